Source: an optimization exercise on an open RTL-to-GDS flow (aim: small area). Production flows keep margins and buffers that such runs may drop. Only simulation tests tie the RTL to the original design; equivalence was not proved. Runs are listed by start time; runs that overlapped did not see each other's results, and the first one shown may already differ from the original design. The series may have gaps, and a smaller design here may also do less where the tests do not look. Power and IR drop assume default switching activity.

File: flow/design.v
`timescale 1 ns / 1 ps
module iq_analyse #
(
  parameter integer DATA_WIDTH = 16
)
(
  input  wire clk,
  input wire  ce,
  input wire strobe_in,
  input wire rst,
  input  wire signed [DATA_WIDTH-1:0]  I_4sum,
  input  wire signed [DATA_WIDTH-1:0]  Q_4sum,
  input  wire [DATA_WIDTH-1:0]  Amp_4sum,
  output reg [6:0] bits_count,
  output wire signed [DATA_WIDTH+8-1:8]  DI_out,
  output wire signed [DATA_WIDTH+8-1:8]  DQ_out,
  output reg max_val_sync,
  output reg strobe_out
);
  integer i;
  reg [22:0] strobe_sr;
  reg strobe1;
  reg strobe2;
  always @(posedge clk) begin
    if (rst) begin
      strobe_sr <= 23'b0;
      strobe1 <= 1'b0;
      strobe2 <= 1'b0;
      strobe_out <= 1'b0;
    end else begin
      strobe_sr <= {strobe_sr[21:0], strobe_in};
      strobe1 <= strobe_sr[22];
      strobe2 <= strobe1;
      strobe_out <= strobe2;
    end
  end
  reg [2:0] sync_count;
  reg [2:0] max_sync;
  reg [15:0] Max_Amp;
  reg [23:0] A [0:4];
  wire samp = ce & strobe_in;
  wire adv = samp & (sync_count == 3'd0);
  wire ave_upd = ce & strobe2 & (sync_count == max_sync);
  wire [15:0] Ave_Amp_Out = A[0][23:8];
  wire [23:0] A_next = A[0] + {8'h00, Amp_4sum} - {8'h00, A[0][23:8]};
  wire max_hi0 = (Max_Amp[15:8] == 8'h00);
  wire [7:0] max_dec = max_hi0 ? {7'b0, |Max_Amp[7:0]} : Max_Amp[15:8];
  wire [15:0] Max_dec = Max_Amp - {8'h00, max_dec};
  always @(posedge clk) begin
    if (rst) begin
      sync_count <= 3'd0;
      max_sync <= 3'd0;
      bits_count <= 7'd0;
      Max_Amp <= 16'h0110;
      for (i = 0; i < 5; i = i + 1)
        A[i] <= 24'h000100;
      max_val_sync <= 1'b0;
    end else begin
      max_val_sync <= (sync_count == max_sync) & strobe_out;
      if (samp) begin
        if (Ave_Amp_Out > Max_Amp) begin
          Max_Amp <= Ave_Amp_Out;
          max_sync <= sync_count;
        end else begin
          Max_Amp <= Max_dec;
        end
        for (i = 0; i < 4; i = i + 1)
          A[i] <= A[i+1];
        A[4] <= A_next;
        sync_count <= (sync_count == 3'd4) ? 3'd0 : sync_count + 3'd1;
        if (sync_count == 3'd0)
          bits_count <= (bits_count == 7'd79) ? 7'd0 : bits_count + 7'd1;
      end
    end
  end
  reg signed [23:0] WI, WQ;           
  reg [47:0] T;                 
  reg [47:0] H [0:3];           
  reg [47:0] R [0:74];          
  reg [4:0] oh;                 
  reg pending;                  
  reg xfer, xfer_n;             
  reg v40, v79;                 
  wire [23:0] I_upd = WI - {{8{WI[23]}}, WI[23:8]} + {{8{I_4sum[15]}}, I_4sum};
  wire [23:0] Q_upd = WQ - {{8{WQ[23]}}, WQ[23:8]} + {{8{Q_4sum[15]}}, Q_4sum};
  wire [23:0] I_live = ave_upd ? I_upd : WI;
  wire [23:0] Q_live = ave_upd ? Q_upd : WQ;
  wire [47:0] head = xfer ? H[1] : H[0];
  wire [4:0] psel = {5{v40}} & (pending ? {oh[3:0], oh[4]} : oh);
  reg [47:0] partner;
  always @(*) begin
    partner = 48'd0;
    for (i = 0; i < 5; i = i + 1)
      partner = partner | (R[35+i] & {48{psel[i]}});
  end
  wire pending_nx = (pending & ~xfer) | adv;
  wire at0_nx = xfer ? oh[0] : oh[1];
  always @(posedge clk) begin
    if (rst) begin
      oh <= 5'b00001;
      pending <= 1'b0;
      xfer <= 1'b0;
      xfer_n <= 1'b1;
      v40 <= 1'b0;
      v79 <= 1'b0;
      WI <= 24'd0;
      WQ <= 24'd0;
    end else begin
      if (!xfer)
        oh <= {oh[0], oh[4:1]};
      pending <= pending_nx;
      xfer <= pending_nx & at0_nx;
      xfer_n <= ~(pending_nx & at0_nx);
      if (adv & (bits_count == 7'd39))
        v40 <= 1'b1;
      if (adv & (bits_count == 7'd78))
        v79 <= 1'b1;
      if (adv) begin
        WI <= head[47:24] & {24{v79}};
        WQ <= head[23:0] & {24{v79}};
      end else begin
        WI <= I_live;
        WQ <= Q_live;
      end
    end
  end
  always @(posedge clk) begin
    if (adv)
      T <= {I_live, Q_live};
  end
  always @(posedge clk) begin
    for (i = 0; i < 3; i = i + 1)
      H[i] <= (H[i+1] & {48{xfer}}) | (H[i] & {48{xfer_n}});
    H[3] <= (R[0] & {48{xfer}}) | (H[3] & {48{xfer_n}});
    for (i = 0; i < 75; i = i + 1) begin
      if (i % 5 == 4) begin
        if (i == 74)
          R[i] <= (T & {48{xfer}}) | (R[i-4] & {48{xfer_n}});
        else
          R[i] <= (R[i+1] & {48{xfer}}) | (R[i-4] & {48{xfer_n}});
      end else begin
        R[i] <= R[i+1];
      end
    end
  end
  reg [23:8] DI, DQ;
  wire lt40 = (bits_count < 7'd40);
  wire [23:0] dI = WI + ~partner[47:24] + {23'd0, lt40};
  wire [23:0] dQ = WQ + ~partner[23:0] + {23'd0, lt40};
  always @(posedge clk) begin
    if (rst) begin
      DI <= 16'd0;
      DQ <= 16'd0;
    end else if (ave_upd) begin
      DI <= dI[23:8] ^ {16{~lt40}};
      DQ <= dQ[23:8] ^ {16{~lt40}};
    end
  end
  assign DI_out = DI;
  assign DQ_out = DQ;
endmodule
File: flow/run.sh
#!/bin/bash
# synth_recipe.tcl (not shown) runs the flow's synth.tcl, then flattens the netlist and writes it again
# the make line also repeats each setting of config.mk as NAME=value (left out here)
make -C /OpenROAD-flow-scripts/flow DESIGN_CONFIG=/design/flow/config.mk WORK_HOME=/design/flow/orfs CLKGATE_MAP_FILE= SYNTH_SCRIPT=/design/flow/synth_recipe.tcl finish
File: flow/config.mk
export PLATFORM = sky130hd
export DESIGN_NAME = iq_analyse
export DESIGN_NICKNAME = iq_analyse
export VERILOG_FILES = /design/flow/design.v
export SDC_FILE = /design/flow/constraint.sdc
export NUM_CORES = 4
export LEC_CHECK = 0
export CAP_MARGIN = 20
export CORE_MARGIN = 2
export CORE_UTILIZATION = 40
export PLACE_DENSITY = 0.6
export SLEW_MARGIN = 20
File: flow/constraint.sdc
create_clock -name core_clock -period 10.0 [get_ports {clk}]
set_input_delay 2.0000 -clock core_clock [delete_from_list [all_inputs] [get_ports {clk}]]
set_output_delay 2.0000 -clock core_clock [all_outputs]
set_load 0.01 [all_outputs]
==> impl_metrics.py, run 1 <==
metrics = {
    "critical_path": {
        "cp-end-kind": "flop",
        "cp.arrival_ps": 6560,
        "cp_max_fo": 79,
        "critPathKind": "in -> reg",
        "crit_required_ps": 10770,
        "crit_start": "ce",
        "rr_startpoint": "pending$_SDFF_PP0_",
        "r2r_slack_ps": 4900,
        "startpoint_type": "input port",
    },
    "sta": {
        "max_freq_mhz": 173,
        "maxSlewHeadroom": 0.208,
        "timing.hold.ws_ps": 233,
        "slew_violations": 0,
        "tns_ps": 0,
        "fin_crit_sh": 0.579,
        "setup_viol": 0,
        "rsz0062_at_grt": "false",
        "timing.final.ws_setup_ps": 4210,
        "tightest_slew_ps": 1190,
        "finClkSkew_ps": 104,
        "min_period_ps": 5790,
        "finalHoldViolCount": 0,
    },
    "global_routing": {
        "grt_pass1_vias": 53891,
        "grt_overflow_total": 0,
        "grt_max_degree": 193,
        "gr-usage-met2": 0.218,
        "use_met1": 0.210,
        "met3_usage": 0.0212,
        "grt_pass1_wl_um": 312000,
        "antenna_found_initial": 5,
        "grt_usage": 0.144,
        "top_usage_layer": "met2",
    },
    "yosys": {
        "syn_area_um2": 106000,
        "yosysTopAreaCellShare": 0.767,
        "netlist_top_cells_count": "dfxtp_1 (4058), a22o_1 (913), nand2_1 (387)",
        "synth.net_count": 7764,
        "synth_seq_cells": 4106,
        "synth_compound_area_frac": 0.119,
        "synth_xor_area_frac": 0.0102,
        "synth_edf_count": 48,
        "synthSimpleGateAreaFrac": 0.0305,
        "ys_seq_area_frac": 0.781,
        "yosys_most_used_dff": "dfxtp_1",
        "synthMuxAreaShare": 0.00630,
        "yosysUniqueCellTypes": 88,
        "syn_inst": 7501,
        "ys_warn_count": 4,
        "synth_top_family_by_area": "compound AO/OA/AOI/OAI gates",
        "avgSynthCellArea_um2": 14.1,
        "yosys.cell_count.top_type": "dfxtp_1",
        "synthAdderAreaFrac": 0.0294,
        "yosysTopAreaCell": "dfxtp_1",
        "async_flop_share": 0,
        "synth_area_leaders": "dfxtp_1 (77%), a22o_1 (7.5%), ha_1 (1.7%)",
    },
    "detailed_routing": {
        "final_antenna_net_count": 0,
        "finalWirelength_um": 197000,
        "drt_first_pass_iters": 8,
        "vias": 53398,
        "routedWlPerCell_um": 17.2,
        "via_per_inst": 4.65,
        "drcViolationCount": 0,
        "drt_iter0_markers": 3329,
    },
    "floorplanning": {
        "fp.dieW_um": 519,
        "core-area_um2": 263000,
        "die_area_um2": 269000,
        "die_h_um": 519,
        "start_util": 0.403,
        "pin_count": 93,
        "row_count": 188,
    },
    "placed_design": {
        "dpl-instance-area_um2": 110000,
        "place_ws_ps": 3390,
        "io_buffer_count": 92,
        "dp_hpwl_um": 116000,
        "gp_congestion": 0.819,
    },
    "cells_and_area": {
        "fin_nets": 7938,
        "area_delta_synth_final_pct": 16.2,
        "regArea_um2": 82700,
        "drive_gt1_frac": 0.0867,
        "multiInputGateArea_um2": 20800,
        "final_area_um2": 123000,
        "fillers": 22925,
    },
    "clock_tree": {
        "cts_max_path_buffers": 4,
        "cts_max_level": 5,
        "cts_setup_buffers": 0,
        "clk_latency_ps": 890,
        "clock-sinks": 4106,
        "clockRootBuffer": "clkbuf_16",
        "cts_made_buffers": 375,
        "clk_pin_slew_worst_paths_ps": 60,
        "hold_buffers": 0,
        "cts_tree": "done",
        "cts_resized": 0,
    },
    "power_and_ir_drop": {
        "vdd_drop_max_mv": 0.282,
        "p_per_area_nw_per_um2": 254,
        "leakage_nw": 48.8,
        "power.total_mw": 31.3,
    },
    "worst_hold_path": {
        "hold_path_class": "reg -> reg",
        "hold_start": "R[12][35]$_DFF_P_",
    },
    "job": {
        "drv_cap": 0,
    },
    "run_status": {
        "status": "no timing/DRC/antenna violations",
    },
}
[path summary, 6_finish.rpt]
| path | depth (start not counted) | to |
|---|---|---|
| worst max-delay path | 10 | WI[22]$_SDFF_PP0_ |
| worst min-delay path | 0 | R[11][35]$_DFF_P_ |
| worst max register to register | 15 | DI[20]$_SDFFE_PP0P_ |
| worst min register to register | 0 | R[11][35]$_DFF_P_ |
[power breakdown]
part	leakage [nW]	switching [mW]	internal, mW
sequential	33.2	0.0390	16.5
combinational	9.41	0.297	0.185
clock	6.23	5.85	8.43
[logic make-up (layout without fill, tap and decap cells)]
group                    count (synthesis)  after routing
other                                    0              4
adder cells (fa/ha/maj)                211            211
XOR/XNOR                               123            123
buffers and inverters                  673           1141
multiplexers                            64             64
flip-flops                            4106           4106
AND/OR/NAND/NOR                        727            727
AO/OA/AOI/OAI                         1597           1597
[layer usage]
metal | part of all wire | vias to the layer above
met5 | 0.000066 | -
li1 | - | 26090
met4 | 0.029 | 2
met1 | 0.50 | 26027
met2 | 0.43 | 938
met3 | 0.037 | 341
[placed cells by master (no fill, tap or decap), types with 8 or more instances in the layout]
| master | instances |
|---|---|
| dfxtp_1 | 4056 |
| a22o_1 | 913 |
| nand2_1 | 386 |
| clkbuf_16 | 384 |
| inv_1 | 333 |
| a21oi_1 | 238 |
| ha_1 | 148 |
| nor2_1 | 125 |
| clkbuf_8 | 104 |
| o21ai_0 | 97 |
| clkdlybuf4s50_1 | 91 |
| xnor2_1 | 87 |
| clkbuf_1 | 84 |
| fa_1 | 63 |
| a222oi_1 | 53 |
| a221oi_1 | 51 |
| nand3_1 | 51 |
| edfxtp_1 | 48 |
| a21o_1 | 47 |
| clkinv_2 | 44 |
| mux2i_1 | 43 |
| nor2b_1 | 42 |
| xor2_1 | 36 |
| buf_4 | 36 |
| nor3_1 | 24 |
| a211oi_1 | 23 |
| bufinv_16 | 23 |
| o21a_1 | 22 |
| o21ai_1 | 22 |
| a31oi_1 | 21 |
| mux2_2 | 21 |
| o211ai_1 | 16 |
| nand2b_1 | 14 |
| nand4_1 | 14 |
| or3_1 | 13 |
| o31ai_1 | 12 |
| inv_6 | 9 |
| clkinv_4 | 8 |
[sequential cells by signal (all words and copies together), names as in the netlist, 23 cells and up]
signal,flops
H,192
A,120
T,48
WI,24
strobe_sr,23
R,3600
WQ,24
[worst max-delay path, stage by stage]
cell	delay, ps
clkdlybuf4s50_1	600
and2_4	710
nand3b_1	380
buf_4	430
inv_4	470
buf_4	610
nand2_1	680
nor2_1	270
a21oi_1	70
o221ai_1	200
[cell type report]
| cell class | count | share of cell area |
|---|---|---|
| timing repair buffer | 135 | 0.0108 |
| tap | 3515 | 0.0357 |
| inverter | 335 | 0.0102 |
| antenna | 4 | 0.0000813 |
| clock inverter | 100 | 0.0105 |
| multi-input combinational | 2722 | 0.169 |
| sequential | 4106 | 0.672 |
| clock buffer | 571 | 0.0921 |
[per-stage QoR]
stage	std cells	utilization
2_1_floorplan	7501	-
3_3_place_gp	10813	0.420
3_5_place_dp	10813	0.420
4_1_cts	11484	0.468
5_1_grt	11487	0.468
6_report	11488	0.468
==> run 2: changes to the inputs <==
--- a/flow/config.mk
+++ b/flow/config.mk
@@ -7,6 +7,7 @@
 export LEC_CHECK = 0
 export CAP_MARGIN = 20
 export CORE_MARGIN = 2
-export CORE_UTILIZATION = 40
-export PLACE_DENSITY = 0.6
+export CORE_UTILIZATION = 65
+export CTS_BUF_LIST = sky130_fd_sc_hd__clkbuf_8
+export PLACE_DENSITY = 0.75
 export SLEW_MARGIN = 20
==> impl_metrics.py, run 2 <==
metrics = {
    "run_status": {
        "status": "no timing/DRC/antenna violations",
    },
    "floorplanning": {
        "die_area_um2": 166000,
        "start_util": 0.653,
        "pin_count": 93,
        "fp.dieW_um": 408,
        "row_count": 148,
        "die_h_um": 408,
        "core-area_um2": 162000,
    },
    "cells_and_area": {
        "drive_gt1_frac": 0.113,
        "final_common_cell": "dfxtp_1",
        "area_delta_synth_final_pct": 13.7,
        "instances_no_fill": 10484,
        "largest_reg_flops": 3600,
        "top_regs": "R x3600, H x192, A x120",
        "fin_nets": 8156,
        "final_cell_mix": "dfxtp_1 (4056), a22o_1 (913), clkbuf_8 (742)",
        "largest-register": "R",
    },
    "clock_tree": {
        "clk_latency_ps": 1060,
        "cts_max_level": 6,
        "cts_setup_buffers": 0,
        "cts_tree": "done",
        "clockRootBuffer": "clkbuf_8",
        "hold_buffers": 0,
        "clk_pin_slew_worst_paths_ps": 60,
        "cts_max_path_buffers": 4,
        "cts_resized": 0,
        "clock-sinks": 4106,
        "cts_made_buffers": 590,
    },
    "sta": {
        "setup_viol": 0,
        "rsz0062_at_grt": "false",
        "timing.final.ws_setup_ps": 4910,
        "finalHoldViolCount": 0,
        "timing.hold.ws_ps": 261,
        "finClkSkew_ps": 80.6,
        "maxSlewHeadroom": 0.134,
        "tightest_slew_ps": 1300,
        "slew_violations": 0,
        "min_period_ps": 5090,
        "tns_ps": 0,
        "max_freq_mhz": 197,
        "fin_crit_sh": 0.509,
    },
    "placed_design": {
        "place_inst": 9475,
        "gp_congestion": 0.889,
        "io_buffer_count": 92,
        "dp_hpwl_um": 115000,
        "place_ws_ps": 4230,
    },
    "worst_hold_path": {
        "hold_path_class": "reg -> reg",
    },
    "yosys": {
        "ys_seq_area_frac": 0.781,
        "synth.net_count": 7764,
        "yosys.cell_count.top_type": "dfxtp_1",
        "yosysUniqueCellTypes": 88,
        "yosysTopAreaCellShare": 0.767,
        "netlist_top_cells_count": "dfxtp_1 (4058), a22o_1 (913), nand2_1 (387)",
        "synth_edf_count": 48,
        "synth_seq_cells": 4106,
        "avgSynthCellArea_um2": 14.1,
        "syn_inst": 7501,
        "yosysTopAreaCell": "dfxtp_1",
        "synth_area_leaders": "dfxtp_1 (77%), a22o_1 (7.5%), ha_1 (1.7%)",
        "async_flop_share": 0,
        "ys_warn_count": 4,
        "syn_area_um2": 106000,
        "yosys_most_used_dff": "dfxtp_1",
    },
    "global_routing": {
        "gr-usage-met2": 0.357,
        "antenna_found_initial": 6,
        "top_usage_layer": "met2",
        "use_met1": 0.337,
        "grt_pass1_vias": 57045,
        "grt_overflow_total": 0,
        "grt_pass1_wl_um": 315000,
        "grt_usage": 0.238,
        "met3_usage": 0.0531,
        "grt_max_degree": 229,
    },
    "critical_path": {
        "crit_required_ps": 10910,
        "critPathKind": "reg -> reg",
        "slowest_delay_ps": 770,
        "cp.arrival_ps": 6000,
        "startpoint_type": "flop",
        "cp_max_fo": 12,
        "cp-end-kind": "flop",
        "r2r_slack_ps": 4910,
        "path_cells": "mux2i_1 -> nor2b_4 -> buf_4 -> a222oi_1 -> inv_1 -> a221oi_1 -> ha_1 -> a21o_1 -> a211oi_1 -> nor2_1 -> a2111oi_4 -> a21oi_4 -> a41oi_4 -> nand2b_2 -> xnor2_1 -> o31ai_1",
        "crit_slowest_cell": "a221oi_1",
    },
    "power_and_ir_drop": {
        "power.total_mw": 29.9,
        "p_per_area_nw_per_um2": 248,
        "leakage_nw": 49.3,
        "vdd_drop_max_mv": 0.207,
    },
    "detailed_routing": {
        "via_per_inst": 5.27,
        "vias": 55230,
        "final_antenna_net_count": 0,
        "finalWirelength_um": 198000,
        "routedWlPerCell_um": 18.9,
        "drt_first_pass_iters": 6,
        "drt_iter0_markers": 3796,
        "drcViolationCount": 0,
    },
    "job": {
        "drv_cap": 0,
    },
}
-- run 2: worst max-delay path, delay by kind of cell, from the launching register on --
| family | cells | cell delay (ps) |
|---|---|---|
| buf+inv | 2 | 300 |
| simple gates | 3 | 300 |
| fa+ha+maj | 1 | 440 |
| xor+xnor | 1 | 500 |
| flops | 1 | 500 |
| mux | 1 | 330 |
| compound gates | 8 | 2540 |
-- run 2: kinds of logic (layout without fill, tap and decap cells) --
| group | count (synthesis) | count (layout) | share of synthesized area |
|---|---|---|---|
| muxes | 64 | 64 | 0.00630 |
| xor gates and xnor gates | 123 | 123 | 0.0102 |
| DFF | 4106 | 4106 | 0.781 |
| and+or+nand+nor | 727 | 727 | 0.0305 |
| buffers and inverters | 673 | 1476 | 0.0240 |
| AOI/OAI and AO/OA | 1597 | 1597 | 0.119 |
| adders and majority gates | 211 | 211 | 0.0294 |
| other | 0 | 5 | 0 |
-- run 2: cell type report --
type,count,area (um2)
inverters,335,1260
fillers,9777,41800
well taps,2175,2720
clock buffers,741,10200
diodes,5,12.5
multi-input cells,2722,20800
flip-flops and latches,4106,82700
repair buffers,138,1320
clock inverters,262,1480
-- run 2: metal layers --
metal	vias up	share of wire
met3	413	0.052
met4	0	0.032
met2	1287	0.44
met5	-	0
met1	26979	0.47
li1	26551	-
-- run 2: metrics by stage --
step	cell area, um2	util
4_1_cts	120000	0.742
2_1_floorplan	106000	-
3_3_place_gp	109000	0.670
6_report	120000	0.742
3_5_place_dp	109000	0.670
5_1_grt	120000	0.742
-- run 2: worst paths after layout --
check / to / start / cells after the start
worst max register to register: DI[20]$_SDFFE_PP0P_ / pending$_SDFF_PP0_ / 16
worst max-delay path: DI[20]$_SDFFE_PP0P_ / pending$_SDFF_PP0_ / 16
worst min register to register: R[73][8]$_DFF_P_ / R[74][8]$_DFF_P_ / 0
worst min-delay path: R[73][8]$_DFF_P_ / R[74][8]$_DFF_P_ / 0
-- run 2: power by group --
part	switching (mW)	internal, mW
clock network	5.91	6.97
logic	0.295	0.183
registers	0.0406	16.5
==> run 3: changes to the inputs <==
--- a/flow/config.mk
+++ b/flow/config.mk
@@ -9,5 +9,7 @@
 export CORE_MARGIN = 2
 export CORE_UTILIZATION = 65
 export CTS_BUF_LIST = sky130_fd_sc_hd__clkbuf_8
+export CTS_CLUSTER_DIAMETER = 50
+export CTS_CLUSTER_SIZE = 15
 export PLACE_DENSITY = 0.75
 export SLEW_MARGIN = 20
==> impl_metrics.py, run 3 <==
metrics = {
    "power_and_ir_drop": {
        "seqPwrFrac": 0.661,
        "leakage_nw": 45.3,
        "p_int_mw": 19.8,
        "power.total_mw": 24.9,
        "vdd_drop_max_mv": 0.188,
        "p_per_area_nw_per_um2": 219,
        "power_frac_comb": 0.019,
        "power.switching_mw": 5.11,
        "clockPowerShare": 0.320,
        "switching_share": 0.205,
    },
    "yosys": {
        "yosysTopAreaCellShare": 0.767,
        "syn_inst": 7501,
        "syn_area_um2": 106000,
        "yosysTopAreaCell": "dfxtp_1",
        "synth_edf_count": 48,
        "netlist_top_cells_count": "dfxtp_1 (4058), a22o_1 (913), nand2_1 (387)",
        "yosysUniqueCellTypes": 88,
        "synth_area_leaders": "dfxtp_1 (77%), a22o_1 (7.5%), ha_1 (1.7%)",
        "synth_seq_cells": 4106,
        "yosys_most_used_dff": "dfxtp_1",
        "async_flop_share": 0,
        "ys_warn_count": 4,
        "avgSynthCellArea_um2": 14.1,
        "ys_seq_area_frac": 0.781,
        "yosys.cell_count.top_type": "dfxtp_1",
        "synth.net_count": 7764,
    },
    "placed_design": {
        "place_inst": 9475,
        "place_ws_ps": 4230,
        "gp_congestion": 0.889,
        "dp_hpwl_um": 115000,
        "io_buffer_count": 92,
        "dpl-instance-area_um2": 109000,
    },
    "detailed_routing": {
        "finalWirelength_um": 186000,
        "vias": 52819,
        "final_antenna_net_count": 0,
        "drt_first_pass_iters": 8,
        "drcViolationCount": 0,
        "via_per_inst": 5.35,
        "drt_iter0_markers": 3740,
        "routedWlPerCell_um": 18.9,
    },
    "sta": {
        "setup_viol": 0,
        "min_period_ps": 5160,
        "tns_ps": 0,
        "max_freq_mhz": 194,
        "rsz0062_at_grt": "false",
        "slew_violations": 0,
        "timing.final.ws_setup_ps": 4840,
        "maxSlewHeadroom": 0.205,
        "timing.hold.ws_ps": 290,
        "finClkSkew_ps": 91.3,
        "tightest_slew_ps": 1190,
        "finalHoldViolCount": 0,
        "fin_crit_sh": 0.516,
    },
    "clock_tree": {
        "clockRootBuffer": "clkbuf_8",
        "clock-sinks": 4106,
        "cts_made_buffers": 332,
        "cts_tree": "done",
        "cts_resized": 0,
        "clk_pin_slew_worst_paths_ps": 100,
        "clk_latency_ps": 1060,
        "cts_max_level": 5,
        "cts_max_path_buffers": 4,
        "hold_buffers": 0,
        "cts_setup_buffers": 0,
    },
    "worst_hold_path": {
        "hold_depth": 0,
        "hold_path_class": "reg -> reg",
        "hold_start": "R[61][7]$_DFF_P_",
    },
    "cells_and_area": {
        "largest_reg_flops": 3600,
        "final_area_um2": 114000,
        "drive_gt1_frac": 0.0616,
        "area_delta_synth_final_pct": 7.45,
        "top_regs": "R x3600, H x192, A x120",
        "instances_no_fill": 9865,
        "final_common_cell": "dfxtp_1",
        "final_cell_mix": "dfxtp_1 (4056), a22o_1 (913), nand2_1 (386)",
        "largest-register": "R",
        "fin_nets": 7897,
        "post-route-util": 0.702,
    },
    "global_routing": {
        "grt_usage": 0.224,
        "grt_pass1_vias": 53257,
        "grt_max_degree": 229,
        "grt_overflow_total": 0,
        "grt_pass1_wl_um": 297000,
        "antenna_found_initial": 8,
    },
    "floorplanning": {
        "row_count": 148,
        "start_util": 0.653,
        "die_area_um2": 166000,
        "pin_count": 93,
        "die_h_um": 408,
        "fp.dieW_um": 408,
        "core-area_um2": 162000,
    },
    "critical_path": {
        "r2r_cells": 15,
        "crit_slowest_cell": "a221oi_1",
        "cpLargestDelayFamily": "compound AO/OA/AOI/OAI gates",
        "crit_start": "pending$_SDFF_PP0_",
        "startpoint_type": "flop",
        "slowest_delay_ps": 920,
        "cp.arrival_ps": 6060,
        "path_depth": 15,
        "rr_startpoint": "pending$_SDFF_PP0_",
        "path_buf_inv": 3,
        "cp-end-kind": "flop",
        "path_cells": "mux2i_1 -> nor2b_4 -> buf_4 -> buf_4 -> a222oi_1 -> inv_1 -> a221oi_1 -> ha_1 -> o211ai_1 -> or3_4 -> a21oi_4 -> a41oi_4 -> nand2b_2 -> xnor2_1 -> o31ai_1",
        "cp_max_fo": 15,
        "critPathKind": "reg -> reg",
        "crit_top_cell": "buf_4",
        "crit_required_ps": 10910,
    },
    "run_status": {
        "status": "no timing/DRC/antenna violations",
    },
    "job": {
        "drv_cap": 0,
    },
}
-- run 3: cell types whose count changed in the layout (fill, tap and decap cells not counted), moves of 4 or more --
| cell | delta |
|---|---|
| inv_6 | -8 |
| bufinv_16 | -9 |
| clkbuf_8 | -399 |
| clkinv_2 | -50 |
| inv_1 | -152 |
| clkinv_8 | +4 |
| clkinvlp_4 | -8 |
-- run 3: worst paths after layout --
check | end | slack [ps]
hold reg to reg | R[60][7]$_DFF_P_ | 290
setup reg to reg | DI[20]$_SDFFE_PP0P_ | 4840
hold / removal | R[60][7]$_DFF_P_ | 290
setup / recovery | DI[20]$_SDFFE_PP0P_ | 4840
-- run 3: per-layer routing --
layer,track usage,vias to the layer above,share of wire
met5,0,-,0
met4,0.0880,0,0.033
met3,0.0391,367,0.047
met2,0.328,1047,0.43
met1,0.333,25749,0.49
li1,-,25656,-
-- run 3: cell type report --
class	instances	area [um2]
Timing Repair Buffer	137	1310
Sequential cell	4106	82700
Tap cell	2175	2720
Clock inverter	42	350
Clock buffer	342	4710
Fill cell	10859	48400
Multi-Input combinational cell	2722	20800
Antenna cell	6	15.0
Inverter	335	1260
-- run 3: kinds of logic (layout without fill, tap and decap cells) --
family | after synthesis | count (layout) | share of synthesized area
DFF | 4106 | 4106 | 0.781
xor gates and xnor gates | 123 | 123 | 0.0102
adders and majority gates | 211 | 211 | 0.0294
muxes | 64 | 64 | 0.00630
and+or+nand+nor | 727 | 727 | 0.0305
AOI/OAI and AO/OA | 1597 | 1597 | 0.119
buffers and inverters | 673 | 856 | 0.0240
other | 0 | 6 | 0
-- run 3: power by group through the flow --
stage                     Sequential (mW)  Combinational (mW)  Clock [mW]
final                                16.5               0.477        7.97
after global routing                 16.5               0.528        8.78
after CTS                            16.5               0.474        8.19
after detailed placement             16.9               0.469           0
after global placement               16.9               0.462           0
after floorplan                      16.8               0.342           0
-- run 3: worst reg2reg max path, stage by stage (launching register included) --
cell and delay [ps]:
dfxtp_1 520, mux2i_1 330, nor2b_4 80, buf_4 230
buf_4 290, a222oi_1 310, inv_1 60, a221oi_1 920
ha_1 480, o211ai_1 300, or3_4 250, a21oi_4 80
a41oi_4 370, nand2b_2 110, xnor2_1 540, o31ai_1 120
==> run 4: changes to the inputs <==
--- a/flow/design.v
+++ b/flow/design.v
@@ -73,19 +73,20 @@
       end
     end
   end
-  reg signed [23:0] WI, WQ;           
-  reg [47:0] T;                 
+  reg [47:0] W;                 
   reg [47:0] H [0:3];           
   reg [47:0] R [0:74];          
   reg [4:0] oh;                 
   reg pending;                  
   reg xfer, xfer_n;             
   reg v40, v79;                 
-  wire [23:0] I_upd = WI - {{8{WI[23]}}, WI[23:8]} + {{8{I_4sum[15]}}, I_4sum};
-  wire [23:0] Q_upd = WQ - {{8{WQ[23]}}, WQ[23:8]} + {{8{Q_4sum[15]}}, Q_4sum};
-  wire [23:0] I_live = ave_upd ? I_upd : WI;
-  wire [23:0] Q_live = ave_upd ? Q_upd : WQ;
-  wire [47:0] head = xfer ? H[1] : H[0];
+  reg hv;                       
+  wire [47:0] live = pending ? (H[0] & {48{hv}}) : W;
+  wire [23:0] LI = live[47:24];
+  wire [23:0] LQ = live[23:0];
+  wire [23:0] I_upd = LI - {{8{LI[23]}}, LI[23:8]} + {{8{I_4sum[15]}}, I_4sum};
+  wire [23:0] Q_upd = LQ - {{8{LQ[23]}}, LQ[23:8]} + {{8{Q_4sum[15]}}, Q_4sum};
+  wire [47:0] live_nx = ave_upd ? {I_upd, Q_upd} : live;
   wire [4:0] psel = {5{v40}} & (pending ? {oh[3:0], oh[4]} : oh);
   reg [47:0] partner;
   always @(*) begin
@@ -103,8 +104,8 @@
       xfer_n <= 1'b1;
       v40 <= 1'b0;
       v79 <= 1'b0;
-      WI <= 24'd0;
-      WQ <= 24'd0;
+      hv <= 1'b0;
+      W <= 48'd0;
     end else begin
       if (!xfer)
         oh <= {oh[0], oh[4:1]};
@@ -115,27 +116,26 @@
         v40 <= 1'b1;
       if (adv & (bits_count == 7'd78))
         v79 <= 1'b1;
-      if (adv) begin
-        WI <= head[47:24] & {24{v79}};
-        WQ <= head[23:0] & {24{v79}};
-      end else begin
-        WI <= I_live;
-        WQ <= Q_live;
-      end
+      if (adv)
+        hv <= v79;
+      else if (ave_upd)
+        hv <= 1'b1;
+      if (xfer | ~pending)
+        W <= live_nx;
     end
   end
   always @(posedge clk) begin
-    if (adv)
-      T <= {I_live, Q_live};
-  end
-  always @(posedge clk) begin
-    for (i = 0; i < 3; i = i + 1)
+    if (xfer)
+      H[0] <= H[1];
+    else if (pending & ave_upd & ~adv)
+      H[0] <= live_nx;
+    for (i = 1; i < 3; i = i + 1)
       H[i] <= (H[i+1] & {48{xfer}}) | (H[i] & {48{xfer_n}});
     H[3] <= (R[0] & {48{xfer}}) | (H[3] & {48{xfer_n}});
     for (i = 0; i < 75; i = i + 1) begin
       if (i % 5 == 4) begin
         if (i == 74)
-          R[i] <= (T & {48{xfer}}) | (R[i-4] & {48{xfer_n}});
+          R[i] <= (W & {48{xfer}}) | (R[i-4] & {48{xfer_n}});
         else
           R[i] <= (R[i+1] & {48{xfer}}) | (R[i-4] & {48{xfer_n}});
       end else begin
@@ -145,8 +145,8 @@
   end
   reg [23:8] DI, DQ;
   wire lt40 = (bits_count < 7'd40);
-  wire [23:0] dI = WI + ~partner[47:24] + {23'd0, lt40};
-  wire [23:0] dQ = WQ + ~partner[23:0] + {23'd0, lt40};
+  wire [23:0] dI = LI + ~partner[47:24] + {23'd0, lt40};
+  wire [23:0] dQ = LQ + ~partner[23:0] + {23'd0, lt40};
   always @(posedge clk) begin
     if (rst) begin
       DI <= 16'd0;
==> flow/flow/run.sh (new file) <==
#!/bin/bash
# The standard layout (standard.sh: the standard flow's synthesis and ORFS flow, unchanged),
# with two settings passed to ORFS through its own variables:
#  - clock tree: clkbuf_8 buffers, small sink clusters, no dummy loads;
#  - port buffers: the smallest buffer (buf_1) on every input and output.
set -euo pipefail
export CTS_ARGS="-sink_clustering_enable -repair_clock_nets -dont_use_dummy_load -buf_list sky130_fd_sc_hd__clkbuf_8 -sink_clustering_size 15 -sink_clustering_max_diameter 50"
export BUFFER_PORTS_ARGS="-buffer_cell sky130_fd_sc_hd__buf_1"
bash standard.sh > standard.log 2>&1
==> flow/standard.sh (new file) <==
#!/bin/bash
# synth_recipe.tcl (not shown) runs the flow's synth.tcl, then flattens the netlist and writes it again
# the make line also repeats each setting of config.mk as NAME=value (left out here)
make -C /OpenROAD-flow-scripts/flow DESIGN_CONFIG=/design/flow/config.mk WORK_HOME=/design/flow/orfs CLKGATE_MAP_FILE= SYNTH_SCRIPT=/design/flow/synth_recipe.tcl "${@:-finish}"
--- a/flow/config.mk
+++ b/flow/config.mk
@@ -8,8 +8,5 @@
 export CAP_MARGIN = 20
 export CORE_MARGIN = 2
 export CORE_UTILIZATION = 65
-export CTS_BUF_LIST = sky130_fd_sc_hd__clkbuf_8
-export CTS_CLUSTER_DIAMETER = 50
-export CTS_CLUSTER_SIZE = 15
 export PLACE_DENSITY = 0.75
 export SLEW_MARGIN = 20
removed: flow/run.sh
==> impl_metrics.py, run 4 <==
metrics = {
    "sta": {
        "tightest_slew_ps": 1190,
        "tns_ps": 0,
        "max_freq_mhz": 171,
        "min_period_ps": 5860,
        "rsz0062_at_grt": "false",
        "timing.hold.ws_ps": 243,
        "slew_violations": 0,
        "finClkSkew_ps": 90.7,
        "setup_viol": 0,
        "fin_crit_sh": 0.586,
        "finalHoldViolCount": 0,
        "maxSlewHeadroom": 0.206,
    },
    "clock_tree": {
        "cts_resized": 0,
        "cts_tree": "done",
        "cts_made_buffers": 336,
        "cts_setup_buffers": 0,
        "clk_pin_slew_worst_paths_ps": 90,
        "clk_latency_ps": 1040,
        "cts_max_path_buffers": 4,
        "hold_buffers": 0,
        "clock-sinks": 4059,
        "clockRootBuffer": "clkbuf_8",
        "cts_max_level": 5,
    },
    "cells_and_area": {
        "final_cell_mix": "dfxtp_1 (4009), a22o_1 (875), nand2_1 (376)",
        "fillers": 10702,
        "top_regs": "R x3600, H x192, A x120",
        "area_delta_synth_final_pct": 6.65,
        "drive_gt1_frac": 0.0625,
        "final_common_cell": "dfxtp_1",
        "fin_nets": 7899,
        "largest_reg_flops": 3600,
        "largest-register": "R",
    },
    "critical_path": {
        "startpoint_type": "flop",
        "r2r_slack_ps": 4140,
        "cp-end-kind": "flop",
        "r2r_cells": 19,
        "cp_max_fo": 24,
        "crit_start": "pending$_SDFF_PP0_",
        "rr_startpoint": "pending$_SDFF_PP0_",
        "crit_required_ps": 10830,
        "crit_end": "H[0][42]$_DFFE_PP_",
        "cp.arrival_ps": 6690,
        "critPathKind": "reg -> reg",
        "r2r_end": "H[0][42]$_DFFE_PP_",
    },
    "yosys": {
        "yosysTopAreaCellShare": 0.764,
        "async_flop_share": 0,
        "synth.net_count": 7751,
        "yosys_most_used_dff": "dfxtp_1",
        "synth_seq_cells": 4059,
        "synth_area_leaders": "dfxtp_1 (76%), a22o_1 (7.3%), ha_1 (1.8%)",
        "avgSynthCellArea_um2": 14.0,
        "ys_seq_area_frac": 0.778,
        "syn_area_um2": 105000,
        "yosys.cell_count.top_type": "dfxtp_1",
        "syn_inst": 7488,
        "synth_edf_count": 48,
        "yosysTopAreaCell": "dfxtp_1",
        "yosysUniqueCellTypes": 77,
        "netlist_top_cells_count": "dfxtp_1 (4011), a22o_1 (875), nand2_1 (377)",
        "ys_warn_count": 4,
    },
    "power_and_ir_drop": {
        "p_per_area_nw_per_um2": 223,
        "leakage_nw": 44.9,
        "power.switching_mw": 5.32,
        "clockPowerShare": 0.306,
        "p_int_mw": 19.7,
        "seqPwrFrac": 0.651,
        "switching_share": 0.213,
        "power_frac_comb": 0.044,
        "vdd_drop_max_mv": 0.186,
    },
    "global_routing": {
        "grt_max_degree": 201,
        "grt_pass1_vias": 52747,
        "grt_pass1_wl_um": 297000,
        "grt_overflow_total": 0,
        "antenna_found_initial": 6,
        "grt_usage": 0.229,
    },
    "run_status": {
        "status": "no timing/DRC/antenna violations",
    },
    "worst_hold_path": {
        "hold_path_class": "reg -> reg",
    },
    "floorplanning": {
        "row_count": 147,
        "fp.dieW_um": 406,
        "pin_count": 93,
        "core-area_um2": 161000,
        "die_h_um": 406,
        "start_util": 0.654,
        "die_area_um2": 165000,
    },
    "detailed_routing": {
        "drcViolationCount": 0,
        "routedWlPerCell_um": 19.2,
        "drt_first_pass_iters": 6,
        "via_per_inst": 5.41,
        "final_antenna_net_count": 0,
        "drt_iter0_markers": 3821,
        "vias": 53024,
        "finalWirelength_um": 188000,
    },
    "placed_design": {
        "io_buffer_count": 92,
        "gp_congestion": 0.927,
        "dp_hpwl_um": 114000,
    },
    "job": {
        "drv_cap": 0,
    },
}
## run 4: cell types whose count changed in the layout (fill, tap and decap cells not counted), sizes merged, moves of 18 or more
| cell | delta |
|---|---|
| a21oi | +23 |
| a22o | -38 |
| inv | -53 |
| dfxtp | -47 |
| buf | +105 |
| clkdlybuf4s50 | -91 |
| nor3 | +18 |
| a22oi | +29 |
| nor2 | +25 |
## run 4: cell type report
| cell class | instances | area, um2 | area share |
|---|---|---|---|
| Sequential cell | 4059 | 81700 | 0.730 |
| Multi-Input combinational cell | 2781 | 21000 | 0.187 |
| Clock buffer | 336 | 4620 | 0.0413 |
| Tap cell | 2160 | 2700 | 0.0241 |
| Inverter | 307 | 1150 | 0.0103 |
| Timing Repair Buffer | 151 | 846 | 0.00755 |
| Antenna cell | 2 | 5.00 | 0.0000447 |
## run 4: cell families after synthesis
family / Yosys count / synth area share
XOR/XNOR: 117 / 0.00975
multiplexers: 63 / 0.00638
adder cells (fa/ha/maj): 211 / 0.0296
buffers and inverters: 648 / 0.0232
AND/OR/NAND/NOR: 780 / 0.0335
flip-flops: 4059 / 0.778
AO/OA/AOI/OAI: 1610 / 0.120
## run 4: critical path, stage by stage (launching register included)
cell and delay, ps:
dfxtp_1 320, buf_4 330, clkinv_1 660, buf_4 530
a22oi_1 390, inv_1 130, ha_1 300, inv_1 60
ha_1 170, inv_1 70, fa_1 440, nand2b_1 200
a21oi_1 320, o31ai_1 140, a211o_1 300, a2111oi_0 400
o21a_1 280, nor3_1 100, o311a_1 350, a21oi_1 130
## run 4: power groups by stage
stage	registers, mW	clock network, mW	logic, mW
after floorplan	16.6	0	0.797
after global placement	16.6	0	1.05
after detailed placement	16.6	0	1.07
after CTS	16.3	7.84	1.07
after global routing	16.3	8.41	1.19
final	16.3	7.64	1.09
## run 4: through the flow
stage / setup slack, ps / std cells / utilization / area [um2] / power (mW)
after floorplan: 5020 / 7488 / - / 105000 / 17.4
after global placement: 4420 / 9458 / 0.669 / 107000 / 17.7
after detailed placement: 4300 / 9458 / 0.669 / 107000 / 17.7
after CTS: 4210 / 9794 / 0.698 / 112000 / 25.2
after global routing: 3850 / 9796 / 0.698 / 112000 / 25.9
final: 4140 / 9796 / 0.698 / 112000 / 25.0
## run 4: worst min-delay path by stage
stage                      start           endpoint  slack, ps  depth (start not counted)
2_1_floorplan    R[1][0]$_DFF_P_    R[0][0]$_DFF_P_        310                          0
3_3_place_gp   R[41][32]$_DFF_P_  R[40][32]$_DFF_P_        310                          0
3_5_place_dp   R[11][14]$_DFF_P_  R[10][14]$_DFF_P_        310                          0
4_1_cts        R[31][20]$_DFF_P_  R[30][20]$_DFF_P_        250                          0
5_1_grt        R[31][20]$_DFF_P_  R[30][20]$_DFF_P_        250                          0
6_report       R[31][20]$_DFF_P_  R[30][20]$_DFF_P_        240                          0
## run 4: layer usage
metal  GRT usage  vias up  share of wire
met5           0        -       0.000069
met2       0.337     1119           0.43
li1            -    25667              -
met1       0.345    25868           0.49
met4      0.0749        2          0.027
met3      0.0367      368          0.048
==> run 5: changes to the inputs <==
==> flow/run.sh (new file) <==
#!/bin/bash
# synth_recipe.tcl (not shown) runs the flow's synth.tcl, then flattens the netlist and writes it again
# the make line also repeats each setting of config.mk as NAME=value (left out here)
make -C /OpenROAD-flow-scripts/flow DESIGN_CONFIG=/design/flow/config.mk WORK_HOME=/design/flow/orfs CLKGATE_MAP_FILE= SYNTH_SCRIPT=/design/flow/synth_recipe.tcl finish
--- a/flow/config.mk
+++ b/flow/config.mk
@@ -7,6 +7,9 @@
 export LEC_CHECK = 0
 export CAP_MARGIN = 20
 export CORE_MARGIN = 2
-export CORE_UTILIZATION = 65
-export PLACE_DENSITY = 0.75
+export CORE_UTILIZATION = 80
+export CTS_BUF_LIST = sky130_fd_sc_hd__clkbuf_8
+export CTS_CLUSTER_DIAMETER = 50
+export CTS_CLUSTER_SIZE = 15
+export PLACE_DENSITY = 0.88
 export SLEW_MARGIN = 20
removed: flow/flow/run.sh
removed: flow/standard.sh
==> impl_metrics.py, run 5 <==
metrics = {
    "power_and_ir_drop": {
        "p_per_area_nw_per_um2": 228,
        "power_frac_comb": 0.046,
        "power.total_mw": 25.7,
        "leakage_nw": 45.4,
        "vdd_drop_max_mv": 0.206,
        "p_int_mw": 19.8,
        "seqPwrFrac": 0.633,
        "switching_share": 0.228,
        "power.switching_mw": 5.85,
        "clockPowerShare": 0.321,
    },
    "sta": {
        "finalHoldViolCount": 0,
        "tightest_slew_ps": 1250,
        "rsz0062_at_grt": "false",
        "slew_violations": 0,
        "tns_ps": 0,
        "maxSlewHeadroom": 0.166,
        "setup_viol": 0,
        "max_freq_mhz": 156,
        "timing.hold.ws_ps": 286,
        "finClkSkew_ps": 77.4,
        "fin_crit_sh": 0.642,
        "min_period_ps": 6420,
    },
    "cells_and_area": {
        "drive_gt1_frac": 0.0644,
        "top_regs": "R x3600, H x192, A x120",
        "instances_no_fill": 9420,
        "final_area_um2": 112000,
        "area_delta_synth_final_pct": 7.04,
        "largest_reg_flops": 3600,
        "largest-register": "R",
        "multiInputGateArea_um2": 21000,
        "fin_nets": 7885,
        "final_common_cell": "dfxtp_1",
        "final_cell_mix": "dfxtp_1 (4009), a22o_1 (875), nand2_1 (376)",
        "fillers": 5129,
        "regArea_um2": 81700,
    },
    "worst_hold_path": {
        "hold_path_class": "reg -> reg",
    },
    "global_routing": {
        "grt_pass1_vias": 59880,
        "antenna_found_initial": 11,
        "grt_overflow_total": 0,
        "grt_max_degree": 250,
        "grt_usage": 0.356,
        "grt_pass1_wl_um": 365000,
    },
    "clock_tree": {
        "clk_pin_slew_worst_paths_ps": 100,
        "hold_buffers": 0,
        "cts_resized": 0,
        "cts_made_buffers": 328,
        "clockRootBuffer": "clkbuf_8",
        "cts_tree": "done",
        "cts_max_path_buffers": 4,
        "cts_setup_buffers": 0,
        "clock-sinks": 4059,
        "cts_max_level": 5,
        "clk_latency_ps": 1060,
    },
    "job": {
        "drv_cap": 0,
    },
    "detailed_routing": {
        "vias": 57387,
        "routedWlPerCell_um": 25.4,
        "drcViolationCount": 0,
        "drt_first_pass_iters": 8,
        "drt_iter0_markers": 5856,
        "finalWirelength_um": 240000,
        "via_per_inst": 6.09,
        "final_antenna_net_count": 0,
    },
    "placed_design": {
        "io_buffer_count": 92,
        "dpl-instance-area_um2": 107000,
        "place_inst": 9032,
        "gp_congestion": 0.898,
        "dp_hpwl_um": 133000,
    },
    "critical_path": {
        "cp.arrival_ps": 7310,
        "crit_required_ps": 10890,
        "crit_end": "DQ[21]$_SDFFE_PP0P_",
        "r2r_slack_ps": 3580,
        "r2r_cells": 17,
        "crit_top_cell": "buf_4",
        "cp_max_fo": 26,
        "path_cells": "buf_4 -> mux2i_1 -> nor2b_4 -> buf_4 -> a222oi_1 -> inv_1 -> a221oi_1 -> ha_1 -> o21a_1 -> o21ai_0 -> o2bb2a_1 -> and4_4 -> nor3b_2 -> o31ai_1 -> o21bai_2 -> xnor2_1 -> o21ai_1",
        "r2r_end": "DQ[21]$_SDFFE_PP0P_",
        "crit_slowest_cell": "xnor2_1",
        "startpoint_type": "flop",
        "cp-end-kind": "flop",
        "critPathKind": "reg -> reg",
        "slowest_delay_ps": 690,
        "crit_start": "pending$_SDFF_PP0_",
        "rr_startpoint": "pending$_SDFF_PP0_",
    },
    "yosys": {
        "synth_xor_area_frac": 0.00975,
        "ys_seq_area_frac": 0.778,
        "synth_top_family_by_area": "compound AO/OA/AOI/OAI gates",
        "synth.net_count": 7751,
        "synthSimpleGateAreaFrac": 0.0335,
        "yosys.cell_count.top_type": "dfxtp_1",
        "async_flop_share": 0,
        "synthAdderAreaFrac": 0.0296,
        "avgSynthCellArea_um2": 14.0,
        "yosysTopAreaCell": "dfxtp_1",
        "synth_compound_area_frac": 0.120,
        "netlist_top_cells_count": "dfxtp_1 (4011), a22o_1 (875), nand2_1 (377)",
        "syn_inst": 7488,
        "synth_area_leaders": "dfxtp_1 (76%), a22o_1 (7.3%), ha_1 (1.8%)",
        "syn_area_um2": 105000,
        "ys_warn_count": 4,
        "synth_seq_cells": 4059,
        "yosys_most_used_dff": "dfxtp_1",
        "synthMuxAreaShare": 0.00638,
        "yosysTopAreaCellShare": 0.764,
        "yosysUniqueCellTypes": 77,
        "synth_edf_count": 48,
    },
    "floorplanning": {
        "core-area_um2": 130000,
        "fp.dieW_um": 366,
        "die_area_um2": 134000,
        "start_util": 0.808,
        "die_h_um": 366,
        "pin_count": 93,
        "row_count": 132,
    },
    "run_status": {
        "status": "no timing/DRC/antenna violations",
    },
}
## run 5: metal layers
layer | global-route usage | vias up | part of all wire
li1 | - | 25694 | -
met1 | 0.464 | 28364 | 0.39
met2 | 0.588 | 2576 | 0.49
met3 | 0.0654 | 745 | 0.072
met4 | 0.154 | 8 | 0.044
met5 | 0 | - | 0.00019
## run 5: worst min-delay path by stage
stage | endpoint | startpoint | cells past startpoint | slack [ps]
after global placement | R[8][41]$_DFF_P_ | R[9][41]$_DFF_P_ | 0 | 310
final | R[68][32]$_DFF_P_ | R[69][32]$_DFF_P_ | 0 | 290
after floorplan | R[0][0]$_DFF_P_ | R[1][0]$_DFF_P_ | 0 | 310
after global routing | R[68][32]$_DFF_P_ | R[69][32]$_DFF_P_ | 0 | 280
after detailed placement | R[10][39]$_DFF_P_ | R[11][39]$_DFF_P_ | 0 | 310
after CTS | R[68][32]$_DFF_P_ | R[69][32]$_DFF_P_ | 0 | 280
## run 5: layout make-up
class                   instances  share of cell area
clock inverters                43             0.00312
flip-flops and latches       4059               0.727
clock buffers                 338              0.0414
repair buffers                145              0.0124
inverters                     307              0.0102
well taps                    1742              0.0194
multi-input cells            2781               0.186
diodes                          5            0.000111
## run 5: cell families after synthesis
logic type	Yosys count
flops	4059
compound gates	1610
simple gates	780
buf+inv	648
fa+ha+maj	211
xor+xnor	117
mux	63
## run 5: power by group through the flow
stage / registers, mW / logic, mW / clock network, mW
after detailed placement: 16.6 / 1.10 / 0
after floorplan: 16.6 / 0.797 / 0
final: 16.3 / 1.17 / 8.25
after CTS: 16.3 / 1.12 / 8.26
after global routing: 16.3 / 1.25 / 8.77
after global placement: 16.6 / 1.08 / 0
## run 5: critical path, delay by kind of cell, from the launching register on
kind	cells	cell delay [ps]
and+or+nand+nor	3	970
muxes	1	190
adders and majority gates	1	390
xor gates and xnor gates	1	690
AOI/OAI and AO/OA	8	2500
DFF	1	330
buffers and inverters	3	1170
## run 5: stage by stage
step	util	worst slack, ps
after global placement	0.826	4090
after CTS	0.865	4200
after detailed placement	0.826	3970
after global routing	0.865	3690
final	0.865	3580
after floorplan	-	5020
==> run 6: changes to the inputs <==
==> flow/flow/run.sh (new file) <==
#!/bin/bash
# The standard layout (standard.sh: the standard flow's synthesis and ORFS flow, unchanged),
# with settings passed to ORFS through its own variables:
#  - after floorplan, OpenROAD's restructure re-maps the combinational logic
#    for area (registers untouched; flow/post_floorplan.tcl);
#  - clock tree: clkbuf_8 buffers, small sink clusters, no dummy loads;
#  - port buffers: the smallest buffer (buf_1) on every input and output.
set -euo pipefail
here=$(pwd)
mkdir -p "$here/rmp"
export RMP_DIR="$here/rmp"
export RMP_FLOW="$here/flow"
export POST_FLOORPLAN_TCL="$here/flow/post_floorplan.tcl"
export CTS_ARGS="-sink_clustering_enable -repair_clock_nets -dont_use_dummy_load -buf_list sky130_fd_sc_hd__clkbuf_8 -sink_clustering_size 15 -sink_clustering_max_diameter 50"
export BUFFER_PORTS_ARGS="-buffer_cell sky130_fd_sc_hd__buf_1"
bash standard.sh > standard.log 2>&1
==> flow/flow/filter_lib.py (new file) <==
#!/usr/bin/env python3
"""Copy a liberty file without the cells whose names match the given patterns
(the platform's don't-use cells), for restructure's ABC run."""
import fnmatch, re, sys

src, dst = sys.argv[1], sys.argv[2]
pats = sys.argv[3:]
text = open(src).read()
out = []
pos = 0
cell_re = re.compile(r'^\s*cell\s*\(\s*"?([\w$]+)"?\s*\)\s*\{', re.M)
while True:
    m = cell_re.search(text, pos)
    if not m:
        out.append(text[pos:])
        break
    # find the end of this cell group by brace matching
    depth = 0
    i = m.end() - 1
    while True:
        c = text[i]
        if c == '{':
            depth += 1
        elif c == '}':
            depth -= 1
            if depth == 0:
                break
        i += 1
    name = m.group(1)
    out.append(text[pos:m.start()])
    if not any(fnmatch.fnmatch(name, p) for p in pats):
        out.append(text[m.start():i + 1])
    pos = i + 1
open(dst, 'w').write(''.join(out))
==> flow/flow/post_floorplan.tcl (new file) <==
# Area recovery: re-map the combinational logic with ABC (OpenROAD restructure).
# ABC reads a copy of the library without the platform's don't-use cells.
set rmp_lib $::env(RMP_DIR)/restructure.lib
exec python3 $::env(RMP_FLOW)/filter_lib.py [lindex $::env(LIB_FILES) 0] $rmp_lib \
  {*}$::env(DONT_USE_CELLS) *lpflow_* *probe*
puts "restructure: area before [expr [rsz::design_area] * 1e12] um2"
restructure -target area \
  -liberty_file $rmp_lib \
  -tielo_port sky130_fd_sc_hd__conb_1/LO \
  -tiehi_port sky130_fd_sc_hd__conb_1/HI \
  -work_dir $::env(RMP_DIR) \
  -abc_logfile $::env(RMP_DIR)/abc.log
puts "restructure: area after [expr [rsz::design_area] * 1e12] um2"
==> flow/standard.sh (new file) <==
#!/bin/bash
# synth_recipe.tcl (not shown) runs the flow's synth.tcl, then flattens the netlist and writes it again
# the make line also repeats each setting of config.mk as NAME=value (left out here)
make -C /OpenROAD-flow-scripts/flow DESIGN_CONFIG=/design/flow/config.mk WORK_HOME=/design/flow/orfs CLKGATE_MAP_FILE= SYNTH_SCRIPT=/design/flow/synth_recipe.tcl "${@:-finish}"
==> flow/config.mk (replaced) <==
export PLATFORM = sky130hd
export DESIGN_NAME = iq_analyse
export DESIGN_NICKNAME = iq_analyse
export VERILOG_FILES = /design/flow/design.v
export SDC_FILE = /design/flow/constraint.sdc
export NUM_CORES = 4
export LEC_CHECK = 0
export CAP_MARGIN = 20
export CORE_MARGIN = 2
export CORE_UTILIZATION = 65
export PLACE_DENSITY = 0.75
export SLEW_MARGIN = 20
removed: flow/run.sh
==> impl_metrics.py, run 6 <==
metrics = {
    "detailed_routing": {
        "top_layer": "met5",
        "drt_iter0_markers": 4183,
        "route.met2.wl_um": 83600,
        "met3_length_um": 10900,
        "vias": 55275,
        "wl_met1_um": 88400,
        "final_antenna_net_count": 0,
        "finalWirelength_um": 190000,
        "drt_first_pass_iters": 6,
        "via_per_inst": 5.47,
        "routedWlPerCell_um": 18.8,
        "drcViolationCount": 0,
    },
    "sta": {
        "tightest_slew_ps": 1200,
        "fin_crit_sh": 0.694,
        "max_freq_mhz": 144,
        "rsz0062_at_grt": "false",
        "slew_violations": 0,
        "maxSlewHeadroom": 0.201,
        "tns_ps": 0,
        "min_period_ps": 6940,
        "finClkSkew_ps": 92.8,
        "finalHoldViolCount": 0,
        "setup_viol": 0,
    },
    "critical_path": {
        "rr_startpoint": "pending$_SDFF_PP0_",
        "r2r_cells": 29,
        "r2r_slack_ps": 3060,
        "r2r_end": "DQ[20]$_SDFFE_PP0P_",
        "crit_top_cell": "a21oi_1",
        "crit_slowest_cell": "o221a_2",
        "critPathKind": "reg -> reg",
        "cp_max_fo": 37,
        "slowest_delay_ps": 810,
        "cp.arrival_ps": 7880,
        "cp-end-kind": "flop",
        "startpoint_type": "flop",
        "crit_required_ps": 10940,
    },
    "yosys": {
        "syn_inst": 7488,
        "synth_edf_count": 48,
        "avgSynthCellArea_um2": 14.0,
        "yosysTopAreaCellShare": 0.764,
        "async_flop_share": 0,
        "netlist_top_cells_count": "dfxtp_1 (4011), a22o_1 (875), nand2_1 (377)",
        "synth_area_leaders": "dfxtp_1 (76%), a22o_1 (7.3%), ha_1 (1.8%)",
        "yosys_most_used_dff": "dfxtp_1",
        "yosys.cell_count.top_type": "dfxtp_1",
        "yosysUniqueCellTypes": 77,
        "ys_seq_area_frac": 0.778,
        "synth.net_count": 7751,
        "ys_warn_count": 4,
        "synth_seq_cells": 4059,
        "syn_area_um2": 105000,
        "yosysTopAreaCell": "dfxtp_1",
    },
    "cells_and_area": {
        "final_common_cell": "dfxtp_1",
        "fillers": 11100,
        "top_regs": "R x3600, H x192, A x120",
        "drive_gt1_frac": 0.0511,
        "fin_nets": 7992,
        "largest_reg_flops": 3600,
        "area_delta_synth_final_pct": 4.17,
        "post-route-util": 0.682,
        "largest-register": "R",
        "final_cell_mix": "dfxtp_1 (4007), o22ai_1 (746), clkinv_1 (710)",
    },
    "clock_tree": {
        "cts_resized": 0,
        "cts_max_level": 5,
        "cts_tree": "done",
        "clockRootBuffer": "clkbuf_8",
        "cts_setup_buffers": 0,
        "cts_made_buffers": 333,
        "cts_max_path_buffers": 4,
        "clock-sinks": 4059,
        "clk_pin_slew_worst_paths_ps": 90,
        "hold_buffers": 0,
        "clk_latency_ps": 1030,
    },
    "global_routing": {
        "grt_pass1_wl_um": 299000,
        "antenna_found_initial": 17,
        "grt_usage": 0.230,
        "grt_max_degree": 194,
        "grt_pass1_vias": 54604,
        "grt_overflow_total": 0,
    },
    "worst_hold_path": {
        "hold_depth": 0,
        "hold_start": "R[64][2]$_DFF_P_",
        "hold_path_class": "reg -> reg",
        "holdPathEnd": "R[63][2]$_DFF_P_",
    },
    "power_and_ir_drop": {
        "p_per_area_nw_per_um2": 244,
        "leakage_nw": 42.4,
        "vdd_drop_max_mv": 0.204,
    },
    "placed_design": {
        "dp_hpwl_um": 115000,
        "gp_congestion": 0.885,
        "io_buffer_count": 92,
    },
    "floorplanning": {
        "core-area_um2": 161000,
        "row_count": 147,
        "fp.dieW_um": 406,
        "die_h_um": 406,
        "pin_count": 93,
        "start_util": 0.654,
        "die_area_um2": 165000,
    },
    "run_status": {
        "status": "no timing/DRC/antenna violations",
    },
    "job": {
        "drv_cap": 0,
    },
}
-- run 6: critical path: cells and delay by family, from the launching register on --
family | cells | cell delay (ps)
AOI/OAI and AO/OA | 19 | 4160
buffers and inverters | 6 | 1660
and+or+nand+nor | 4 | 690
DFF | 1 | 330
-- run 6: metrics by stage --
stage / hold slack (ps) / area [um2] / worst slack (ps) / total power [mW] / instances
floorplan: 310 / 105000 / 5020 / 17.4 / 7488
global placement: 310 / 105000 / 3130 / 19.4 / 9765
detailed placement: 312 / 105000 / 3130 / 19.5 / 9765
CTS: 246 / 109000 / 3230 / 27.0 / 10098
global route: 254 / 109000 / 2390 / 27.8 / 10102
finish: 264 / 109000 / 3060 / 26.7 / 10105
-- run 6: worst max path at each step --
stage,from,endpoint,slack [ps]
after floorplan,Q_4sum[10],H[0][21]$_DFFE_PP_,5020
after global placement,I_4sum[1],H[0][46]$_DFFE_PP_,3130
after detailed placement,I_4sum[1],H[0][46]$_DFFE_PP_,3130
after CTS,pending$_SDFF_PP0_,H[0][46]$_DFFE_PP_,3230
after global routing,pending$_SDFF_PP0_,H[0][46]$_DFFE_PP_,2390
final,pending$_SDFF_PP0_,DQ[20]$_SDFFE_PP0P_,3060
-- run 6: per-layer routing --
layer / global-route usage / up-vias
li1: - / 26768
met1: 0.322 / 26613
met2: 0.353 / 1425
met3: 0.0431 / 457
met4: 0.0946 / 12
met5: 0 / -
-- run 6: cell type report --
| type | instances | area (um2) | area share |
|---|---|---|---|
| diodes | 7 | 17.5 | 0.000160 |
| inverters | 717 | 2710 | 0.0248 |
| repair buffers | 141 | 754 | 0.00689 |
| flip-flops and latches | 4059 | 81700 | 0.747 |
| clock buffers | 333 | 4580 | 0.0419 |
| multi-input cells | 2688 | 16900 | 0.155 |
| well taps | 2160 | 2700 | 0.0247 |
-- run 6: cells by family (layout without fill, tap and decap cells) --
logic type	Yosys count	after routing	share of synthesized area
muxes	63	0	0.00638
other	0	7	0
and+or+nand+nor	780	667	0.0335
buffers and inverters	648	1191	0.0232
DFF	4059	4059	0.778
adders and majority gates	211	0	0.0296
xor gates and xnor gates	117	43	0.00975
AOI/OAI and AO/OA	1610	1978	0.120
-- run 6: report_power, final --
group          switching [mW]  internal [mW]
logic                   0.931          0.562
clock network            4.59           2.99
registers               0.368           17.3
==> run 7: changes to the inputs <==
==> flow/flow/run.sh (replaced) <==
#!/bin/bash
# The standard layout (standard.sh: the standard flow's synthesis and ORFS flow, unchanged),
# with settings passed to ORFS through its own variables:
#  - after floorplan, OpenROAD's restructure re-maps the combinational logic (three passes)
#    for area (registers untouched; flow/post_floorplan.tcl);
#  - clock tree: clkbuf_8 at the leaves, clkbuf_4 above them, small sink clusters, no dummy loads;
#  - port buffers: the smallest buffer (buf_1) on every input and output.
set -euo pipefail
here=$(pwd)
mkdir -p "$here/rmp"
export RMP_DIR="$here/rmp"
export RMP_FLOW="$here/flow"
export POST_FLOORPLAN_TCL="$here/flow/post_floorplan.tcl"
export CTS_ARGS="-sink_clustering_enable -repair_clock_nets -dont_use_dummy_load -buf_list sky130_fd_sc_hd__clkbuf_4 -sink_clustering_buffer sky130_fd_sc_hd__clkbuf_8 -sink_clustering_size 15 -sink_clustering_max_diameter 50"
export BUFFER_PORTS_ARGS="-buffer_cell sky130_fd_sc_hd__buf_1"
bash standard.sh > standard.log 2>&1
==> flow/flow/post_floorplan.tcl (replaced) <==
# Area recovery: re-map the combinational logic with ABC (OpenROAD restructure).
# ABC reads a copy of the library without the platform's don't-use cells.
set rmp_lib $::env(RMP_DIR)/restructure.lib
exec python3 $::env(RMP_FLOW)/filter_lib.py [lindex $::env(LIB_FILES) 0] $rmp_lib \
  {*}$::env(DONT_USE_CELLS) *lpflow_* *probe*
puts "restructure: area before [expr [rsz::design_area] * 1e12] um2"
for {set pass 1} {$pass <= 3} {incr pass} {
  restructure -target area \
    -liberty_file $rmp_lib \
    -tielo_port sky130_fd_sc_hd__conb_1/LO \
    -tiehi_port sky130_fd_sc_hd__conb_1/HI \
    -work_dir $::env(RMP_DIR) \
    -abc_logfile $::env(RMP_DIR)/abc_$pass.log
  puts "restructure: area after pass $pass [expr [rsz::design_area] * 1e12] um2"
}
==> impl_metrics.py, run 7 <==
metrics = {
    "sta": {
        "finClkSkew_ps": 157,
        "maxSlewHeadroom": 0.0799,
        "setup_viol": 0,
        "timing.final.ws_setup_ps": 2210,
        "max_freq_mhz": 128,
        "finalHoldViolCount": 0,
        "rsz0062_at_grt": "false",
        "tns_ps": 0,
        "min_period_ps": 7790,
        "fin_crit_sh": 0.779,
        "slew_violations": 0,
        "tightest_slew_ps": 1380,
    },
    "clock_tree": {
        "clockRootBuffer": "clkbuf_4",
        "cts_resized": 0,
        "clock-sinks": 4059,
        "cts_max_path_buffers": 4,
        "clk_latency_ps": 1420,
        "cts_max_level": 5,
        "cts_tree": "done",
        "hold_buffers": 0,
        "clk_pin_slew_worst_paths_ps": 90,
        "cts_setup_buffers": 0,
        "cts_made_buffers": 331,
    },
    "placed_design": {
        "dpl-instance-area_um2": 105000,
        "io_buffer_count": 92,
        "place_ws_ps": 2410,
        "gp_congestion": 0.901,
        "dp_hpwl_um": 114000,
    },
    "yosys": {
        "avgSynthCellArea_um2": 14.0,
        "ys_warn_count": 4,
        "synth.net_count": 7751,
        "synth_edf_count": 48,
        "yosys_most_used_dff": "dfxtp_1",
        "netlist_top_cells_count": "dfxtp_1 (4011), a22o_1 (875), nand2_1 (377)",
        "ys_seq_area_frac": 0.778,
        "yosysTopAreaCellShare": 0.764,
        "yosysUniqueCellTypes": 77,
        "synth_area_leaders": "dfxtp_1 (76%), a22o_1 (7.3%), ha_1 (1.8%)",
        "syn_area_um2": 105000,
        "syn_inst": 7488,
        "async_flop_share": 0,
        "synth_seq_cells": 4059,
        "yosysTopAreaCell": "dfxtp_1",
        "yosys.cell_count.top_type": "dfxtp_1",
    },
    "detailed_routing": {
        "drcViolationCount": 0,
        "finalWirelength_um": 186000,
        "drt_first_pass_iters": 6,
        "vias": 55181,
        "final_antenna_net_count": 0,
        "via_per_inst": 5.40,
        "drt_iter0_markers": 3994,
        "routedWlPerCell_um": 18.2,
    },
    "run_status": {
        "status": "no timing/DRC/antenna violations",
    },
    "power_and_ir_drop": {
        "seqPwrFrac": 0.674,
        "p_per_area_nw_per_um2": 246,
        "switching_share": 0.222,
        "power_frac_comb": 0.055,
        "leakage_nw": 42.8,
        "p_int_mw": 20.9,
        "vdd_drop_max_mv": 0.138,
        "power.switching_mw": 5.96,
        "clockPowerShare": 0.271,
    },
    "floorplanning": {
        "core-area_um2": 161000,
        "start_util": 0.654,
        "row_count": 147,
        "die_h_um": 406,
        "fp.dieW_um": 406,
        "pin_count": 93,
        "die_area_um2": 165000,
    },
    "critical_path": {
        "cp-end-kind": "flop",
        "r2r_slack_ps": 2210,
        "crit_start": "pending$_SDFF_PP0_",
        "startpoint_type": "flop",
        "r2r_cells": 31,
        "slowest_delay_ps": 650,
        "crit_required_ps": 11160,
        "cp_max_fo": 18,
        "cp.arrival_ps": 8950,
        "critPathKind": "reg -> reg",
        "rr_startpoint": "pending$_SDFF_PP0_",
        "r2r_end": "H[0][22]$_DFFE_PP_",
        "crit_top_cell": "nor2_1",
        "crit_slowest_cell": "dfxtp_2",
        "crit_end": "H[0][22]$_DFFE_PP_",
    },
    "global_routing": {
        "grt_max_degree": 215,
        "grt_usage": 0.226,
        "grt_pass1_wl_um": 296000,
        "grt_overflow_total": 0,
        "grt_pass1_vias": 54408,
        "antenna_found_initial": 26,
    },
    "cells_and_area": {
        "largest-register": "R",
        "fin_nets": 8106,
        "largest_reg_flops": 3600,
        "post-route-util": 0.683,
        "final_common_cell": "dfxtp_1",
        "drive_gt1_frac": 0.0496,
        "final_area_um2": 110000,
        "area_delta_synth_final_pct": 4.34,
        "top_regs": "R x3600, H x192, A x120",
        "final_cell_mix": "dfxtp_1 (4007), clkinv_1 (1046), o22ai_1 (901)",
    },
    "worst_hold_path": {
        "hold_path_class": "reg -> reg",
    },
    "job": {
        "drv_cap": 0,
    },
}
## run 7: cell types whose count changed in the layout (fill, tap and decap cells not counted), sizes merged, moves of 34 or more
cell,delta
clkinv,+337
o211ai,+34
o221a,+113
o21ai,-59
a21oi,-66
a22o,-326
o211a,+41
o22ai,+155
nor2,-138
## run 7: layout make-up
| type | count | area (um2) |
|---|---|---|
| well taps | 2160 | 2700 |
| diodes | 9 | 22.5 |
| inverters | 1053 | 3970 |
| clock buffers | 331 | 4250 |
| fillers | 11065 | 51000 |
| multi-input cells | 2473 | 16200 |
| repair buffers | 136 | 714 |
| flip-flops and latches | 4059 | 81700 |
## run 7: worst min-delay path by stage
stage	slack, ps	to	from	cells after the start
2_1_floorplan	310	R[0][0]$_DFF_P_	R[1][0]$_DFF_P_	0
3_3_place_gp	310	R[20][14]$_DFF_P_	R[21][14]$_DFF_P_	0
3_5_place_dp	310	R[0][33]$_DFF_P_	R[1][33]$_DFF_P_	0
4_1_cts	200	R[72][39]$_DFF_P_	R[73][39]$_DFF_P_	0
5_1_grt	200	R[72][39]$_DFF_P_	R[73][39]$_DFF_P_	0
6_report	220	R[72][39]$_DFF_P_	R[73][39]$_DFF_P_	0
## run 7: cell families after synthesis
group | Yosys count | share of synthesized area
adders and majority gates | 211 | 0.0296
and+or+nand+nor | 780 | 0.0335
xor gates and xnor gates | 117 | 0.00975
muxes | 63 | 0.00638
buffers and inverters | 648 | 0.0232
DFF | 4059 | 0.778
AOI/OAI and AO/OA | 1610 | 0.120
## run 7: power groups by stage
stage | sequential [mW] | combinational [mW] | clock [mW]
3_3_place_gp | 18.4 | 1.41 | 0
4_1_cts | 18.2 | 1.47 | 7.48
5_1_grt | 18.3 | 1.65 | 8.06
2_1_floorplan | 16.6 | 0.797 | 0
6_report | 18.1 | 1.49 | 7.28
3_5_place_dp | 18.5 | 1.45 | 0
## run 7: critical path: cells and delay by family, from the launching register on
kind / cells / cell delay, ps
AND/OR/NAND/NOR: 11 / 1760
XOR/XNOR: 1 / 250
flip-flops: 1 / 650
AO/OA/AOI/OAI: 15 / 4030
buffers and inverters: 4 / 920
## run 7: through the flow
step,power (mW),hold WS (ps),std cells
floorplan,17.4,310,7488
global placement,19.9,310,9881
detailed placement,20.0,312,9881
CTS,27.1,200,10212
global route,28.0,201,10219
finish,26.9,216,10221
## run 7: metal layers
metal  routed length [um]  GRT usage  up-vias
met5                  100          0        -
met4                 5020     0.0755       16
met3                11300     0.0493      386
met2                79000      0.335     1271
met1                90500      0.329    26564
li1                     -          -    26944
==> run 8: changes to the inputs <==
--- a/flow/flow/run.sh
+++ b/flow/flow/run.sh
@@ -2,7 +2,8 @@
 # The standard layout (standard.sh: the standard flow's synthesis and ORFS flow, unchanged),
 # with settings passed to ORFS through its own variables:
 #  - after floorplan, OpenROAD's restructure re-maps the combinational logic (three passes)
-#    for area (registers untouched; flow/post_floorplan.tcl);
+#    for area (registers untouched; flow/post_floorplan.tcl), then o22ai cells
+#    fed by four inverters go back to a22o (flow/peephole.tcl);
 #  - clock tree: clkbuf_8 at the leaves, clkbuf_4 above them, small sink clusters, no dummy loads;
 #  - port buffers: the smallest buffer (buf_1) on every input and output.
 set -euo pipefail
==> flow/flow/peephole.tcl (new file) <==
# Peephole after restructure: o22ai whose four inputs all come from inverters
# is an a22o of the inverters' inputs; inverters left without loads go away.
proc rmp_driver_iterm { net } {
  foreach t [$net getITerms] {
    if { [$t isOutputSignal] } { return $t }
  }
  return ""
}
proc rmp_o22ai_to_a22o {} {
  set db [ord::get_db]
  set block [ord::get_db_block]
  set a22o [$db findMaster sky130_fd_sc_hd__a22o_1]
  set n 0
  foreach inst [$block getInsts] {
    if { ![string match sky130_fd_sc_hd__o22ai_* [[$inst getMaster] getName]] } { continue }
    set ins {}
    set ok 1
    foreach p {A1 A2 B1 B2} {
      set net [[$inst findITerm $p] getNet]
      if { $net == "NULL" || [llength [$net getBTerms]] > 0 } { set ok 0; break }
      set drv [rmp_driver_iterm $net]
      if { $drv == "" } { set ok 0; break }
      if { ![regexp {__(clk)?inv_[0-9]+$} [[[$drv getInst] getMaster] getName]] } { set ok 0; break }
      set innet [[[$drv getInst] findITerm A] getNet]
      if { $innet == "NULL" } { set ok 0; break }
      lappend ins $innet
    }
    if { !$ok } { continue }
    set ynet [[$inst findITerm Y] getNet]
    set name [$inst getName]
    foreach p {A1 A2 B1 B2 Y} { [$inst findITerm $p] disconnect }
    odb::dbInst_destroy $inst
    set new [odb::dbInst_create $block $a22o "${name}_a22o"]
    foreach p {A1 A2 B1 B2} net $ins { [$new findITerm $p] connect $net }
    [$new findITerm X] connect $ynet
    incr n
  }
  set removed 0
  set again 1
  while { $again } {
    set again 0
    foreach inst [$block getInsts] {
      if { ![regexp {__(clk)?inv_[0-9]+$} [[$inst getMaster] getName]] } { continue }
      set ynet [[$inst findITerm Y] getNet]
      if { $ynet != "NULL" && ([llength [$ynet getITerms]] > 1 || [llength [$ynet getBTerms]] > 0) } { continue }
      set anet [[$inst findITerm A] getNet]
      foreach p {A Y} { [$inst findITerm $p] disconnect }
      odb::dbInst_destroy $inst
      if { $ynet != "NULL" } { odb::dbNet_destroy $ynet }
      incr removed
      set again 1
    }
  }
  puts "peephole: $n o22ai to a22o, $removed inverters removed"
}
--- a/flow/flow/post_floorplan.tcl
+++ b/flow/flow/post_floorplan.tcl
@@ -4,7 +4,8 @@
 exec python3 $::env(RMP_FLOW)/filter_lib.py [lindex $::env(LIB_FILES) 0] $rmp_lib \
   {*}$::env(DONT_USE_CELLS) *lpflow_* *probe*
 puts "restructure: area before [expr [rsz::design_area] * 1e12] um2"
-for {set pass 1} {$pass <= 3} {incr pass} {
+set rmp_passes [expr {[info exists ::env(RMP_PASSES)] ? $::env(RMP_PASSES) : 2}]
+for {set pass 1} {$pass <= $rmp_passes} {incr pass} {
   restructure -target area \
     -liberty_file $rmp_lib \
     -tielo_port sky130_fd_sc_hd__conb_1/LO \
@@ -13,3 +14,8 @@
     -abc_logfile $::env(RMP_DIR)/abc_$pass.log
   puts "restructure: area after pass $pass [expr [rsz::design_area] * 1e12] um2"
 }
+# ABC maps some and-or selections as o22ai fed by four inverters; put those
+# back as a22o (the same function) and drop the inverters left unused.
+source $::env(RMP_FLOW)/peephole.tcl
+rmp_o22ai_to_a22o
+puts "restructure: area after peephole [expr [rsz::design_area] * 1e12] um2"
==> impl_metrics.py, run 8 <==
metrics = {
    "power_and_ir_drop": {
        "vdd_drop_max_mv": 0.189,
        "power_frac_comb": 0.039,
        "switching_share": 0.215,
        "p_per_area_nw_per_um2": 229,
        "p_int_mw": 19.5,
        "seqPwrFrac": 0.667,
        "clockPowerShare": 0.294,
        "power.switching_mw": 5.33,
        "leakage_nw": 41.7,
    },
    "sta": {
        "maxSlewHeadroom": 0.279,
        "tns_ps": 0,
        "fin_crit_sh": 0.759,
        "finClkSkew_ps": 134,
        "slew_violations": 0,
        "tightest_slew_ps": 1080,
        "min_period_ps": 7590,
        "finalHoldViolCount": 0,
        "rsz0062_at_grt": "false",
        "max_freq_mhz": 132,
        "setup_viol": 0,
        "timing.hold.ws_ps": 197,
    },
    "detailed_routing": {
        "routedWlPerCell_um": 19.1,
        "drt_first_pass_iters": 6,
        "final_antenna_net_count": 0,
        "drcViolationCount": 0,
        "via_per_inst": 5.51,
        "drt_iter0_markers": 4060,
        "vias": 53132,
        "finalWirelength_um": 184000,
    },
    "floorplanning": {
        "row_count": 147,
        "core-area_um2": 161000,
        "die_h_um": 406,
        "fp.dieW_um": 406,
        "pin_count": 93,
        "start_util": 0.654,
        "die_area_um2": 165000,
    },
    "worst_hold_path": {
        "hold_depth": 0,
        "hold_path_class": "reg -> reg",
        "hold_start": "R[21][11]$_DFF_P_",
        "holdPathEnd": "R[20][11]$_DFF_P_",
    },
    "yosys": {
        "synthMuxAreaShare": 0.00638,
        "yosys_most_used_dff": "dfxtp_1",
        "ys_warn_count": 4,
        "yosysUniqueCellTypes": 77,
        "yosysTopAreaCellShare": 0.764,
        "synthSimpleGateAreaFrac": 0.0335,
        "yosysTopAreaCell": "dfxtp_1",
        "synth_top_family_by_area": "compound AO/OA/AOI/OAI gates",
        "synth_compound_area_frac": 0.120,
        "syn_area_um2": 105000,
        "netlist_top_cells_count": "dfxtp_1 (4011), a22o_1 (875), nand2_1 (377)",
        "ys_seq_area_frac": 0.778,
        "synth_area_leaders": "dfxtp_1 (76%), a22o_1 (7.3%), ha_1 (1.8%)",
        "synth_xor_area_frac": 0.00975,
        "async_flop_share": 0,
        "syn_inst": 7488,
        "avgSynthCellArea_um2": 14.0,
        "synth.net_count": 7751,
        "synthAdderAreaFrac": 0.0296,
        "synth_seq_cells": 4059,
        "yosys.cell_count.top_type": "dfxtp_1",
        "synth_edf_count": 48,
    },
    "cells_and_area": {
        "fin_nets": 7515,
        "post-route-util": 0.675,
        "area_delta_synth_final_pct": 3.23,
        "final_cell_mix": "dfxtp_1 (4007), a22o_1 (809), nor2_1 (349)",
        "largest_reg_flops": 3600,
        "final_common_cell": "dfxtp_1",
        "largest-register": "R",
        "top_regs": "R x3600, H x192, A x120",
        "drive_gt1_frac": 0.0535,
    },
    "run_status": {
        "status": "no timing/DRC/antenna violations",
    },
    "critical_path": {
        "rr_startpoint": "pending$_SDFF_PP0_",
        "r2r_cells": 33,
        "r2r_slack_ps": 2410,
        "cp.arrival_ps": 8620,
        "path_depth": 33,
        "slowest_delay_ps": 630,
        "critPathKind": "reg -> reg",
        "crit_top_cell": "nor2_1",
        "crit_required_ps": 11030,
        "crit_slowest_cell": "dfxtp_2",
        "cpLargestDelayFamily": "compound AO/OA/AOI/OAI gates",
        "startpoint_type": "flop",
        "cp-end-kind": "flop",
        "cp_max_fo": 21,
        "path_buf_inv": 4,
        "r2r_end": "H[0][23]$_DFFE_PP_",
    },
    "clock_tree": {
        "cts_setup_buffers": 0,
        "cts_resized": 0,
        "clk_pin_slew_worst_paths_ps": 90,
        "cts_made_buffers": 332,
        "cts_tree": "done",
        "hold_buffers": 0,
        "cts_max_level": 5,
        "clk_latency_ps": 1370,
        "clockRootBuffer": "clkbuf_4",
        "clock-sinks": 4059,
        "cts_max_path_buffers": 4,
    },
    "global_routing": {
        "grt_pass1_wl_um": 291000,
        "antenna_found_initial": 24,
        "grt_pass1_vias": 52793,
        "grt_max_degree": 224,
        "grt_overflow_total": 0,
        "grt_usage": 0.223,
    },
    "job": {
        "drv_cap": 0,
    },
    "placed_design": {
        "gp_congestion": 0.910,
        "dp_hpwl_um": 111000,
        "io_buffer_count": 92,
    },
}
==> run 8: cell count changes in the layout (fill, tap and decap cells not counted), sizes merged, moves of 32 or more <==
cell and change:
o21ai +67, a22o +796, o221a -117, clkinv -766, o211a -41, nor2 +116, a21oi +56, o211ai -41
o221ai -32, o22ai -597
==> run 8: worst max-delay path by stage <==
stage	start	end	slack (ps)
after floorplan	Q_4sum[10]	H[0][21]$_DFFE_PP_	5020
after global placement	Q_4sum[1]	H[0][23]$_DFFE_PP_	2600
after detailed placement	Q_4sum[1]	H[0][23]$_DFFE_PP_	2530
after global routing	pending$_SDFF_PP0_	H[0][42]$_DFFE_PP_	1620
after CTS	pending$_SDFF_PP0_	H[0][42]$_DFFE_PP_	2620
final	pending$_SDFF_PP0_	H[0][23]$_DFFE_PP_	2410
==> run 8: routing by layer <==
metal	vias up	global-route usage	routed length [um]	share of wire
met1	25607	0.319	86900	0.47
met5	-	0	123	0.00067
met2	1476	0.335	80300	0.44
li1	25645	-	-	-
met3	382	0.0510	12700	0.069
met4	22	0.0743	4390	0.024
==> run 8: kinds of logic (layout without fill, tap and decap cells) <==
group,after synthesis,in the layout
mux,63,0
compound gates,1610,1977
xor+xnor,117,52
simple gates,780,618
flops,4059,4059
fa+ha+maj,211,0
buf+inv,648,755
other cells,0,14
==> run 8: worst register-to-register path: cells and delay by family (launching register included) <==
family	cells	cell delay, ps
and+or+nand+nor	11	1730
buffers and inverters	4	850
DFF	1	630
AOI/OAI and AO/OA	18	4120
==> run 8: power groups by stage <==
stage,sequential [mW],clock [mW],combinational (mW)
floorplan,16.6,0,0.797
global placement,16.9,0,0.920
detailed placement,17.0,0,0.937
CTS,16.6,7.51,0.943
global route,16.6,8.09,1.06
finish,16.6,7.30,0.969
==> run 8: layout make-up <==
type / instances / area [um2]
multi-input cells: 2647 / 17900
clock buffers: 332 / 4260
fillers: 10941 / 52100
repair buffers: 137 / 741
diodes: 14 / 35.0
well taps: 2160 / 2700
inverters: 286 / 1080
flip-flops and latches: 4059 / 81700
==> run 8: per-stage QoR <==
step | area, um2 | instances | power, mW | setup slack, ps
detailed placement | 104000 | 9288 | 17.9 | 2530
finish | 108000 | 9635 | 24.8 | 2410
CTS | 108000 | 9620 | 25.0 | 2620
global route | 108000 | 9629 | 25.8 | 1620
floorplan | 105000 | 7488 | 17.4 | 5020
global placement | 104000 | 9288 | 17.9 | 2600
==> run 9: changes to the inputs <==
--- a/flow/flow/run.sh
+++ b/flow/flow/run.sh
@@ -12,6 +12,6 @@
 export RMP_DIR="$here/rmp"
 export RMP_FLOW="$here/flow"
 export POST_FLOORPLAN_TCL="$here/flow/post_floorplan.tcl"
-export CTS_ARGS="-sink_clustering_enable -repair_clock_nets -dont_use_dummy_load -buf_list sky130_fd_sc_hd__clkbuf_4 -sink_clustering_buffer sky130_fd_sc_hd__clkbuf_8 -sink_clustering_size 15 -sink_clustering_max_diameter 50"
+export CTS_ARGS="-sink_clustering_enable -repair_clock_nets -dont_use_dummy_load -buf_list sky130_fd_sc_hd__clkbuf_4 -sink_clustering_buffer sky130_fd_sc_hd__clkbuf_8 -sink_clustering_size 18 -sink_clustering_max_diameter 50"
 export BUFFER_PORTS_ARGS="-buffer_cell sky130_fd_sc_hd__buf_1"
 bash standard.sh > standard.log 2>&1
==> impl_metrics.py, run 9 <==
metrics = {
    "power_and_ir_drop": {
        "vdd_drop_max_mv": 0.175,
        "p_per_area_nw_per_um2": 226,
        "leakage_nw": 41.3,
    },
    "detailed_routing": {
        "routedWlPerCell_um": 19.2,
        "via_per_inst": 5.51,
        "vias": 52870,
        "finalWirelength_um": 184000,
        "drcViolationCount": 0,
        "drt_iter0_markers": 4120,
        "final_antenna_net_count": 0,
        "drt_first_pass_iters": 8,
    },
    "clock_tree": {
        "cts_resized": 0,
        "clk_latency_ps": 1320,
        "cts_setup_buffers": 0,
        "clock-sinks": 4059,
        "cts_max_level": 5,
        "clockRootBuffer": "clkbuf_4",
        "cts_tree": "done",
        "clk_pin_slew_worst_paths_ps": 100,
        "cts_max_path_buffers": 4,
        "cts_made_buffers": 289,
        "hold_buffers": 0,
    },
    "yosys": {
        "yosys_most_used_dff": "dfxtp_1",
        "synth.net_count": 7751,
        "synth_edf_count": 48,
        "synth_area_leaders": "dfxtp_1 (76%), a22o_1 (7.3%), ha_1 (1.8%)",
        "avgSynthCellArea_um2": 14.0,
        "ys_warn_count": 4,
        "syn_inst": 7488,
        "yosys.cell_count.top_type": "dfxtp_1",
        "ys_seq_area_frac": 0.778,
        "netlist_top_cells_count": "dfxtp_1 (4011), a22o_1 (875), nand2_1 (377)",
        "yosysUniqueCellTypes": 77,
        "yosysTopAreaCell": "dfxtp_1",
        "synth_seq_cells": 4059,
        "syn_area_um2": 105000,
        "async_flop_share": 0,
        "yosysTopAreaCellShare": 0.764,
    },
    "worst_hold_path": {
        "hold_depth": 0,
        "hold_path_class": "reg -> reg",
    },
    "sta": {
        "finalHoldViolCount": 0,
        "slew_violations": 0,
        "setup_viol": 0,
        "finClkSkew_ps": 118,
        "max_freq_mhz": 132,
        "maxSlewHeadroom": 0.271,
        "rsz0062_at_grt": "false",
        "min_period_ps": 7590,
        "fin_crit_sh": 0.759,
        "tightest_slew_ps": 1090,
        "tns_ps": 0,
    },
    "cells_and_area": {
        "drive_gt1_frac": 0.0480,
        "top_regs": "R x3600, H x192, A x120",
        "largest_reg_flops": 3600,
        "largest-register": "R",
        "fillers": 10988,
        "area_delta_synth_final_pct": 2.66,
        "regArea_um2": 81700,
        "multiInputGateArea_um2": 17900,
        "final_cell_mix": "dfxtp_1 (4007), a22o_1 (809), nor2_1 (349)",
        "final_common_cell": "dfxtp_1",
        "post-route-util": 0.672,
        "fin_nets": 7472,
    },
    "critical_path": {
        "startpoint_type": "flop",
        "cp_max_fo": 21,
        "crit_slowest_cell": "dfxtp_2",
        "cp.arrival_ps": 8580,
        "crit_required_ps": 10990,
        "r2r_cells": 31,
        "critPathKind": "reg -> reg",
        "crit_top_cell": "o21ai_0",
        "cp-end-kind": "flop",
        "slowest_delay_ps": 630,
    },
    "placed_design": {
        "gp_congestion": 0.910,
        "dp_hpwl_um": 111000,
        "io_buffer_count": 92,
    },
    "floorplanning": {
        "row_count": 147,
        "die_h_um": 406,
        "start_util": 0.654,
        "fp.dieW_um": 406,
        "core-area_um2": 161000,
        "pin_count": 93,
        "die_area_um2": 165000,
    },
    "global_routing": {
        "grt_pass1_vias": 52124,
        "use_met1": 0.319,
        "grt_overflow_total": 0,
        "gr-usage-met2": 0.334,
        "grt_usage": 0.221,
        "top_usage_layer": "met2",
        "grt_max_degree": 224,
        "antenna_found_initial": 25,
        "grt_pass1_wl_um": 289000,
        "met3_usage": 0.0472,
    },
    "run_status": {
        "status": "no timing/DRC/antenna violations",
    },
    "job": {
        "drv_cap": 0,
    },
}
-- run 9: path summary, 6_finish.rpt --
kind                 startpoint                  to  slack (ps)
max          pending$_SDFF_PP0_  H[0][23]$_DFFE_PP_        2410
max reg2reg  pending$_SDFF_PP0_  H[0][23]$_DFFE_PP_        2410
min           R[72][26]$_DFF_P_   R[71][26]$_DFF_P_         240
min reg2reg   R[72][26]$_DFF_P_   R[71][26]$_DFF_P_         240
-- run 9: stage by stage --
stage          instances  area [um2]  total power, mW  setup WS (ps)  hold slack (ps)
6_report            9589      108000             24.4           2410              236
3_3_place_gp        9288      104000             17.9           2600              310
4_1_cts             9577      108000             24.6           2720              205
5_1_grt             9588      108000             25.3           1680              230
3_5_place_dp        9288      104000             17.9           2530              312
2_1_floorplan       7488      105000             17.4           5020              310
-- run 9: per-layer routing --
layer	wire (um)	share of wire
met5	115	0.00062
met3	12600	0.068
met2	79400	0.43
met1	86800	0.47
met4	5170	0.028
-- run 9: kinds of logic after synthesis --
logic type | after synthesis | synth area share
xor+xnor | 117 | 0.00975
fa+ha+maj | 211 | 0.0296
mux | 63 | 0.00638
buf+inv | 648 | 0.0232
flops | 4059 | 0.778
compound gates | 1610 | 0.120
simple gates | 780 | 0.0335
-- run 9: power by group --
| part | total (mW) | switching (mW) | internal (mW) |
|---|---|---|---|
| logic | 0.970 | 0.616 | 0.354 |
| registers | 16.6 | 0.150 | 16.4 |
| clock network | 6.84 | 4.47 | 2.37 |
-- run 9: worst max-delay path, delay by kind of cell, from the launching register on --
kind	cells	cell delay, ps
AO/OA/AOI/OAI	18	4070
AND/OR/NAND/NOR	8	1440
buffers and inverters	5	1170
flip-flops	1	630
-- run 9: cell type report --
class / instances / area share
multi-input cells: 2647 / 0.166
well taps: 2160 / 0.0251
diodes: 11 / 0.000255
clock buffers: 289 / 0.0340
flip-flops and latches: 4059 / 0.758
repair buffers: 137 / 0.00687
inverters: 286 / 0.0100
==> run 10: changes to the inputs <==
--- a/flow/design.v
+++ b/flow/design.v
@@ -74,44 +74,41 @@
     end
   end
   reg [47:0] W;                 
-  reg [47:0] H [0:3];           
-  reg [47:0] R [0:74];          
-  reg [4:0] oh;                 
+  reg [47:0] H0;                
+  reg [47:0] R [0:77];          
+  reg [5:0] oh;                 
   reg pending;                  
-  reg xfer, xfer_n;             
   reg v40, v79;                 
   reg hv;                       
-  wire [47:0] live = pending ? (H[0] & {48{hv}}) : W;
+  wire [47:0] live = pending ? (H0 & {48{hv}}) : W;
   wire [23:0] LI = live[47:24];
   wire [23:0] LQ = live[23:0];
   wire [23:0] I_upd = LI - {{8{LI[23]}}, LI[23:8]} + {{8{I_4sum[15]}}, I_4sum};
   wire [23:0] Q_upd = LQ - {{8{LQ[23]}}, LQ[23:8]} + {{8{Q_4sum[15]}}, Q_4sum};
   wire [47:0] live_nx = ave_upd ? {I_upd, Q_upd} : live;
-  wire [4:0] psel = {5{v40}} & (pending ? {oh[3:0], oh[4]} : oh);
+  wire xfer = oh[0] & (pending | adv);
+  wire xfer_n = ~xfer;
+  wire adv_now = adv & ~pending & oh[0];
+  wire [47:0] tail = pending ? W : live_nx;
+  wire [5:0] psel = {6{v40}} & (pending ? {oh[2:0], oh[5:3]} : {oh[3:0], oh[5:4]});
   reg [47:0] partner;
   always @(*) begin
     partner = 48'd0;
-    for (i = 0; i < 5; i = i + 1)
-      partner = partner | (R[35+i] & {48{psel[i]}});
+    for (i = 0; i < 6; i = i + 1)
+      partner = partner | (R[36+i] & {48{psel[i]}});
   end
-  wire pending_nx = (pending & ~xfer) | adv;
-  wire at0_nx = xfer ? oh[0] : oh[1];
   always @(posedge clk) begin
     if (rst) begin
-      oh <= 5'b00001;
+      oh <= 6'b000001;
       pending <= 1'b0;
-      xfer <= 1'b0;
-      xfer_n <= 1'b1;
       v40 <= 1'b0;
       v79 <= 1'b0;
       hv <= 1'b0;
       W <= 48'd0;
     end else begin
       if (!xfer)
-        oh <= {oh[0], oh[4:1]};
-      pending <= pending_nx;
-      xfer <= pending_nx & at0_nx;
-      xfer_n <= ~(pending_nx & at0_nx);
+        oh <= {oh[0], oh[5:1]};
+      pending <= (pending & ~xfer) | (adv & ~adv_now);
       if (adv & (bits_count == 7'd39))
         v40 <= 1'b1;
       if (adv & (bits_count == 7'd78))
@@ -120,24 +117,23 @@
         hv <= v79;
       else if (ave_upd)
         hv <= 1'b1;
-      if (xfer | ~pending)
+      if (adv_now)
+        W <= H0 & {48{v79}};
+      else if (xfer | ~pending)
         W <= live_nx;
     end
   end
   always @(posedge clk) begin
     if (xfer)
-      H[0] <= H[1];
-    else if (pending & ave_upd & ~adv)
-      H[0] <= live_nx;
-    for (i = 1; i < 3; i = i + 1)
-      H[i] <= (H[i+1] & {48{xfer}}) | (H[i] & {48{xfer_n}});
-    H[3] <= (R[0] & {48{xfer}}) | (H[3] & {48{xfer_n}});
-    for (i = 0; i < 75; i = i + 1) begin
-      if (i % 5 == 4) begin
-        if (i == 74)
-          R[i] <= (W & {48{xfer}}) | (R[i-4] & {48{xfer_n}});
+      H0 <= R[0];
+    else if (pending & ave_upd)
+      H0 <= live_nx;
+    for (i = 0; i < 78; i = i + 1) begin
+      if (i % 6 == 5) begin
+        if (i == 77)
+          R[i] <= (tail & {48{xfer}}) | (R[i-5] & {48{xfer_n}});
         else
-          R[i] <= (R[i+1] & {48{xfer}}) | (R[i-4] & {48{xfer_n}});
+          R[i] <= (R[i+1] & {48{xfer}}) | (R[i-5] & {48{xfer_n}});
       end else begin
         R[i] <= R[i+1];
       end
--- a/flow/flow/run.sh
+++ b/flow/flow/run.sh
@@ -1,9 +1,9 @@
 #!/bin/bash
 # The standard layout (standard.sh: the standard flow's synthesis and ORFS flow, unchanged),
 # with settings passed to ORFS through its own variables:
-#  - after floorplan, OpenROAD's restructure re-maps the combinational logic (three passes)
+#  - after floorplan, OpenROAD's restructure re-maps the combinational logic (one pass)
 #    for area (registers untouched; flow/post_floorplan.tcl), then o22ai cells
-#    fed by four inverters go back to a22o (flow/peephole.tcl);
+#    with inverted inputs go back to a22o where that saves inverters (flow/peephole.tcl);
 #  - clock tree: clkbuf_8 at the leaves, clkbuf_4 above them, small sink clusters, no dummy loads;
 #  - port buffers: the smallest buffer (buf_1) on every input and output.
 set -euo pipefail
==> flow/flow/peephole.tcl (replaced) <==
# Peephole after restructure: an o22ai with an inverter on one input of each
# OR pair, o22ai(~a, s, ~b, t) = (a & ~s) | (b & ~t), is put back as an a22o
# of the complements (the inverter's input, or one shared new inverter per
# other net with many loads); inverters left without loads go away.
proc rmp_driver_iterm { net } {
  foreach t [$net getITerms] {
    if { [$t isOutputSignal] } { return $t }
  }
  return ""
}
proc rmp_inv_input { net } {
  # The input net of the inverter driving net, or "" if net has no inverter driver.
  if { $net == "NULL" || [llength [$net getBTerms]] > 0 } { return "" }
  set drv [rmp_driver_iterm $net]
  if { $drv == "" } { return "" }
  if { ![regexp {__(clk)?inv_[0-9]+$} [[[$drv getInst] getMaster] getName]] } { return "" }
  set a [[[$drv getInst] findITerm A] getNet]
  if { $a == "NULL" } { return "" }
  return $a
}
proc rmp_o22ai_to_a22o {} {
  set db [ord::get_db]
  set block [ord::get_db_block]
  set a22o [$db findMaster sky130_fd_sc_hd__a22o_1]
  set inv [$db findMaster sky130_fd_sc_hd__inv_1]
  array set comp {}
  set n 0
  set ninv 0
  foreach inst [$block getInsts] {
    if { ![string match sky130_fd_sc_hd__o22ai_* [[$inst getMaster] getName]] } { continue }
    set ok 1
    set plan {}
    foreach {p q} {A1 A2 B1 B2} {
      set np [[$inst findITerm $p] getNet]
      set nq [[$inst findITerm $q] getNet]
      if { $np == "NULL" || $nq == "NULL" } { set ok 0; break }
      set cp [rmp_inv_input $np]
      set cq [rmp_inv_input $nq]
      if { $cp == "" && $cq == "" } { set ok 0; break }
      if { $cp == "" && [llength [$np getITerms]] < 17 } { set ok 0; break }
      if { $cq == "" && [llength [$nq getITerms]] < 17 } { set ok 0; break }
      lappend plan $np $cp $nq $cq
    }
    if { !$ok } { continue }
    set ins {}
    foreach {net c} $plan {
      if { $c == "" } {
        set key [$net getName]
        if { ![info exists comp($key)] } {
          set nn [odb::dbNet_create $block "${key}_rmpn"]
          set ii [odb::dbInst_create $block $inv "${key}_rmpinv"]
          [$ii findITerm A] connect $net
          [$ii findITerm Y] connect $nn
          set comp($key) $nn
          incr ninv
        }
        set c $comp($key)
      }
      lappend ins $c
    }
    set ynet [[$inst findITerm Y] getNet]
    set name [$inst getName]
    foreach p {A1 A2 B1 B2 Y} { [$inst findITerm $p] disconnect }
    odb::dbInst_destroy $inst
    set new [odb::dbInst_create $block $a22o "${name}_a22o"]
    foreach p {A1 A2 B1 B2} net $ins { [$new findITerm $p] connect $net }
    [$new findITerm X] connect $ynet
    incr n
  }
  set removed 0
  set again 1
  while { $again } {
    set again 0
    foreach inst [$block getInsts] {
      if { ![regexp {__(clk)?inv_[0-9]+$} [[$inst getMaster] getName]] } { continue }
      set ynet [[$inst findITerm Y] getNet]
      if { $ynet != "NULL" && ([llength [$ynet getITerms]] > 1 || [llength [$ynet getBTerms]] > 0) } { continue }
      foreach p {A Y} { [$inst findITerm $p] disconnect }
      odb::dbInst_destroy $inst
      if { $ynet != "NULL" } { odb::dbNet_destroy $ynet }
      incr removed
      set again 1
    }
  }
  puts "peephole: $n o22ai to a22o, $ninv inverters added, $removed inverters removed"
}
--- a/flow/flow/post_floorplan.tcl
+++ b/flow/flow/post_floorplan.tcl
@@ -4,7 +4,7 @@
 exec python3 $::env(RMP_FLOW)/filter_lib.py [lindex $::env(LIB_FILES) 0] $rmp_lib \
   {*}$::env(DONT_USE_CELLS) *lpflow_* *probe*
 puts "restructure: area before [expr [rsz::design_area] * 1e12] um2"
-set rmp_passes [expr {[info exists ::env(RMP_PASSES)] ? $::env(RMP_PASSES) : 2}]
+set rmp_passes [expr {[info exists ::env(RMP_PASSES)] ? $::env(RMP_PASSES) : 1}]
 for {set pass 1} {$pass <= $rmp_passes} {incr pass} {
   restructure -target area \
     -liberty_file $rmp_lib \
==> impl_metrics.py, run 10 <==
metrics = {
    "sta": {
        "rsz0062_at_grt": "false",
        "max_freq_mhz": 134,
        "min_period_ps": 7490,
        "tns_ps": 0,
        "tightest_slew_ps": 1330,
        "maxSlewHeadroom": 0.107,
        "fin_crit_sh": 0.749,
        "finalHoldViolCount": 0,
        "slew_violations": 0,
        "finClkSkew_ps": 172,
        "setup_viol": 0,
    },
    "clock_tree": {
        "hold_buffers": 0,
        "cts_max_level": 5,
        "clock-sinks": 4058,
        "cts_max_path_buffers": 4,
        "clk_latency_ps": 1380,
        "cts_setup_buffers": 0,
        "cts_tree": "done",
        "cts_resized": 0,
        "cts_made_buffers": 290,
        "clk_pin_slew_worst_paths_ps": 100,
        "clockRootBuffer": "clkbuf_4",
    },
    "yosys": {
        "yosysUniqueCellTypes": 73,
        "avgSynthCellArea_um2": 12.2,
        "yosysTopAreaCell": "dfxtp_1",
        "synth.net_count": 8845,
        "async_flop_share": 0,
        "yosysTopAreaCellShare": 0.765,
        "synth_edf_count": 48,
        "syn_inst": 8582,
        "ys_warn_count": 3,
        "synth_seq_cells": 4058,
        "yosys.cell_count.top_type": "dfxtp_1",
        "ys_seq_area_frac": 0.779,
        "synth_area_leaders": "dfxtp_1 (77%), nand2_1 (7.9%), ha_1 (1.8%)",
        "yosys_most_used_dff": "dfxtp_1",
        "syn_area_um2": 105000,
        "netlist_top_cells_count": "dfxtp_1 (4010), nand2_1 (2214), a21oi_1 (298)",
    },
    "detailed_routing": {
        "vias": 52680,
        "final_antenna_net_count": 0,
        "finalWirelength_um": 187000,
        "drt_iter0_markers": 4287,
        "drcViolationCount": 0,
        "via_per_inst": 5.49,
        "drt_first_pass_iters": 6,
        "routedWlPerCell_um": 19.5,
    },
    "cells_and_area": {
        "final_cell_mix": "dfxtp_1 (4009), a22o_1 (579), nor2_1 (436)",
        "instances_no_fill": 9601,
        "fin_nets": 7480,
        "drive_gt1_frac": 0.0505,
        "final_common_cell": "dfxtp_1",
        "largest-register": "R",
        "area_delta_synth_final_pct": 2.13,
        "largest_reg_flops": 3744,
        "top_regs": "R x3744, A x120",
    },
    "critical_path": {
        "cp-end-kind": "flop",
        "rr_startpoint": "pending$_SDFF_PP0_",
        "cp_max_fo": 38,
        "slowest_delay_ps": 790,
        "startpoint_type": "flop",
        "crit_top_cell": "nor2_1",
        "crit_slowest_cell": "clkinv_2",
        "crit_start": "pending$_SDFF_PP0_",
        "critPathKind": "reg -> reg",
        "r2r_slack_ps": 2510,
        "cp.arrival_ps": 8560,
        "crit_required_ps": 11070,
    },
    "placed_design": {
        "place_inst": 9296,
        "gp_congestion": 0.928,
        "io_buffer_count": 92,
        "dp_hpwl_um": 115000,
    },
    "run_status": {
        "status": "no timing/DRC/antenna violations",
    },
    "power_and_ir_drop": {
        "p_per_area_nw_per_um2": 237,
        "p_int_mw": 19.9,
        "leakage_nw": 41.3,
        "vdd_drop_max_mv": 0.226,
        "clockPowerShare": 0.270,
        "power_frac_comb": 0.040,
        "power.switching_mw": 5.47,
        "seqPwrFrac": 0.690,
        "switching_share": 0.215,
    },
    "floorplanning": {
        "fp.dieW_um": 406,
        "core-area_um2": 160000,
        "row_count": 147,
        "pin_count": 93,
        "start_util": 0.654,
        "die_area_um2": 165000,
        "die_h_um": 406,
    },
    "global_routing": {
        "grt_overflow_total": 0,
        "antenna_found_initial": 12,
        "grt_pass1_vias": 51519,
        "grt_pass1_wl_um": 292000,
        "grt_usage": 0.226,
        "grt_max_degree": 195,
    },
    "worst_hold_path": {
        "hold_start": "R[25][24]$_DFF_P_",
        "hold_path_class": "reg -> reg",
    },
    "job": {
        "drv_cap": 0,
    },
}
## run 10: final timing paths
path,to,cells past startpoint
worst min-delay path,R[24][24]$_DFF_P_,0
worst min register to register,R[24][24]$_DFF_P_,0
worst max-delay path,W[45]$_SDFFE_PP0P_,25
worst max register to register,W[45]$_SDFFE_PP0P_,25
## run 10: final cells by class
cell class                      instances  area (um2)
Antenna cell                           15        37.5
Clock buffer                          290        3680
Fill cell                           11124       53300
Inverter                              299        1140
Multi-Input combinational cell       2628       17000
Sequential cell                      4058       81700
Tap cell                             2160        2700
Timing Repair Buffer                  151         842
## run 10: metrics by stage
step	power, mW	hold WS (ps)	area, um2	utilization	setup WS (ps)
global route	26.4	200	107000	0.668	2020
floorplan	17.5	310	105000	-	3230
CTS	25.6	194	107000	0.668	2840
detailed placement	18.9	312	103000	0.645	2870
finish	25.4	218	107000	0.668	2510
global placement	18.8	310	103000	0.645	3130
## run 10: kinds of logic (layout without fill, tap and decap cells)
| family | after synthesis | in the layout | share of synthesized area |
|---|---|---|---|
| xor+xnor | 132 | 47 | 0.0110 |
| compound gates | 921 | 1779 | 0.0568 |
| fa+ha+maj | 211 | 0 | 0.0297 |
| other cells | 0 | 15 | 0 |
| buf+inv | 568 | 740 | 0.0204 |
| simple gates | 2660 | 802 | 0.0998 |
| mux | 32 | 0 | 0.00307 |
| flops | 4058 | 4058 | 0.779 |
## run 10: worst max-delay path: cells and delay by family (launching register included)
family                    cells  cell delay, ps
AOI/OAI and AO/OA            14            4060
and+or+nand+nor               8            1330
buffers and inverters         2            1060
DFF                           1             670
xor gates and xnor gates      1             100
## run 10: power by group through the flow
stage	combinational, mW	sequential (mW)	clock (mW)
6_report	1.01	17.5	6.86
2_1_floorplan	0.635	16.9	0
5_1_grt	1.10	17.6	7.62
3_5_place_dp	0.980	17.9	0
3_3_place_gp	0.969	17.9	0
4_1_cts	0.990	17.5	7.05
## run 10: layer usage
| layer | vias up | track usage | wire length (um) |
|---|---|---|---|
| met4 | 12 | 0.0882 | 6650 |
| met2 | 1534 | 0.337 | 80700 |
| met5 | - | 0 | 72 |
| li1 | 25303 | - | - |
| met1 | 25392 | 0.327 | 87900 |
| met3 | 439 | 0.0435 | 11900 |
==> run 11: changes to the inputs <==
--- a/flow/flow/run.sh
+++ b/flow/flow/run.sh
@@ -12,6 +12,6 @@
 export RMP_DIR="$here/rmp"
 export RMP_FLOW="$here/flow"
 export POST_FLOORPLAN_TCL="$here/flow/post_floorplan.tcl"
-export CTS_ARGS="-sink_clustering_enable -repair_clock_nets -dont_use_dummy_load -buf_list sky130_fd_sc_hd__clkbuf_4 -sink_clustering_buffer sky130_fd_sc_hd__clkbuf_8 -sink_clustering_size 18 -sink_clustering_max_diameter 50"
+export CTS_ARGS="-sink_clustering_enable -repair_clock_nets -dont_use_dummy_load -buf_list sky130_fd_sc_hd__clkbuf_4 -sink_clustering_buffer sky130_fd_sc_hd__clkbuf_8 -sink_clustering_size 19 -sink_clustering_max_diameter 60"
 export BUFFER_PORTS_ARGS="-buffer_cell sky130_fd_sc_hd__buf_1"
 bash standard.sh > standard.log 2>&1
==> impl_metrics.py, run 11 <==
metrics = {
    "detailed_routing": {
        "route.met2.wl_um": 81200,
        "final_antenna_net_count": 0,
        "drt_first_pass_iters": 7,
        "drt_iter0_markers": 4293,
        "vias": 52289,
        "finalWirelength_um": 186000,
        "via_per_inst": 5.48,
        "top_layer": "met5",
        "wl_met1_um": 87600,
        "routedWlPerCell_um": 19.5,
        "met3_length_um": 11700,
        "drcViolationCount": 0,
    },
    "yosys": {
        "yosys.cell_count.top_type": "dfxtp_1",
        "yosysTopAreaCellShare": 0.765,
        "synthSimpleGateAreaFrac": 0.0998,
        "synth_top_family_by_area": "simple AND/OR/NAND/NOR gates",
        "synthMuxAreaShare": 0.00307,
        "yosysUniqueCellTypes": 73,
        "syn_area_um2": 105000,
        "synth_area_leaders": "dfxtp_1 (77%), nand2_1 (7.9%), ha_1 (1.8%)",
        "synth_edf_count": 48,
        "netlist_top_cells_count": "dfxtp_1 (4010), nand2_1 (2214), a21oi_1 (298)",
        "ys_seq_area_frac": 0.779,
        "yosysTopAreaCell": "dfxtp_1",
        "synth_xor_area_frac": 0.0110,
        "ys_warn_count": 3,
        "async_flop_share": 0,
        "avgSynthCellArea_um2": 12.2,
        "synthAdderAreaFrac": 0.0297,
        "synth_compound_area_frac": 0.0568,
        "synth_seq_cells": 4058,
        "syn_inst": 8582,
        "synth.net_count": 8845,
        "yosys_most_used_dff": "dfxtp_1",
    },
    "sta": {
        "maxSlewHeadroom": 0.258,
        "tightest_slew_ps": 1110,
        "setup_viol": 0,
        "min_period_ps": 7360,
        "timing.final.ws_setup_ps": 2640,
        "finalHoldViolCount": 0,
        "finClkSkew_ps": 163,
        "timing.hold.ws_ps": 222,
        "rsz0062_at_grt": "false",
        "tns_ps": 0,
        "max_freq_mhz": 136,
        "slew_violations": 0,
        "fin_crit_sh": 0.736,
    },
    "clock_tree": {
        "cts_resized": 0,
        "cts_max_path_buffers": 3,
        "clock-sinks": 4058,
        "clk_latency_ps": 1380,
        "clk_pin_slew_worst_paths_ps": 110,
        "hold_buffers": 0,
        "cts_max_level": 4,
        "clockRootBuffer": "clkbuf_4",
        "cts_made_buffers": 241,
        "cts_setup_buffers": 0,
        "cts_tree": "done",
    },
    "power_and_ir_drop": {
        "leakage_nw": 41.0,
        "p_int_mw": 19.6,
        "p_per_area_nw_per_um2": 234,
        "power.switching_mw": 5.34,
        "vdd_drop_max_mv": 0.187,
        "power_frac_comb": 0.040,
        "switching_share": 0.214,
        "seqPwrFrac": 0.703,
        "clockPowerShare": 0.257,
    },
    "cells_and_area": {
        "post-route-util": 0.665,
        "final_cell_mix": "dfxtp_1 (4009), a22o_1 (579), nor2_1 (436)",
        "fin_nets": 7431,
        "multiInputGateArea_um2": 17000,
        "drive_gt1_frac": 0.0443,
        "largest_reg_flops": 3744,
        "area_delta_synth_final_pct": 1.67,
        "regArea_um2": 81700,
        "largest-register": "R",
        "final_common_cell": "dfxtp_1",
        "top_regs": "R x3744, A x120",
        "instances_no_fill": 9548,
        "fillers": 11169,
    },
    "floorplanning": {
        "pin_count": 93,
        "start_util": 0.654,
        "die_area_um2": 165000,
        "row_count": 147,
        "fp.dieW_um": 406,
        "core-area_um2": 160000,
        "die_h_um": 406,
    },
    "global_routing": {
        "grt_pass1_wl_um": 290000,
        "grt_overflow_total": 0,
        "grt_usage": 0.225,
        "grt_max_degree": 195,
        "antenna_found_initial": 13,
        "grt_pass1_vias": 51060,
    },
    "critical_path": {
        "startpoint_type": "flop",
        "critPathKind": "reg -> reg",
        "cp.arrival_ps": 8590,
        "crit_required_ps": 11230,
        "cp_max_fo": 38,
        "cp-end-kind": "flop",
    },
    "run_status": {
        "status": "no timing/DRC/antenna violations",
    },
    "placed_design": {
        "gp_congestion": 0.928,
        "dp_hpwl_um": 115000,
        "io_buffer_count": 92,
        "place_inst": 9296,
        "place_ws_ps": 2870,
    },
    "worst_hold_path": {
        "hold_path_class": "reg -> reg",
    },
    "job": {
        "drv_cap": 0,
    },
}
run 11: cell types whose count changed in the layout (fill, tap and decap cells not counted), sizes merged:
cell and delta:
diode -4, clkbuf -49
run 11: cell families after synthesis:
family / count (synthesis)
fa+ha+maj: 211
simple gates: 2660
flops: 4058
buf+inv: 568
mux: 32
compound gates: 921
xor+xnor: 132
run 11: path summary, 6_finish.rpt:
kind	slack (ps)	start	cells past startpoint	to
worst max-delay path	2640	pending$_SDFF_PP0_	26	W[47]$_SDFFE_PP0P_
worst min register to register	220	R[19][14]$_DFF_P_	0	R[18][14]$_DFF_P_
worst min-delay path	220	R[19][14]$_DFF_P_	0	R[18][14]$_DFF_P_
worst max register to register	2640	pending$_SDFF_PP0_	26	W[47]$_SDFFE_PP0P_
run 11: metrics by stage:
stage	power, mW	cell area [um2]
CTS	25.1	107000
global route	25.9	107000
global placement	18.8	103000
floorplan	17.5	105000
detailed placement	18.9	103000
finish	25.0	107000
run 11: power groups by stage:
stage	Sequential, mW	Combinational, mW	Clock (mW)
floorplan	16.9	0.635	0
finish	17.5	1.01	6.41
global route	17.6	1.10	7.16
global placement	17.9	0.969	0
detailed placement	17.9	0.980	0
CTS	17.6	0.990	6.60
run 11: final cells by class:
| class | instances | share of cell area |
|---|---|---|
| Sequential cell | 4058 | 0.766 |
| Multi-Input combinational cell | 2628 | 0.159 |
| Clock buffer | 241 | 0.0301 |
| Tap cell | 2160 | 0.0253 |
| Inverter | 299 | 0.0107 |
| Timing Repair Buffer | 151 | 0.00790 |
| Antenna cell | 11 | 0.000258 |
run 11: critical path, cell delays in order, from the launching register on:
cell	delay, ps
dfxtp_4	680
clkinv_2	780
a32oi_1	780
clkinv_1	260
nor2_1	210
a21oi_1	80
o21ai_0	320
o21ai_0	220
o22ai_1	200
and2_0	190
nor2_1	70
o22ai_1	220
nor2_1	100
o41ai_1	690
nand2_1	190
a21o_1	230
nor3_1	230
a222oi_1	140
nor2_1	250
o21ai_0	240
clkinv_1	110
o21bai_1	80
xnor2_1	190
or2_0	160
a2bb2oi_1	210
o21ai_0	120
o32ai_1	290
run 11: metal layers:
metal | up-vias | GRT usage
li1 | 25179 | -
met1 | 25235 | 0.327
met2 | 1504 | 0.340
met3 | 357 | 0.0429
met4 | 14 | 0.0724
met5 | - | 0
==> run 12: changes to the inputs <==
==> flow/flow/run.sh (replaced) <==
#!/bin/bash
# The standard layout (standard.sh: the standard flow's synthesis and ORFS flow, unchanged),
# with settings passed to ORFS through its own variables:
#  - after floorplan, OpenROAD's restructure re-maps the combinational logic (one pass)
#    for area (registers untouched; flow/post_floorplan.tcl), then o22ai cells
#    with inverted inputs go back to a22o where that saves inverters (flow/peephole.tcl);
#  - clock tree: clkbuf_8 at the leaves, clkbuf_2 above them, small sink clusters, no dummy loads;
#  - port buffers: the smallest buffer (buf_1) on every input and output.
set -euo pipefail
here=$(pwd)
mkdir -p "$here/rmp"
export RMP_DIR="$here/rmp"
export RMP_FLOW="$here/flow"
export POST_FLOORPLAN_TCL="$here/flow/post_floorplan.tcl"
export CTS_ARGS="-sink_clustering_enable -repair_clock_nets -dont_use_dummy_load -buf_list sky130_fd_sc_hd__clkbuf_2 -sink_clustering_buffer sky130_fd_sc_hd__clkbuf_8 -sink_clustering_size 18 -sink_clustering_max_diameter 60"
export BUFFER_PORTS_ARGS="-buffer_cell sky130_fd_sc_hd__buf_1"
bash standard.sh > standard.log 2>&1
==> impl_metrics.py, run 12 <==
metrics = {
    "run_status": {
        "status": "no timing/DRC/antenna violations",
    },
    "floorplanning": {
        "start_util": 0.654,
        "row_count": 147,
        "die_area_um2": 165000,
        "pin_count": 93,
        "fp.dieW_um": 406,
        "die_h_um": 406,
        "core-area_um2": 160000,
    },
    "sta": {
        "setup_viol": 0,
        "max_freq_mhz": 133,
        "slew_violations": 0,
        "timing.hold.ws_ps": 144,
        "finClkSkew_ps": 226,
        "tightest_slew_ps": 1150,
        "tns_ps": 0,
        "maxSlewHeadroom": 0.232,
        "finalHoldViolCount": 0,
        "fin_crit_sh": 0.750,
        "min_period_ps": 7500,
        "rsz0062_at_grt": "false",
    },
    "critical_path": {
        "cp_max_fo": 38,
        "cp.arrival_ps": 9060,
        "critPathKind": "reg -> reg",
        "startpoint_type": "flop",
        "crit_required_ps": 11570,
        "cp-end-kind": "flop",
    },
    "global_routing": {
        "grt_usage": 0.226,
        "grt_pass1_vias": 51463,
        "grt_overflow_total": 0,
        "grt_pass1_wl_um": 292000,
        "antenna_found_initial": 14,
        "grt_max_degree": 195,
    },
    "worst_hold_path": {
        "hold_path_class": "reg -> reg",
    },
    "clock_tree": {
        "cts_resized": 0,
        "clockRootBuffer": "clkbuf_2",
        "hold_buffers": 0,
        "cts_made_buffers": 285,
        "cts_tree": "done",
        "cts_max_path_buffers": 4,
        "clk_pin_slew_worst_paths_ps": 110,
        "clk_latency_ps": 1860,
        "cts_setup_buffers": 0,
        "clock-sinks": 4058,
        "cts_max_level": 5,
    },
    "yosys": {
        "yosys.cell_count.top_type": "dfxtp_1",
        "async_flop_share": 0,
        "syn_area_um2": 105000,
        "yosys_most_used_dff": "dfxtp_1",
        "synth.net_count": 8845,
        "ys_seq_area_frac": 0.779,
        "synth_edf_count": 48,
        "netlist_top_cells_count": "dfxtp_1 (4010), nand2_1 (2214), a21oi_1 (298)",
        "ys_warn_count": 3,
        "syn_inst": 8582,
        "avgSynthCellArea_um2": 12.2,
        "yosysTopAreaCell": "dfxtp_1",
        "yosysUniqueCellTypes": 73,
        "synth_area_leaders": "dfxtp_1 (77%), nand2_1 (7.9%), ha_1 (1.8%)",
        "yosysTopAreaCellShare": 0.765,
        "synth_seq_cells": 4058,
    },
    "cells_and_area": {
        "largest_reg_flops": 3744,
        "largest-register": "R",
        "top_regs": "R x3744, A x120",
        "final_area_um2": 107000,
        "final_cell_mix": "dfxtp_1 (4009), a22o_1 (579), nor2_1 (436)",
        "fin_nets": 7475,
        "drive_gt1_frac": 0.0500,
        "final_common_cell": "dfxtp_1",
        "area_delta_synth_final_pct": 1.94,
    },
    "detailed_routing": {
        "vias": 52558,
        "final_antenna_net_count": 0,
        "finalWirelength_um": 187000,
        "drt_iter0_markers": 4433,
        "drcViolationCount": 0,
        "met3_length_um": 12000,
        "route.met2.wl_um": 80900,
        "via_per_inst": 5.48,
        "drt_first_pass_iters": 8,
        "wl_met1_um": 87700,
        "routedWlPerCell_um": 19.5,
        "top_layer": "met5",
    },
    "job": {
        "drv_cap": 0,
    },
    "placed_design": {
        "dp_hpwl_um": 115000,
        "io_buffer_count": 92,
        "dpl-instance-area_um2": 103000,
        "gp_congestion": 0.928,
    },
    "power_and_ir_drop": {
        "leakage_nw": 41.2,
        "p_per_area_nw_per_um2": 236,
        "power.total_mw": 25.2,
        "vdd_drop_max_mv": 0.197,
    },
}
[run 12: power breakdown]
group / leakage, nW / internal (mW) / switching (mW)
Combinational: 6.34 / 0.365 / 0.643
Clock: 1.90 / 2.21 / 4.46
Sequential: 33.0 / 17.2 / 0.347
[run 12: final cells by class]
cell class | instances | area, um2
multi-input cells | 2628 | 17000
clock buffers | 285 | 3490
inverters | 299 | 1140
diodes | 11 | 27.5
flip-flops and latches | 4058 | 81700
repair buffers | 151 | 842
well taps | 2160 | 2700
fillers | 11187 | 53500
[run 12: worst max-delay path, stage by stage (launching register included)]
cell,delay [ps]
dfxtp_4,660
clkinv_2,790
a32oi_1,790
clkinv_1,260
nor2_1,220
a21oi_1,80
o21ai_0,330
o21ai_0,210
o22ai_1,190
and2_0,190
nor2_1,80
o22ai_1,210
nor2_1,90
o41ai_1,690
nand2_1,200
a21o_1,230
nor3_1,230
a222oi_1,140
nor2_1,260
o21ai_0,240
clkinv_1,110
o21bai_1,90
xnor2_1,190
or2_0,160
a2bb2oi_1,240
o21ai_0,130
o32ai_1,290
[run 12: path summary, 6_finish.rpt]
kind / from / end / slack, ps / cells past startpoint
worst max-delay path: pending$_SDFF_PP0_ / W[47]$_SDFFE_PP0P_ / 2500 / 26
worst min-delay path: R[28][24]$_DFF_P_ / R[27][24]$_DFF_P_ / 140 / 0
worst max register to register: pending$_SDFF_PP0_ / W[47]$_SDFFE_PP0P_ / 2500 / 26
worst min register to register: R[28][24]$_DFF_P_ / R[27][24]$_DFF_P_ / 140 / 0
[run 12: through the flow]
stage,setup slack [ps],std cells,util
floorplan,3230,8582,-
global placement,3130,9296,0.645
detailed placement,2870,9296,0.645
CTS,2780,9581,0.666
global route,1940,9591,0.667
finish,2500,9592,0.667
[run 12: kinds of logic after synthesis]
group / share of synthesized area
xor+xnor: 0.0110
simple gates: 0.0998
flops: 0.779
compound gates: 0.0568
fa+ha+maj: 0.0297
mux: 0.00307
buf+inv: 0.0204
[run 12: routing by layer]
layer,GRT usage,up-vias
li1,-,25275
met1,0.328,25253
met2,0.338,1601
met3,0.0437,413
met4,0.0817,16
met5,0,-

## re-timing with driven ports
In the flow no input, the clock included, has a driving cell. The finished layouts below were timed again as built, in two steps. Step 1 (the two cells are an assumption about what drives the block):
set clk [get_ports {clk}]
set_driving_cell -lib_cell sky130_fd_sc_hd__clkbuf_16 $clk
set_driving_cell -lib_cell sky130_fd_sc_hd__buf_2 [delete_from_list [all_inputs] $clk]
Step 2 adds t to the input delays and takes it off the output delays; t is the mean of the earliest and latest rising clock arrival at the registers after step 1. Input paths then give back, and output paths get back, about the clock's delay inside the block. Slacks: ideal ports / drivers / drivers and shift; pairs: ideal ports / drivers.
run | shift t [ns] | slack for setup (ns) | hold WS [ns] | worst register clock-pin slew, ns
run 1 | 0.934 | 4.211 / 4.281 / 3.346 | 0.233 / 0.233 / 0.233 | 0.07 / 0.07
run 2 | 1.093 | 4.912 / 4.912 / 4.160 | 0.261 / 0.261 / 0.261 | 0.07 / 0.07
run 3 | 1.091 | 4.843 / 4.843 / 4.165 | 0.290 / 0.290 / 0.290 | 0.10 / 0.10
run 4 | 1.095 | 4.139 / 4.139 / 4.139 | 0.243 / 0.243 / 0.243 | 0.10 / 0.10
run 5 | 1.112 | 3.583 / 3.583 / 3.583 | 0.286 / 0.286 / 0.286 | 0.12 / 0.12
run 6 | 1.071 | 3.060 / 3.060 / 2.909 | 0.264 / 0.264 / 0.264 | 0.10 / 0.10
run 7 | 1.414 | 2.214 / 2.214 / 2.166 | 0.216 / 0.216 / 0.216 | 0.09 / 0.09
run 8 | 1.373 | 2.413 / 2.413 / 2.230 | 0.197 / 0.197 / 0.197 | 0.10 / 0.10
run 9 | 1.345 | 2.407 / 2.407 / 2.181 | 0.236 / 0.236 / 0.236 | 0.11 / 0.11
run 10 | 1.377 | 2.514 / 2.514 / 2.514 | 0.218 / 0.218 / 0.218 | 0.11 / 0.11
run 11 | 1.368 | 2.639 / 2.639 / 2.639 | 0.222 / 0.222 / 0.222 | 0.12 / 0.12
run 12 | 1.821 | 2.505 / 2.505 / 2.505 | 0.144 / 0.144 / 0.144 | 0.11 / 0.11
After both steps setup and hold are still met in every run listed. The setup slack of run 1, which loses most, moves by +0.070 ns with the drivers and by -0.865 ns with both steps.
